What follows belongs to an exercise in optimizing a design on an open flow for small area; a production flow would make more cautious choices.
The RTL was checked by simulation tests, not by an equivalence proof against the original design.
Order is by start time. A run may have started before the one above it ended, and the first run may already hold edits.
Not every run is shown, and edits may drop behaviour that the tests do not exercise.
Power and IR drop assume default switching activity.

**flow/config.mk**
```make
export PLATFORM = sky130hd
export DESIGN_NAME = rv32i_top
export DESIGN_NICKNAME = rv32i_top
export VERILOG_FILES = /design/flow/design.v
export SDC_FILE = /design/flow/constraint.sdc
export NUM_CORES = 4
export LEC_CHECK = 0
export CAP_MARGIN = 30
export CORE_MARGIN = 2
export CORE_UTILIZATION = 40
export SLEW_MARGIN = 30
```
**flow/constraint.sdc**
```tcl
create_clock -name core_clock -period 10.0 [get_ports {clk}]
set_input_delay 2.0000 -clock core_clock [delete_from_list [all_inputs] [get_ports {clk}]]
set_output_delay 2.0000 -clock core_clock [all_outputs]
set_load 0.01 [all_outputs]
```
**flow/run.sh**
```bash
#!/bin/bash
# synth_recipe.tcl (not shown) runs the flow's synth.tcl, then flattens the netlist and writes it again
# the make line also repeats each setting of config.mk as NAME=value (left out here)
make -C /OpenROAD-flow-scripts/flow DESIGN_CONFIG=/design/flow/config.mk WORK_HOME=/design/flow/orfs CLKGATE_MAP_FILE= SYNTH_SCRIPT=/design/flow/synth_recipe.tcl finish
```
**flow/design.v**
```verilog
module instruction_decompressor(
    input  logic         decompressor_en,
    input  logic [31:0]  compressed_inst,
    output logic [31:0]  decompressed_inst
);
    logic [15:0] compressed_instr;
    assign compressed_instr = compressed_inst[15:0];
    always_comb begin
        if (!decompressor_en)
            decompressed_inst = compressed_inst;
        else begin
            case ({compressed_instr[15:13], compressed_instr[1:0]})
                5'b00000: decompressed_inst = {2'b00, compressed_instr[10:7], compressed_instr[12:11],
                                compressed_instr[5], compressed_instr[6], 2'b00,
                                5'd2, 3'b000, 2'b01, compressed_instr[4:2], 7'b0010011};
                5'b01000: decompressed_inst = {5'b00000, compressed_instr[5], compressed_instr[12:10],
                                compressed_instr[6], 2'b00, 2'b01, compressed_instr[9:7],
                                3'b010, 2'b01, compressed_instr[4:2], 7'b0000011};
                5'b11000: decompressed_inst = {5'b00000, compressed_instr[5], compressed_instr[12],
                                2'b01, compressed_instr[4:2], 2'b01, compressed_instr[9:7],
                                3'b010, compressed_instr[11:10], compressed_instr[6], 2'b00,
                                7'b0100011};
                5'b00001: begin
                    if (compressed_instr[12:2] == 11'b0)
                        decompressed_inst = {25'b0, 7'b0010011};
                    else
                        decompressed_inst = {{7{compressed_instr[12]}}, compressed_instr[6:2],
                                compressed_instr[11:7], 3'b000, compressed_instr[11:7],
                                7'b0010011};
                end
                5'b00101: decompressed_inst = {compressed_instr[12], compressed_instr[8],
                                compressed_instr[10:9], compressed_instr[6],
                                compressed_instr[7], compressed_instr[2],
                                compressed_instr[11], compressed_instr[5:3],
                                compressed_instr[12], {8{compressed_instr[12]}},
                                5'd1, 7'b1101111};
                5'b01001: decompressed_inst = {{7{compressed_instr[12]}}, compressed_instr[6:2],
                                5'd0, 3'b000, compressed_instr[11:7],
                                7'b0010011};
                5'b01101: begin
                    if (compressed_instr[11:7] == 5'd2)
                        decompressed_inst = {{3{compressed_instr[12]}}, compressed_instr[4],
                                compressed_instr[3], compressed_instr[5],
                                compressed_instr[2], compressed_instr[6], 4'b0000,
                                5'd2, 3'b000, 5'd2, 7'b0010011};
                    else
                        decompressed_inst = {{15{compressed_instr[12]}}, compressed_instr[6:2],
                                compressed_instr[11:7], 7'b0110111};
                end
                5'b10001: begin
                    if ((compressed_instr[12:10] == 3'b011) && (compressed_instr[6:5] == 2'b00))
                        decompressed_inst = {7'b0100000, 2'b01, compressed_instr[4:2],
                                2'b01, compressed_instr[9:7], 3'b000,
                                2'b01, compressed_instr[9:7], 7'b0110011};
                    else if ((compressed_instr[12:10] == 3'b011) && (compressed_instr[6:5] == 2'b01))
                        decompressed_inst = {7'b0000000, 2'b01, compressed_instr[4:2],
                                2'b01, compressed_instr[9:7], 3'b100,
                                2'b01, compressed_instr[9:7], 7'b0110011};
                    else if ((compressed_instr[12:10] == 3'b011) && (compressed_instr[6:5] == 2'b10))
                        decompressed_inst = {7'b0000000, 2'b01, compressed_instr[4:2],
                                2'b01, compressed_instr[9:7], 3'b110,
                                2'b01, compressed_instr[9:7], 7'b0110011};
                    else if ((compressed_instr[12:10] == 3'b011) && (compressed_instr[6:5] == 2'b11))
                        decompressed_inst = {7'b0000000, 2'b01, compressed_instr[4:2],
                                2'b01, compressed_instr[9:7], 3'b111,
                                2'b01, compressed_instr[9:7], 7'b0110011};
                    else if (compressed_instr[11:10] == 2'b10)
                        decompressed_inst = {{7{compressed_instr[12]}}, compressed_instr[6:2],
                                2'b01, compressed_instr[9:7], 3'b111,
                                2'b01, compressed_instr[9:7], 7'b0010011};
                    else if ((compressed_instr[12] == 1'b0) && (compressed_instr[6:2] == 5'b0))
                        decompressed_inst = 32'b0;
                    else if (compressed_instr[11:10] == 2'b00)
                        decompressed_inst = {7'b0000000, compressed_instr[6:2],
                                2'b01, compressed_instr[9:7], 3'b101,
                                2'b01, compressed_instr[9:7], 7'b0010011};
                    else
                        decompressed_inst = {7'b0100000, compressed_instr[6:2],
                                2'b01, compressed_instr[9:7], 3'b101,
                                2'b01, compressed_instr[9:7], 7'b0010011};
                end
                5'b10101: decompressed_inst = {compressed_instr[12], compressed_instr[8],
                                compressed_instr[10:9], compressed_instr[6],
                                compressed_instr[7], compressed_instr[2],
                                compressed_instr[11], compressed_instr[5:3],
                                compressed_instr[12], {8{compressed_instr[12]}},
                                5'd0, 7'b1101111};
                5'b11001: decompressed_inst = {{4{compressed_instr[12]}}, compressed_instr[6],
                                compressed_instr[5], compressed_instr[2], 5'd0,
                                2'b01, compressed_instr[9:7], 3'b000,
                                compressed_instr[11], compressed_instr[10],
                                compressed_instr[4], compressed_instr[3],
                                compressed_instr[12], 7'b1100011};
                5'b11101: decompressed_inst = {{4{compressed_instr[12]}}, compressed_instr[6],
                                compressed_instr[5], compressed_instr[2], 5'd0,
                                2'b01, compressed_instr[9:7], 3'b001,
                                compressed_instr[11], compressed_instr[10],
                                compressed_instr[4], compressed_instr[3],
                                compressed_instr[12], 7'b1100011};
                5'b00010: decompressed_inst = {7'b0000000, compressed_instr[6:2],
                                compressed_instr[11:7], 3'b001,
                                compressed_instr[11:7], 7'b0010011};
                5'b01010: decompressed_inst = {4'b0000, compressed_instr[3:2],
                                compressed_instr[12], compressed_instr[6:4],
                                2'b0, 5'd2, 3'b010,
                                compressed_instr[11:7], 7'b0000011};
                5'b11010: decompressed_inst = {4'b0000, compressed_instr[8:7],
                                compressed_instr[12], compressed_instr[6:2],
                                5'd2, 3'b010, compressed_instr[11:9],
                                2'b00, 7'b0100011};
                5'b10010: begin
                    if (compressed_instr[6:2] == 5'd0) begin
                        if (compressed_instr[12] && (compressed_instr[11:7] != 5'b0))
                            decompressed_inst = {12'b0, compressed_instr[11:7], 3'b000,
                                   5'd1, 7'b1100111};
                        else
                            decompressed_inst = {12'b0, compressed_instr[11:7], 3'b000,
                                   5'd0, 7'b1100111};
                    end else if (compressed_instr[11:7] != 5'b0) begin
                        if (compressed_instr[12] == 1'b0)
                            decompressed_inst = {7'b0000000, compressed_instr[6:2],
                                   5'd0, 3'b000, compressed_instr[11:7],
                                   7'b0110011};
                        else
                            decompressed_inst = {7'b0000000, compressed_instr[6:2],
                                   compressed_instr[11:7], 3'b000,
                                   compressed_instr[11:7], 7'b0110011};
                    end else begin
                        decompressed_inst = 32'b0;
                    end
                end
                default: decompressed_inst = compressed_inst;
            endcase
        end
    end
endmodule
module rv32i_top #(
    parameter DMEM_DEPTH = 1024,
    parameter IMEM_DEPTH = 1024
)(
    input  logic        clk,
    input  logic        reset_n,
    output logic [31:0] mem_addr_mem,
    output logic [31:0] mem_wdata_mem,
    output logic        mem_write_mem,
    output logic [2:0]  mem_op_mem,
    input  logic [31:0] mem_rdata_mem,
    output logic        mem_read_mem,
    output logic [31:0] current_pc,
    input  logic [31:0] inst,
    input  logic        stall_pipl,
    output logic        if_id_reg_en,
    input  logic        timer_int
);
    logic load_hazard, pc_sel_mem, trap_taken, mret_mem, hold_pc;
    logic flush;
    assign flush        = pc_sel_mem | trap_taken | mret_mem;
    assign if_id_reg_en = ~(stall_pipl | load_hazard);
    logic pipe_en;
    assign pipe_en      = ~stall_pipl;
    logic [31:0] pc, pc_plus_4, trap_pc, pc_jump_mem;
    logic [31:1] mepc;
    logic        ecall_mem;
    logic [31:2] mtvec_hi;
    assign pc_plus_4 = {pc[31:2] + 30'd1, pc[1:0]};
    assign trap_pc   = {mtvec_hi + (ecall_mem ? 30'd11 : 30'd7), 2'b00};
    always_ff @(posedge clk or negedge reset_n) begin
        if (!reset_n)
            pc <= 32'hfffff000;
        else if ((if_id_reg_en | trap_taken | mret_mem) & ~hold_pc) begin
            if (trap_taken)      pc <= trap_pc;
            else if (mret_mem)   pc <= {mepc, 1'b0};
            else if (pc_sel_mem) pc <= pc_jump_mem;
            else                 pc <= pc_plus_4;
        end
    end
    assign current_pc = pc;
    logic        en_ff, clr_ff;
    logic [31:0] pc4_if2, inst_ff, raw;
    always_ff @(posedge clk or negedge reset_n) begin
        if (!reset_n) begin
            en_ff   <= 1'b0;
            clr_ff  <= 1'b0;
            pc4_if2 <= 32'h0;
            inst_ff <= 32'h0;
        end else begin
            en_ff  <= if_id_reg_en;
            clr_ff <= flush;
            if (flush)             pc4_if2 <= 32'h0;
            else if (if_id_reg_en) pc4_if2 <= pc_plus_4;
            if (flush)             inst_ff <= 32'h00000013;
            else if (en_ff)        inst_ff <= inst;
        end
    end
    assign raw = en_ff ? inst : inst_ff;
    localparam logic [1:0] S_NORMAL = 2'd0, S_SECOND16 = 2'd1, S_SPLIT32 = 2'd2;
    logic [1:0]  cstate, cstate_nx;
    logic        v_inst;
    logic [15:0] saved_half, saved_upper;
    logic [31:0] saved_pc;
    logic        lower_c, upper_c;
    assign lower_c = v_inst & (raw[1:0]   != 2'b11);
    assign upper_c = v_inst & (raw[17:16] != 2'b11);
    always_ff @(posedge clk or negedge reset_n) begin
        if (!reset_n) begin
            cstate      <= S_NORMAL;
            v_inst      <= 1'b0;
            saved_half  <= 16'h0;
            saved_upper <= 16'h0;
            saved_pc    <= 32'h0;
        end else begin
            v_inst      <= 1'b1;
            cstate      <= cstate_nx;
            saved_upper <= raw[31:16];
            if (cstate == S_NORMAL && lower_c && !upper_c) begin
                saved_half <= raw[31:16];
                saved_pc   <= pc;
            end
        end
    end
    logic        is_comp;
    logic [31:0] dec_in, corrected_pc;
    always_comb begin
        cstate_nx    = S_NORMAL;
        hold_pc      = 1'b0;
        is_comp      = 1'b0;
        dec_in       = raw;
        corrected_pc = pc;
        case (cstate)
            S_NORMAL: begin
                if (lower_c) begin
                    is_comp = 1'b1;
                    dec_in  = {16'b0, raw[15:0]};
                    if (upper_c) begin
                        cstate_nx = S_SECOND16;
                        hold_pc   = 1'b1;
                    end else
                        cstate_nx = S_SPLIT32;
                end
            end
            S_SECOND16: begin
                is_comp      = 1'b1;
                dec_in       = {16'b0, saved_upper};
                corrected_pc = {pc[31:1] + 31'd1, pc[0]};
            end
            S_SPLIT32: begin
                dec_in       = {raw[15:0], saved_half};
                corrected_pc = saved_pc;
                if (upper_c) begin
                    cstate_nx = S_SECOND16;
                    hold_pc   = 1'b1;
                end
            end
            default: ;
        endcase
    end
    logic [31:0] inst_if;
    instruction_decompressor decomp (
        .decompressor_en  (is_comp),
        .compressed_inst  (dec_in),
        .decompressed_inst(inst_if)
    );
    logic [31:0] pc_id, pc4_id, inst_id;
    always_ff @(posedge clk or negedge reset_n) begin
        if (!reset_n) begin
            pc_id   <= 32'h0;
            pc4_id  <= 32'h0;
            inst_id <= 32'h0;
        end else if (flush | clr_ff) begin
            pc_id   <= 32'h0;
            pc4_id  <= 32'h0;
            inst_id <= 32'h0;
        end else if (if_id_reg_en) begin
            pc_id   <= corrected_pc;
            pc4_id  <= pc4_if2;
            inst_id <= inst_if;
        end
    end
    logic [6:0] opcode_id;
    logic [2:0] f3_id;
    logic [4:0] rs1_id, rs2_id;
    assign opcode_id = inst_id[6:0];
    assign f3_id     = inst_id[14:12];
    assign rs1_id    = inst_id[19:15];
    assign rs2_id    = inst_id[24:20];
    logic is_sys_id, mret_id, ecall_id, csr_id;
    assign is_sys_id = (opcode_id == 7'b1110011);
    assign mret_id   = is_sys_id & (f3_id == 3'b000) & (inst_id[31:20] == 12'h302);
    assign ecall_id  = is_sys_id & (f3_id == 3'b000) & (inst_id[31:20] == 12'h000);
    assign csr_id    = is_sys_id & (f3_id != 3'b000);
    logic rw_id, mw_id, m2r_id, br_id, src_id, jump_id, lui_id, auipc_id, jal_id, rtype_id;
    logic [1:0] aop_id;
    always_comb begin
        rw_id = 0; mw_id = 0; m2r_id = 0; br_id = 0; src_id = 0; jump_id = 0;
        lui_id = 0; auipc_id = 0; jal_id = 0; rtype_id = 0; aop_id = 2'b00;
        case (opcode_id)
            7'b0110011: begin rw_id = 1; aop_id = 2'b11; rtype_id = 1; end
            7'b0010011: begin rw_id = 1; aop_id = 2'b01; src_id = 1; end
            7'b1100111: begin rw_id = 1; src_id = 1; jump_id = 1; end
            7'b0000011: begin rw_id = 1; m2r_id = 1; src_id = 1; end
            7'b0100011: begin mw_id = 1; src_id = 1; end
            7'b1100011: begin aop_id = 2'b10; br_id = 1; end
            7'b1101111: begin rw_id = 1; src_id = 1; jump_id = 1; jal_id = 1; end
            7'b0110111: begin rw_id = 1; src_id = 1; lui_id = 1; end
            7'b0010111: begin rw_id = 1; src_id = 1; auipc_id = 1; end
            7'b1110011: begin rw_id = csr_id; end
            default: ;
        endcase
    end
    logic [4:0]  rd_wb;
    logic        rw_wb;
    logic [31:0] wdata_wb;
    logic [31:1][31:0] rf;
    logic [31:1]       rf_valid;
    logic [31:1]       rf_we;
    always_comb begin
        for (int i = 1; i < 32; i++)
            rf_we[i] = rw_wb & (rd_wb == i[4:0]);
    end
    always_ff @(posedge clk or negedge reset_n) begin
        if (!reset_n)
            rf_valid <= '0;
        else
            rf_valid <= rf_valid | rf_we;
    end
    always_ff @(posedge clk) begin
        for (int i = 1; i < 32; i++)
            if (rf_we[i]) rf[i] <= wdata_wb;
    end
    logic [31:0] rf_rd1, rf_rd2;
    always_comb begin
        rf_rd1 = '0;
        rf_rd2 = '0;
        for (int i = 1; i < 32; i++) begin
            rf_rd1 = rf_rd1 | ({32{rf_valid[i] & (rs1_id == i[4:0])}} & rf[i]);
            rf_rd2 = rf_rd2 | ({32{rf_valid[i] & (rs2_id == i[4:0])}} & rf[i]);
        end
    end
    logic fwd1_id, fwd2_id;
    assign fwd1_id = rw_wb & (rs1_id == rd_wb) & (rd_wb != 5'd0);
    assign fwd2_id = rw_wb & (rs2_id == rd_wb) & (rd_wb != 5'd0);
    logic [31:0] rdata1_id, rdata2_id;
    assign rdata1_id = fwd1_id ? wdata_wb : rf_rd1;
    assign rdata2_id = fwd2_id ? wdata_wb : rf_rd2;
    logic        m2r_exe;
    logic [4:0]  rd_exe;
    assign load_hazard = m2r_exe & (rd_exe != 5'd0) &
                         (((rd_exe == rs1_id) & ~(auipc_id | lui_id)) |
                          ((rd_exe == rs2_id) & (rtype_id | br_id)));
    logic [31:0] pc_exe, pc4_exe, rdata1_exe, rdata2_exe;
    logic [31:7] ir_exe;
    logic rw_exe, mw_exe, br_exe, src_exe, jump_exe, lui_exe, auipc_exe, jal_exe;
    logic csel_exe, csr_exe, mret_exe, ecall_exe;
    logic [1:0] aop_exe;
    always_ff @(posedge clk or negedge reset_n) begin
        if (!reset_n) begin
            pc_exe <= '0; pc4_exe <= '0; rdata1_exe <= '0; rdata2_exe <= '0; ir_exe <= '0;
            rw_exe <= 0; mw_exe <= 0; m2r_exe <= 0; br_exe <= 0; src_exe <= 0; jump_exe <= 0;
            lui_exe <= 0; auipc_exe <= 0; jal_exe <= 0; aop_exe <= '0;
            csel_exe <= 0; csr_exe <= 0; mret_exe <= 0; ecall_exe <= 0;
        end else if (flush | load_hazard) begin
            pc_exe <= '0; pc4_exe <= '0; rdata1_exe <= '0; rdata2_exe <= '0; ir_exe <= '0;
            rw_exe <= 0; mw_exe <= 0; m2r_exe <= 0; br_exe <= 0; src_exe <= 0; jump_exe <= 0;
            lui_exe <= 0; auipc_exe <= 0; jal_exe <= 0; aop_exe <= '0;
            csel_exe <= 0; csr_exe <= 0; mret_exe <= 0; ecall_exe <= 0;
        end else if (pipe_en) begin
            pc_exe <= pc_id; pc4_exe <= pc4_id; rdata1_exe <= rdata1_id; rdata2_exe <= rdata2_id;
            ir_exe <= inst_id[31:7];
            rw_exe <= rw_id; mw_exe <= mw_id; m2r_exe <= m2r_id; br_exe <= br_id; src_exe <= src_id;
            jump_exe <= jump_id; lui_exe <= lui_id; auipc_exe <= auipc_id; jal_exe <= jal_id;
            aop_exe <= aop_id;
            csel_exe <= csr_id & f3_id[2]; csr_exe <= csr_id; mret_exe <= mret_id; ecall_exe <= ecall_id;
        end
    end
    logic [4:0] rs1_exe, rs2_exe;
    logic [2:0] f3_exe;
    assign rs1_exe = ir_exe[19:15];
    assign rs2_exe = ir_exe[24:20];
    assign rd_exe  = ir_exe[11:7];
    assign f3_exe  = ir_exe[14:12];
    logic [31:0] imm_exe;
    logic u_t, i_t;
    assign u_t = lui_exe | auipc_exe;
    assign i_t = ~(jal_exe | br_exe | mw_exe | u_t);
    assign imm_exe[0]     = (ir_exe[20] & i_t) | (ir_exe[7] & mw_exe);
    assign imm_exe[4:1]   = ((ir_exe[24:21] & {4{jal_exe | i_t}}) | (ir_exe[11:8] & {4{br_exe | mw_exe}})) & ~{4{u_t}};
    assign imm_exe[10:5]  = ir_exe[30:25] & ~{6{u_t}};
    assign imm_exe[11]    = (ir_exe[20] & jal_exe) | (ir_exe[7] & br_exe) | (ir_exe[31] & (i_t | mw_exe));
    assign imm_exe[19:12] = (u_t | jal_exe) ? ir_exe[19:12] : {8{ir_exe[31]}};
    assign imm_exe[30:20] = u_t ? ir_exe[30:20] : {11{ir_exe[31]}};
    assign imm_exe[31]    = ir_exe[31];
    logic [4:0]  rd_mem;
    logic        rw_mem;
    logic [31:0] result_mem;
    logic [31:0] a_raw, a_fwd, b_fwd;
    assign a_raw = csel_exe ? {27'b0, rs1_exe} : rdata1_exe;
    always_comb begin
        if (rw_mem & (rs1_exe == rd_mem) & (rd_mem != 5'd0))     a_fwd = result_mem;
        else if (rw_wb & (rs1_exe == rd_wb) & (rd_wb != 5'd0))   a_fwd = wdata_wb;
        else                                                    a_fwd = a_raw;
        if (rw_mem & (rs2_exe == rd_mem) & (rd_mem != 5'd0))     b_fwd = result_mem;
        else if (rw_wb & (rs2_exe == rd_wb) & (rd_wb != 5'd0))   b_fwd = wdata_wb;
        else                                                    b_fwd = rdata2_exe;
    end
    logic [31:0] op1, op2;
    assign op1 = auipc_exe ? pc_exe : a_fwd;
    assign op2 = src_exe ? imm_exe : b_fwd;
    logic [3:0] actl;
    always_comb begin
        case (aop_exe)
            2'b11: actl = {ir_exe[30], f3_exe};
            2'b01: actl = {(f3_exe == 3'b101) & ir_exe[30], f3_exe};
            2'b10: actl = f3_exe[2] ? 4'd2 : 4'd8;
            default: actl = 4'd0;
        endcase
    end
    logic [31:0] alu_out;
    logic [31:0] sum;
    assign sum = op1 + (op2 ^ {32{actl[3]}}) + {31'b0, actl[3]};
    always_comb begin
        case (actl)
            4'd0, 4'd8: alu_out = sum;
            4'd2, 4'd3: alu_out = {31'b0, op1 < op2};
            4'd1:       alu_out = op1 << op2[4:0];
            4'd5:       alu_out = op1 >> op2[4:0];
            4'd13:      alu_out = $signed(op1) >>> op2[4:0];
            4'd4:       alu_out = op1 ^ op2;
            4'd6:       alu_out = op1 | op2;
            4'd7:       alu_out = op1 & op2;
            default:    alu_out = 32'd0;
        endcase
    end
    logic [31:0] pc_jump_exe, result_exe;
    assign pc_jump_exe = ((~jal_exe & jump_exe) ? a_fwd : pc_exe) + imm_exe;
    assign result_exe  = lui_exe ? imm_exe : (jump_exe ? pc4_exe : alu_out);
    logic [2:0] csel_code_exe;
    always_comb begin
        case (ir_exe[31:20])
            12'h300: csel_code_exe = 3'd1;
            12'h304: csel_code_exe = 3'd2;
            12'h305: csel_code_exe = 3'd3;
            12'h340: csel_code_exe = 3'd4;
            12'h341: csel_code_exe = 3'd5;
            12'h342: csel_code_exe = 3'd6;
            12'h344: csel_code_exe = 3'd7;
            default: csel_code_exe = 3'd0;
        endcase
    end
    logic [31:0] b_mem, cwd_mem, pc_mem;
    logic [4:0]  rs1_mem, rs2_mem;
    logic [2:0]  f3_mem, ccode_mem;
    logic mw_mem, m2r_mem, br_mem, jump_mem, zero_mem, csr_mem;
    always_ff @(posedge clk or negedge reset_n) begin
        if (!reset_n) begin
            result_mem <= '0; pc_jump_mem <= '0; b_mem <= '0; cwd_mem <= '0; pc_mem <= '0;
            rs1_mem <= '0; rs2_mem <= '0; rd_mem <= '0; f3_mem <= '0; ccode_mem <= '0;
            rw_mem <= 0; mw_mem <= 0; m2r_mem <= 0; br_mem <= 0; jump_mem <= 0; zero_mem <= 0;
            csr_mem <= 0; mret_mem <= 0; ecall_mem <= 0;
        end else if (flush) begin
            result_mem <= '0; pc_jump_mem <= '0; b_mem <= '0; cwd_mem <= '0; pc_mem <= '0;
            rs1_mem <= '0; rs2_mem <= '0; rd_mem <= '0; f3_mem <= '0; ccode_mem <= '0;
            rw_mem <= 0; mw_mem <= 0; m2r_mem <= 0; br_mem <= 0; jump_mem <= 0; zero_mem <= 0;
            csr_mem <= 0; mret_mem <= 0; ecall_mem <= 0;
        end else if (pipe_en) begin
            result_mem <= result_exe; pc_jump_mem <= pc_jump_exe; b_mem <= b_fwd;
            cwd_mem <= rdata1_exe; pc_mem <= pc_exe;
            rs1_mem <= rs1_exe; rs2_mem <= rs2_exe; rd_mem <= rd_exe; f3_mem <= f3_exe;
            ccode_mem <= csel_code_exe;
            rw_mem <= rw_exe; mw_mem <= mw_exe; m2r_mem <= m2r_exe; br_mem <= br_exe;
            jump_mem <= jump_exe; zero_mem <= (alu_out == 32'd0);
            csr_mem <= csr_exe; mret_mem <= mret_exe; ecall_mem <= ecall_exe;
        end
    end
    assign mem_addr_mem  = result_mem;
    assign mem_op_mem    = f3_mem;
    assign mem_write_mem = mw_mem;
    assign mem_read_mem  = m2r_mem;
    assign mem_wdata_mem = (rw_wb & (rs2_mem == rd_wb) & (rd_wb != 5'd0)) ? wdata_wb : b_mem;
    logic cmp;
    always_comb begin
        case (f3_mem)
            3'd0, 3'd3, 3'd5, 3'd7: cmp = zero_mem;
            default:                cmp = ~zero_mem;
        endcase
    end
    assign pc_sel_mem = (br_mem & cmp) | jump_mem;
    logic [31:0] mstatus, mie, mscratch, mcause, pc_anti_flush;
    logic [1:0]  mtvec_lo;
    logic        mip7;
    logic [31:0] result_wb;
    logic [31:0] csr_wdata, csr_rdata;
    assign csr_wdata = (rs1_mem == rd_wb) ? result_wb : cwd_mem;
    always_comb begin
        case (ccode_mem)
            3'd1: csr_rdata = mstatus;
            3'd2: csr_rdata = mie;
            3'd3: csr_rdata = {mtvec_hi, mtvec_lo};
            3'd4: csr_rdata = mscratch;
            3'd5: csr_rdata = {mepc, 1'b0};
            3'd6: csr_rdata = mcause;
            3'd7: csr_rdata = {24'b0, mip7, 7'b0};
            default: csr_rdata = 32'h0;
        endcase
    end
    assign trap_taken = (mstatus[3] & mip7 & mie[7] & ~mret_mem) | ecall_mem;
    function automatic [31:0] csr_upd(input [31:0] old, input [2:0] op, input [31:0] wd);
        case (op)
            3'b001:  csr_upd = wd;
            3'b010:  csr_upd = old | wd;
            3'b011:  csr_upd = old & ~wd;
            default: csr_upd = old;
        endcase
    endfunction
    always_ff @(posedge clk or negedge reset_n) begin
        if (!reset_n) begin
            mstatus <= '0; mie <= '0; mtvec_hi <= '0; mtvec_lo <= '0; mscratch <= '0;
            mepc <= '0; mcause <= '0; mip7 <= 1'b0; pc_anti_flush <= '0;
        end else begin
            mip7 <= timer_int;
            if (mret_mem) begin
                mstatus[3] <= mstatus[7];
                mstatus[7] <= 1'b1;
            end
            if (pc_mem != 32'd0)
                pc_anti_flush <= pc_mem;
            else if (trap_taken) begin
                mepc       <= pc_anti_flush[31:1];
                mcause     <= ecall_mem ? 32'd11 : 32'h80000007;
                mstatus[7] <= mstatus[3];
                mstatus[3] <= 1'b0;
                mip7       <= 1'b0;
            end
            if (csr_mem) begin
                case (ccode_mem)
                    3'd1: mstatus  <= csr_upd(mstatus, f3_mem, csr_wdata);
                    3'd2: mie      <= csr_upd(mie, f3_mem, csr_wdata);
                    3'd3: {mtvec_hi, mtvec_lo} <= csr_upd({mtvec_hi, mtvec_lo}, f3_mem, csr_wdata);
                    3'd4: mscratch <= csr_upd(mscratch, f3_mem, csr_wdata);
                    3'd5: mepc     <= csr_upd({mepc, 1'b0}, f3_mem, csr_wdata) >> 1;
                    3'd6: mcause   <= csr_upd(mcause, f3_mem, csr_wdata);
                    default: ;
                endcase
            end
        end
    end
    logic [31:0] cdata_wb;
    logic        m2r_wb, c2r_wb;
    always_ff @(posedge clk or negedge reset_n) begin
        if (!reset_n) begin
            rd_wb <= '0; result_wb <= '0; cdata_wb <= '0; rw_wb <= 0; m2r_wb <= 0; c2r_wb <= 0;
        end else if (pipe_en) begin
            rd_wb <= rd_mem; result_wb <= result_mem; cdata_wb <= csr_rdata;
            rw_wb <= rw_mem; m2r_wb <= m2r_mem; c2r_wb <= csr_mem;
        end
    end
    assign wdata_wb = m2r_wb ? mem_rdata_mem : (c2r_wb ? cdata_wb : result_wb);
endmodule
```
==> results of run 1 <==
## worst max-delay path, cell delays in order
cell and delay (ns):
clkdlybuf4s50_1 0.48, nand2_1 0.14, o21ai_2 0.14, and4_1 0.34, o311ai_4 0.61, nand2_2 0.21
a21o_1 0.24, fa_1 0.48, a211oi_1 0.34, o21ai_0 0.23, a2111oi_0 0.43, buf_4 0.20
or3_1 0.15, a21oi_1 0.14, o21ai_0 0.37, o21ai_0 0.21, a21oi_1 0.22, xnor2_1 0.17
nor2_1 0.07, or4_1 0.66, nand4bb_1 0.23, or4_1 0.55, nor2_1 0.12, a21o_1 0.10
## placed cells by master, fill, tap and decap left out, drive strengths merged, types with 76 or more instances in the layout
cell	n
nand2	599
a21o	88
inv	220
nor3	121
nor4	84
nand4	184
xnor2	124
mux2	110
ha	167
buf	331
a221oi	376
o21ai	717
a22o	592
nand3	194
edfxtp	992
clkbuf	271
mux2i	344
and3	92
clkdlybuf4s50	167
clkinv	84
nor2	545
a22oi	402
a21oi	410
and2	76
dfrtp	925
## layout make-up
type | instances | area, µm² | area share [%]
Clock inverter | 116 | 1510 | 1.34
Inverter | 222 | 841 | 0.745
Timing Repair Buffer | 498 | 4420 | 3.92
Antenna cell | 25 | 62.6 | 0.0554
Clock buffer | 271 | 5720 | 5.07
Tap cell | 3312 | 4140 | 3.67
Sequential cell | 1937 | 53500 | 47.4
Multi-Input combinational cell | 6143 | 42700 | 37.9
## cells by family (layout without fill, tap and decap cells)
kind of cell	after synthesis	after routing
xor gates and xnor gates	181	181
and+or+nand+nor	2090	2090
other	1	26
muxes	466	466
AOI/OAI and AO/OA	3236	3236
adders and majority gates	169	169
DFF	1937	1937
buffers and inverters	1008	1107
## metrics by stage
stage	std cells	worst slack, ns
floorplan	9088	2.12
CTS	12500	2.09
global placement	12100	1.11
global route	12500	1.54
detailed placement	12100	1.20
finish	12500	1.91
## worst min path at each step
| stage | endpoint | cells after the start |
|---|---|---|
| 6_report | pc_anti_flush[5] | 1 |
| 5_1_grt | pc_exe[6] | 1 |
| 4_1_cts | pc_anti_flush[18] | 1 |
| 3_5_place_dp | pc_anti_flush[14] | 1 |
| 3_3_place_gp | pc_anti_flush[6] | 1 |
| 2_1_floorplan | mret_exe | 2 |
## per-layer routing
layer / share of wire (%) / wire length, µm
met3: 13 / 69000
met4: 9.5 / 48500
met5: 0.060 / 306
met1: 36 / 182000
met2: 41 / 212000
## power breakdown
part	internal [mW]	switching (mW)	total (mW)
registers	9.90	1.54	11.4
clock network	4.64	3.53	8.17
logic	3.28	7.37	10.7
total	17.8	12.4	30.3
==> summary.txt, run 1 <==
Run status
  – Status: complete, no violations

Global route
  – GR Util met1: 48.8%
  – Vias in the first global route: 85000
  – Global-route wire length before repair: 697000 µm
  – Total grt overflow: 0
  – Met3 usage in global routing: 13.4%
  – Antenna violations before repair: 41
  – Largest net degree at the start of global routing: 158
  – Grt met2 use: 56.5%
  – GRT Util Overall: 39.4%
  – GRT busiest layer: met2

Clocking
  – Clock Sinks: 1937
  – Clock latency on the worst-skew pair: 0.95 ns
  – Hold buffer count at cts: 0
  – CTS HTree Levels: 4
  – Root Buffer: clkbuf_16
  – CTS tree: done
  – Post_cts resized: 0
  – Post-CTS setup buffers: 0
  – Clock-pin slew on the worst setup and hold paths: 0.07 ns
  – Max clock buf depth: 3
  – Num CTS Buffers: 207

Layout
  – Fin util: 45.8%
  – Largest Register: rf
  – Finished Cell Area: 0.113 mm²
  – Largest register FFs: 992
  – Filler cells: 22700
  – Nets: 9246
  – Area grow syn2layout: 13.8%
  – Share of layout cells above drive strength 1: 11.7%

Floorplanning
  – Die W: 502 µm
  – Initial Util: 40.3%
  – Die area: 0.252 mm²
  – Core box area: 0.246 mm²
  – Core Rows: 182
  – Die span in y: 502 µm
  – # IOs: 170

Timing
  – Final setup viols: 0
  – Final Hold Vio Count: 0
  – Slew Limit Headroom: 21.9%
  – RSZ-0062 raised after global routing: no
  – Fmax: 0.124 GHz
  – Minimum clock period: 8.09 ns
  – Worst Tran Pin Value: 1.17 ns
  – Worst hold slack: 0.462 ns
  – Setup Skew: 0.128 ns
  – Final period util: 80.9%
  – Fin Setup TNS: 0 ns
  – Fin. max-slew vios: 0

Logic synthesis
  – FFs w/ async S/R, synth: 48.8%
  – Post-Syn Area: 0.0992 mm²
  – Synthesized area per cell: 10.9 µm²
  – Most common cell in the synthesized netlist: edfxtp_1
  – Netlist cell types: 99
  – Ranking of synthesized cells by area: edfxtp_1 (30%), dfrtp_1 (23%), a22o_1 (5.2%), o21ai_0 (3.6%), mux2i_1 (3.5%)
  – Mux contribution to synthesized area: 4.99%
  – Number of synthesized flops with an enable pin: 992
  – Synth Area in Simple Gates: 10.0%
  – Area share of fa/ha/maj cells after synthesis: 2.15%
  – Post-Syn Instances: 9088
  – Xor/xnor share of the synthesized area: 1.60%
  – Top cell type's share of synthesized area: 30.0%
  – Top_reg_cell synth: edfxtp_1
  – Largest family of logic cells by synthesized area: compound AO/OA/AOI/OAI gates
  – Synthesis Warnings: 2
  – FF+latch count, synth: 1937
  – Cell taking the most area after synthesis: edfxtp_1
  – Sequential share of the synthesized area: 53.9%
  – Synth Area in Compound Gates: 23.4%
  – Post-synth top cells: edfxtp_1 (992), dfrtp_1 (925), o21ai_0 (705), clkbuf_1 (657), nand2_1 (598)

Drt
  – Mean number of vias per cell: 7.24
  – Number of routed nets with antenna violations: 0
  – DR iter-0 viols: 17000
  – Total number of vias: 90700
  – Routed len/inst: 40.9 µm
  – # DRC: 0
  – Final wirelength: 512000 µm
  – 1st-pass router iterations: 10

Power
  – Total Power: 30.3 mW
  – Maximum VDD drop: 0.000204 V
  – PD cells: 268 mW/mm²
  – Leak: 44.0 nW

Setup path
  – Worst r2r path cells: 23
  – Critical Path Start: mem_rdata_mem[0]
  – CP Capture Type: register
  – CP max FO: 13
  – Critical path class: in2reg
  – Setup crit end: zero_mem
  – Worst setup SP type: primary input
  – Required time worst endpoint: 10.81 ns
  – R2R Setup Slk: 2.02 ns
  – RR Endpoint: zero_mem
  – Crit path arrival time: 8.90 ns
  – R2r startpoint: lui_exe

Run
  – # Max-Cap Violations: 0

Hold path
  – Tightest Hold Check Type: reg2reg
  – Hold Path Origin: pc_mem[5]

Place
  – Port bufs: 169
  – Placed cell area: 0.105 mm²
  – Post-DP HPWL: 326000 µm
  – Gpl congestion: 1.05
==> run 2: changes to the inputs <==
--- a/flow/design.v
+++ b/flow/design.v
@@ -178,3 +178,4 @@
     logic        en_ff, clr_ff;
-    logic [31:0] pc4_if2, inst_ff, raw;
+    logic [31:0] inst_ff, raw;
+    logic        z_if, h_if;
     always_ff @(posedge clk or negedge reset_n) begin
@@ -183,3 +184,4 @@
             clr_ff  <= 1'b0;
-            pc4_if2 <= 32'h0;
+            z_if    <= 1'b1;
+            h_if    <= 1'b0;
             inst_ff <= 32'h0;
@@ -188,4 +190,7 @@
             clr_ff <= flush;
-            if (flush)             pc4_if2 <= 32'h0;
-            else if (if_id_reg_en) pc4_if2 <= pc_plus_4;
+            if (flush)             z_if <= 1'b1;
+            else if (if_id_reg_en) begin
+                z_if <= 1'b0;
+                h_if <= hold_pc;
+            end
             if (flush)             inst_ff <= 32'h00000013;
@@ -198,4 +203,3 @@
     logic        v_inst;
-    logic [15:0] saved_half, saved_upper;
-    logic [31:0] saved_pc;
+    logic [15:0] saved_upper;
     logic        lower_c, upper_c;
@@ -207,5 +211,2 @@
             v_inst      <= 1'b0;
-            saved_half  <= 16'h0;
-            saved_upper <= 16'h0;
-            saved_pc    <= 32'h0;
         end else begin
@@ -213,11 +214,10 @@
             cstate      <= cstate_nx;
-            saved_upper <= raw[31:16];
-            if (cstate == S_NORMAL && lower_c && !upper_c) begin
-                saved_half <= raw[31:16];
-                saved_pc   <= pc;
-            end
         end
     end
+    always_ff @(posedge clk) begin
+        saved_upper <= raw[31:16];
+    end
     logic        is_comp;
     logic [31:0] dec_in, corrected_pc;
+    logic [1:0]  pc_off;    
     always_comb begin
@@ -227,3 +227,3 @@
         dec_in       = raw;
-        corrected_pc = pc;
+        pc_off       = 2'd0;
         case (cstate)
@@ -243,7 +243,7 @@
                 dec_in       = {16'b0, saved_upper};
-                corrected_pc = {pc[31:1] + 31'd1, pc[0]};
+                pc_off       = 2'd1;
             end
             S_SPLIT32: begin
-                dec_in       = {raw[15:0], saved_half};
-                corrected_pc = saved_pc;
+                dec_in       = {raw[15:0], saved_upper};
+                pc_off       = {en_ff, 1'b0};
                 if (upper_c) begin
@@ -256,2 +256,3 @@
     end
+    assign corrected_pc = pc + (pc_off[1] ? 32'hFFFF_FFFC : {30'b0, pc_off[0], 1'b0});
     logic [31:0] inst_if;
@@ -262,3 +263,6 @@
     );
-    logic [31:0] pc_id, pc4_id, inst_id;
+    logic [31:0] pc_id, inst_id;
+    logic [3:0]  lk_if, lk_id;
+    assign lk_if = {z_if, cstate == S_SECOND16,
+                    2'(((cstate == S_SPLIT32) & en_ff)) + 2'(h_if)};
     always_ff @(posedge clk or negedge reset_n) begin
@@ -266,3 +270,2 @@
             pc_id   <= 32'h0;
-            pc4_id  <= 32'h0;
             inst_id <= 32'h0;
@@ -270,3 +273,2 @@
             pc_id   <= 32'h0;
-            pc4_id  <= 32'h0;
             inst_id <= 32'h0;
@@ -274,3 +276,2 @@
             pc_id   <= corrected_pc;
-            pc4_id  <= pc4_if2;
             inst_id <= inst_if;
@@ -278,2 +279,4 @@
     end
+    always_ff @(posedge clk)
+        if (if_id_reg_en & ~(flush | clr_ff)) lk_id <= lk_if;
     logic [6:0] opcode_id;
@@ -329,2 +332,3 @@
     end
+    logic [4:0]  rs2_exe;
     logic [31:0] rf_rd1, rf_rd2;
@@ -335,11 +339,9 @@
             rf_rd1 = rf_rd1 | ({32{rf_valid[i] & (rs1_id == i[4:0])}} & rf[i]);
-            rf_rd2 = rf_rd2 | ({32{rf_valid[i] & (rs2_id == i[4:0])}} & rf[i]);
+            rf_rd2 = rf_rd2 | ({32{rf_valid[i] & (rs2_exe == i[4:0])}} & rf[i]);
         end
     end
-    logic fwd1_id, fwd2_id;
+    logic fwd1_id;
     assign fwd1_id = rw_wb & (rs1_id == rd_wb) & (rd_wb != 5'd0);
-    assign fwd2_id = rw_wb & (rs2_id == rd_wb) & (rd_wb != 5'd0);
-    logic [31:0] rdata1_id, rdata2_id;
+    logic [31:0] rdata1_id;
     assign rdata1_id = fwd1_id ? wdata_wb : rf_rd1;
-    assign rdata2_id = fwd2_id ? wdata_wb : rf_rd2;
     logic        m2r_exe;
@@ -349,3 +351,4 @@
                           ((rd_exe == rs2_id) & (rtype_id | br_id)));
-    logic [31:0] pc_exe, pc4_exe, rdata1_exe, rdata2_exe;
+    logic [31:0] pc_exe, rdata1_exe;
+    logic [3:0]  lk_exe;
     logic [31:7] ir_exe;
@@ -354,5 +357,13 @@
     logic [1:0] aop_exe;
+    always_ff @(posedge clk) begin
+        if (flush | load_hazard) begin
+            rdata1_exe <= '0; ir_exe <= '0;
+        end else if (pipe_en) begin
+            rdata1_exe <= rdata1_id; ir_exe <= inst_id[31:7];
+        end
+        if (pipe_en & ~(flush | load_hazard)) lk_exe <= lk_id;
+    end
     always_ff @(posedge clk or negedge reset_n) begin
         if (!reset_n) begin
-            pc_exe <= '0; pc4_exe <= '0; rdata1_exe <= '0; rdata2_exe <= '0; ir_exe <= '0;
+            pc_exe <= '0;
             rw_exe <= 0; mw_exe <= 0; m2r_exe <= 0; br_exe <= 0; src_exe <= 0; jump_exe <= 0;
@@ -361,3 +372,3 @@
         end else if (flush | load_hazard) begin
-            pc_exe <= '0; pc4_exe <= '0; rdata1_exe <= '0; rdata2_exe <= '0; ir_exe <= '0;
+            pc_exe <= '0;
             rw_exe <= 0; mw_exe <= 0; m2r_exe <= 0; br_exe <= 0; src_exe <= 0; jump_exe <= 0;
@@ -366,4 +377,3 @@
         end else if (pipe_en) begin
-            pc_exe <= pc_id; pc4_exe <= pc4_id; rdata1_exe <= rdata1_id; rdata2_exe <= rdata2_id;
-            ir_exe <= inst_id[31:7];
+            pc_exe <= pc_id;
             rw_exe <= rw_id; mw_exe <= mw_id; m2r_exe <= m2r_id; br_exe <= br_id; src_exe <= src_id;
@@ -374,3 +384,3 @@
     end
-    logic [4:0] rs1_exe, rs2_exe;
+    logic [4:0] rs1_exe;
     logic [2:0] f3_exe;
@@ -402,3 +412,3 @@
         else if (rw_wb & (rs2_exe == rd_wb) & (rd_wb != 5'd0))   b_fwd = wdata_wb;
-        else                                                    b_fwd = rdata2_exe;
+        else                                                    b_fwd = rf_rd2;
     end
@@ -418,3 +428,13 @@
     logic [31:0] sum;
-    assign sum = op1 + (op2 ^ {32{actl[3]}}) + {31'b0, actl[3]};
+    logic        sub, cout;
+    assign sub = actl[3] | (actl[3:1] == 3'b001);
+    assign {cout, sum} = {1'b0, op1} + {1'b0, op2 ^ {32{sub}}} + {32'b0, sub};
+    logic        shl;
+    logic [31:0] sh_in, sh_out, sh_rev;
+    assign shl = (actl == 4'd1);
+    always_comb
+        for (int i = 0; i < 32; i++) sh_in[i] = shl ? op1[31 - i] : op1[i];
+    assign sh_out = 32'($signed({(actl == 4'd13) & op1[31], sh_in}) >>> op2[4:0]);
+    always_comb
+        for (int i = 0; i < 32; i++) sh_rev[i] = sh_out[31 - i];
     always_comb begin
@@ -422,6 +442,5 @@
             4'd0, 4'd8: alu_out = sum;
-            4'd2, 4'd3: alu_out = {31'b0, op1 < op2};
-            4'd1:       alu_out = op1 << op2[4:0];
-            4'd5:       alu_out = op1 >> op2[4:0];
-            4'd13:      alu_out = $signed(op1) >>> op2[4:0];
+            4'd2, 4'd3: alu_out = {31'b0, ~cout};
+            4'd1:       alu_out = sh_rev;
+            4'd5, 4'd13: alu_out = sh_out;
             4'd4:       alu_out = op1 ^ op2;
@@ -434,2 +453,5 @@
     assign pc_jump_exe = ((~jal_exe & jump_exe) ? a_fwd : pc_exe) + imm_exe;
+    logic [31:0] lk_off, pc4_exe;
+    assign lk_off  = lk_exe[2] ? (lk_exe[0] ? 32'd2 : 32'hFFFF_FFFE) : {28'b0, lk_exe[1:0], 2'b00};
+    assign pc4_exe = lk_exe[3] ? 32'd0 : pc_exe + lk_off;
     assign result_exe  = lui_exe ? imm_exe : (jump_exe ? pc4_exe : alu_out);
@@ -448,25 +470,29 @@
     end
-    logic [31:0] b_mem, cwd_mem, pc_mem;
-    logic [4:0]  rs1_mem, rs2_mem;
+    logic [31:0] x_exe, x_mem;
+    logic [4:0]  rs2_mem;
     logic [2:0]  f3_mem, ccode_mem;
-    logic mw_mem, m2r_mem, br_mem, jump_mem, zero_mem, csr_mem;
+    logic mw_mem, m2r_mem, br_mem, jump_mem, zero_mem, csr_mem, nz_mem;
+    logic [31:0] last_pc;    
+    assign x_exe = csr_exe ? ((rs1_exe == rd_mem) ? result_mem : rdata1_exe)
+                 : (mw_exe ? b_fwd : pc_jump_exe);
+    always_ff @(posedge clk) begin
+        if (pipe_en & ~flush) begin
+            result_mem <= result_exe; x_mem <= x_exe;
+            rs2_mem <= rs2_exe; rd_mem <= rd_exe; f3_mem <= f3_exe;
+            ccode_mem <= csel_code_exe; zero_mem <= (alu_out == 32'd0);
+        end
+    end
     always_ff @(posedge clk or negedge reset_n) begin
         if (!reset_n) begin
-            result_mem <= '0; pc_jump_mem <= '0; b_mem <= '0; cwd_mem <= '0; pc_mem <= '0;
-            rs1_mem <= '0; rs2_mem <= '0; rd_mem <= '0; f3_mem <= '0; ccode_mem <= '0;
-            rw_mem <= 0; mw_mem <= 0; m2r_mem <= 0; br_mem <= 0; jump_mem <= 0; zero_mem <= 0;
-            csr_mem <= 0; mret_mem <= 0; ecall_mem <= 0;
+            rw_mem <= 0; mw_mem <= 0; m2r_mem <= 0; br_mem <= 0; jump_mem <= 0;
+            csr_mem <= 0; mret_mem <= 0; ecall_mem <= 0; nz_mem <= 0;
+            last_pc <= '0;
         end else if (flush) begin
-            result_mem <= '0; pc_jump_mem <= '0; b_mem <= '0; cwd_mem <= '0; pc_mem <= '0;
-            rs1_mem <= '0; rs2_mem <= '0; rd_mem <= '0; f3_mem <= '0; ccode_mem <= '0;
-            rw_mem <= 0; mw_mem <= 0; m2r_mem <= 0; br_mem <= 0; jump_mem <= 0; zero_mem <= 0;
-            csr_mem <= 0; mret_mem <= 0; ecall_mem <= 0;
+            rw_mem <= 0; mw_mem <= 0; m2r_mem <= 0; br_mem <= 0; jump_mem <= 0;
+            csr_mem <= 0; mret_mem <= 0; ecall_mem <= 0; nz_mem <= 0;
         end else if (pipe_en) begin
-            result_mem <= result_exe; pc_jump_mem <= pc_jump_exe; b_mem <= b_fwd;
-            cwd_mem <= rdata1_exe; pc_mem <= pc_exe;
-            rs1_mem <= rs1_exe; rs2_mem <= rs2_exe; rd_mem <= rd_exe; f3_mem <= f3_exe;
-            ccode_mem <= csel_code_exe;
             rw_mem <= rw_exe; mw_mem <= mw_exe; m2r_mem <= m2r_exe; br_mem <= br_exe;
-            jump_mem <= jump_exe; zero_mem <= (alu_out == 32'd0);
-            csr_mem <= csr_exe; mret_mem <= mret_exe; ecall_mem <= ecall_exe;
+            jump_mem <= jump_exe; csr_mem <= csr_exe; mret_mem <= mret_exe; ecall_mem <= ecall_exe;
+            nz_mem <= (pc_exe != 32'd0);
+            if (pc_exe != 32'd0) last_pc <= pc_exe;
         end
@@ -477,3 +503,4 @@
     assign mem_read_mem  = m2r_mem;
-    assign mem_wdata_mem = (rw_wb & (rs2_mem == rd_wb) & (rd_wb != 5'd0)) ? wdata_wb : b_mem;
+    assign mem_wdata_mem = (rw_wb & (rs2_mem == rd_wb) & (rd_wb != 5'd0)) ? wdata_wb : x_mem;
+    assign pc_jump_mem   = x_mem;
     logic cmp;
@@ -486,8 +513,7 @@
     assign pc_sel_mem = (br_mem & cmp) | jump_mem;
-    logic [31:0] mstatus, mie, mscratch, mcause, pc_anti_flush;
+    logic [31:0] mstatus, mie, mscratch, mcause;
     logic [1:0]  mtvec_lo;
     logic        mip7;
-    logic [31:0] result_wb;
     logic [31:0] csr_wdata, csr_rdata;
-    assign csr_wdata = (rs1_mem == rd_wb) ? result_wb : cwd_mem;
+    assign csr_wdata = x_mem;
     always_comb begin
@@ -504,3 +530,2 @@
     end
-    assign trap_taken = (mstatus[3] & mip7 & mie[7] & ~mret_mem) | ecall_mem;
     function automatic [31:0] csr_upd(input [31:0] old, input [2:0] op, input [31:0] wd);
@@ -513,2 +538,5 @@
     endfunction
+    logic [31:0] csr_new;
+    assign csr_new = csr_upd(csr_rdata, f3_mem, csr_wdata);
+    assign trap_taken = (mstatus[3] & mip7 & mie[7] & ~mret_mem) | ecall_mem;
     always_ff @(posedge clk or negedge reset_n) begin
@@ -516,3 +544,3 @@
             mstatus <= '0; mie <= '0; mtvec_hi <= '0; mtvec_lo <= '0; mscratch <= '0;
-            mepc <= '0; mcause <= '0; mip7 <= 1'b0; pc_anti_flush <= '0;
+            mepc <= '0; mcause <= '0; mip7 <= 1'b0;
         end else begin
@@ -523,6 +551,4 @@
             end
-            if (pc_mem != 32'd0)
-                pc_anti_flush <= pc_mem;
-            else if (trap_taken) begin
-                mepc       <= pc_anti_flush[31:1];
+            if (!nz_mem && trap_taken) begin
+                mepc       <= last_pc[31:1];
                 mcause     <= ecall_mem ? 32'd11 : 32'h80000007;
@@ -532,10 +558,10 @@
             end
-            if (csr_mem) begin
+            if (csr_mem && (f3_mem == 3'b001 || f3_mem == 3'b010 || f3_mem == 3'b011)) begin
                 case (ccode_mem)
-                    3'd1: mstatus  <= csr_upd(mstatus, f3_mem, csr_wdata);
-                    3'd2: mie      <= csr_upd(mie, f3_mem, csr_wdata);
-                    3'd3: {mtvec_hi, mtvec_lo} <= csr_upd({mtvec_hi, mtvec_lo}, f3_mem, csr_wdata);
-                    3'd4: mscratch <= csr_upd(mscratch, f3_mem, csr_wdata);
-                    3'd5: mepc     <= csr_upd({mepc, 1'b0}, f3_mem, csr_wdata) >> 1;
-                    3'd6: mcause   <= csr_upd(mcause, f3_mem, csr_wdata);
+                    3'd1: mstatus  <= csr_new;
+                    3'd2: mie      <= csr_new;
+                    3'd3: {mtvec_hi, mtvec_lo} <= csr_new;
+                    3'd4: mscratch <= csr_new;
+                    3'd5: mepc     <= csr_new[31:1];
+                    3'd6: mcause   <= csr_new;
                     default: ;
@@ -545,13 +571,17 @@
     end
-    logic [31:0] cdata_wb;
-    logic        m2r_wb, c2r_wb;
+    logic [31:0] val_wb;
+    logic        m2r_wb;
     always_ff @(posedge clk or negedge reset_n) begin
         if (!reset_n) begin
-            rd_wb <= '0; result_wb <= '0; cdata_wb <= '0; rw_wb <= 0; m2r_wb <= 0; c2r_wb <= 0;
+            rw_wb <= 0; m2r_wb <= 0;
         end else if (pipe_en) begin
-            rd_wb <= rd_mem; result_wb <= result_mem; cdata_wb <= csr_rdata;
-            rw_wb <= rw_mem; m2r_wb <= m2r_mem; c2r_wb <= csr_mem;
+            rw_wb <= rw_mem; m2r_wb <= m2r_mem;
         end
     end
-    assign wdata_wb = m2r_wb ? mem_rdata_mem : (c2r_wb ? cdata_wb : result_wb);
+    always_ff @(posedge clk)
+        if (pipe_en) begin
+            rd_wb  <= rd_mem;
+            val_wb <= csr_mem ? csr_rdata : result_mem;
+        end
+    assign wdata_wb = m2r_wb ? mem_rdata_mem : val_wb;
 endmodule
--- a/flow/config.mk
+++ b/flow/config.mk
@@ -7,5 +7,8 @@
 export LEC_CHECK = 0
-export CAP_MARGIN = 30
+export CAP_MARGIN = 20
 export CORE_MARGIN = 2
-export CORE_UTILIZATION = 40
-export SLEW_MARGIN = 30
+export CORE_UTILIZATION = 45
+export CTS_BUF_LIST = sky130_fd_sc_hd__clkbuf_16
+export CTS_CLUSTER_DIAMETER = 100
+export CTS_CLUSTER_SIZE = 20
+export SLEW_MARGIN = 20
==> run 2 against run 1 <==
Against the previous run: critical endpoint is now result_mem[0]; clock-buffer cell count is 171 lower; largest cell class unchanged; routed wire length is 9.1% lower; still clean; area after synthesis is 13% lower; critical path type is now reg2reg; die area is 22% lower; total power is 25% lower; sequential share of layout area is 1.1 points higher; non-clock buffer count is 14 higher; maximum frequency is 9.2% lower; first-iteration DRC count is 6.6% higher; combinational power is 22% lower.
==> summary.txt, run 2 <==
Global route
  – GRT busiest layer: met1
  – Grt met2 use: 60.8%
  – Met3 usage in global routing: 20.0%
  – GRT Util Overall: 45.7%
  – GR Util met1: 62.7%
  – Total grt overflow: 0
  – Largest net degree at the start of global routing: 113
  – Global-route wire length before repair: 621000 µm
  – Vias in the first global route: 73200
  – Antenna violations before repair: 30

Logic synthesis
  – Cell taking the most area after synthesis: edfxtp_1
  – Ranking of synthesized cells by area: edfxtp_1 (39%), dfrtp_1 (12%), a22o_1 (4.2%), a221oi_1 (4.1%), ha_1 (2.8%)
  – Synthesized area per cell: 10.9 µm²
  – Post-synth top cells: edfxtp_1 (1118), nor2_1 (628), nand2_1 (627), clkbuf_1 (476), a21oi_1 (475)
  – FFs w/ async S/R, synth: 27.3%
  – Post-Syn Instances: 7953
  – FF+latch count, synth: 1638
  – Top cell type's share of synthesized area: 38.7%
  – Most common cell in the synthesized netlist: edfxtp_1
  – Sequential share of the synthesized area: 53.4%
  – Number of synthesized flops with an enable pin: 1118
  – Synthesis Warnings: 2
  – Post-Syn Area: 0.0867 mm²
  – Top_reg_cell synth: edfxtp_1
  – Netlist cell types: 105

Run
  – # Max-Cap Violations: 0

Timing
  – Minimum clock period: 8.91 ns
  – Fin. max-slew vios: 0
  – Worst Tran Pin Value: 1.21 ns
  – Worst hold slack: 0.428 ns
  – Fmax: 0.112 GHz
  – Final Hold Vio Count: 0
  – Setup Skew: 0.105 ns
  – Final period util: 89.1%
  – Fin Setup TNS: 0 ns
  – RSZ-0062 raised after global routing: no
  – Final setup viols: 0
  – Slew Limit Headroom: 18.3%

Run status
  – Status: complete, no violations

Layout
  – Most common cell after layout, fill and taps aside: edfxtp_1
  – Nets: 8234
  – Largest register FFs: 992
  – Most frequent cells in the layout: edfxtp_1 (1118), nand2_1 (625), nor2_1 (588)
  – Share of layout cells above drive strength 1: 10.3%
  – Largest Register: rf
  – Finished Cell Area: 0.0955 mm²
  – Area grow syn2layout: 10.1%
  – Fin util: 49.7%

Floorplanning
  – # IOs: 170
  – Initial Util: 45.1%
  – Core box area: 0.192 mm²
  – Die span in y: 443 µm
  – Die W: 443 µm
  – Core Rows: 161
  – Die area: 0.196 mm²

Power
  – Combinational share of power: 37.0%
  – Leak: 35.8 nW
  – Sw Ratio: 42.9%
  – Sequential share of power: 43.3%
  – Total Power: 22.7 mW
  – Switching power: 9.72 mW
  – Internal Power: 12.9 mW
  – PD cells: 237 mW/mm²
  – Clock share of power: 19.7%
  – Maximum VDD drop: 0.000169 V

Setup path
  – Required time worst endpoint: 10.53 ns
  – Worst setup SP type: register
  – Critical path class: reg2reg
  – Worst r2r path cells: 28
  – Crit path largest cell delay: 1.13 ns
  – Most used cell, CP: a21oi_1
  – Crit path arrival time: 9.43 ns
  – CP max FO: 19
  – Slowest stage cell, crit path: and3_2
  – CP Capture Type: register

Clocking
  – CTS HTree Levels: 3
  – Clock latency on the worst-skew pair: 0.86 ns
  – Hold buffer count at cts: 0
  – CTS tree: done
  – Max clock buf depth: 3
  – Num CTS Buffers: 99
  – Post-CTS setup buffers: 0
  – Root Buffer: clkbuf_16
  – Clock Sinks: 1638
  – Clock-pin slew on the worst setup and hold paths: 0.09 ns
  – Post_cts resized: 0

Drt
  – Routed len/inst: 44.0 µm
  – DR iter-0 viols: 18100
  – Number of routed nets with antenna violations: 0
  – 1st-pass router iterations: 22
  – Total number of vias: 81000
  – Mean number of vias per cell: 7.66
  – Final wirelength: 465000 µm
  – # DRC: 0

Hold path
  – WHS Path Cells: 0
  – Tightest Hold Check Type: reg2reg

Place
  – Placed cell area: 0.0923 mm²
  – Gpl congestion: 1.04
  – Post-DP HPWL: 306000 µm
  – Port bufs: 169
[run 2: changes by cell type in the layout (fill, tap and decap cells not counted), moves of 44 or more]
cell | previous run | this run
edfxtp_1 | 992 | 1118
dfrtp_1 | 921 | 419
dfxtp_1 | 0 | 72
a21o_1 | 88 | 39
and3_1 | 33 | 90
clkbuf_16 | 207 | 100
o21ai_0 | 697 | 382
mux2i_1 | 338 | 185
nor2_1 | 505 | 588
a22o_1 | 592 | 417
xor2_1 | 57 | 101
a21oi_1 | 407 | 474
nor3_1 | 97 | 141
a22oi_1 | 402 | 297
[run 2: worst max-delay path, delay by kind of cell, from the launching register on]
| family | cells | cell delay [ns] |
|---|---|---|
| DFF | 1 | 0.56 |
| and+or+nand+nor | 9 | 3.10 |
| buffers and inverters | 1 | 0.45 |
| muxes | 1 | 0.29 |
| adders and majority gates | 1 | 0.44 |
| AOI/OAI and AO/OA | 15 | 3.58 |
| xor gates and xnor gates | 1 | 0.14 |
[run 2: worst paths after layout]
check / start / to / slack, ns
worst max-delay path: ir_exe[23] / result_mem[0] / 1.09
worst min-delay path: lk_id[2] / lk_exe[2] / 0.43
worst max register to register: ir_exe[23] / result_mem[0] / 1.09
worst min register to register: lk_id[2] / lk_exe[2] / 0.43
max in group asynchronous: reset_n / csr_exe / 6.74
min in group asynchronous: reset_n / mscratch[22] / 1.19
[run 2: routing by layer]
layer / part of all wire (%) / wire length, µm / vias to the layer above
met1: 38 / 176000 / 39900
met4: 6.5 / 30000 / 24
met3: 17 / 79200 / 1771
li1: - / - / 31100
met5: 0.053 / 248 / -
met2: 39 / 180000 / 8206
[run 2: cells by family (layout without fill, tap and decap cells)]
| family | count (synthesis) | count (layout) | share of synthesized area, % |
|---|---|---|---|
| AOI/OAI and AO/OA | 2636 | 2636 | 22.1 |
| xor gates and xnor gates | 215 | 215 | 2.17 |
| adders and majority gates | 202 | 202 | 2.95 |
| buffers and inverters | 806 | 877 | 3.66 |
| DFF | 1638 | 1638 | 53.4 |
| muxes | 289 | 289 | 3.89 |
| other | 1 | 29 | 0.00433 |
| and+or+nand+nor | 2166 | 2166 | 11.9 |
[run 2: cell type report]
class,count,area (µm²)
clock inverter,60,522
sequential,1638,46300
inverter,205,774
timing repair buffer,512,4380
antenna,28,70.1
tap,2526,3160
multi-input combinational,5509,37800
clock buffer,100,2500
fill,17300,96500
[run 2: power by group through the flow]
| stage | Clock (mW) | Sequential [mW] | Combinational, mW |
|---|---|---|---|
| 6_report | 4.47 | 9.80 | 8.39 |
| 5_1_grt | 4.66 | 9.75 | 8.68 |
| 4_1_cts | 4.44 | 9.69 | 7.98 |
| 3_5_place_dp | 0 | 9.83 | 7.94 |
| 3_3_place_gp | 0 | 9.82 | 7.93 |
| 2_1_floorplan | 0 | 8.97 | 4.46 |
[run 2: per-stage QoR]
stage	cells	setup slack [ns]
after floorplan	7953	3.08
after global placement	10400	0.718
after detailed placement	10400	1.26
after CTS	10500	1.68
after global routing	10600	1.00
final	10600	1.09
==> run 3: changes to the inputs <==
--- a/flow/design.v
+++ b/flow/design.v
@@ -164,4 +164,8 @@
     logic [31:2] mtvec_hi;
+    logic        v_mie, v_mtvec, v_mscratch, v_mepc, v_mcause;
+    logic        mie7_g;
+    logic [31:2] mtvec_g;
+    logic [31:1] mepc_g;
     assign pc_plus_4 = {pc[31:2] + 30'd1, pc[1:0]};
-    assign trap_pc   = {mtvec_hi + (ecall_mem ? 30'd11 : 30'd7), 2'b00};
+    assign trap_pc   = {mtvec_g + (ecall_mem ? 30'd11 : 30'd7), 2'b00};
     always_ff @(posedge clk or negedge reset_n) begin
@@ -171,3 +175,3 @@
             if (trap_taken)      pc <= trap_pc;
-            else if (mret_mem)   pc <= {mepc, 1'b0};
+            else if (mret_mem)   pc <= {mepc_g, 1'b0};
             else if (pc_sel_mem) pc <= pc_jump_mem;
@@ -267,11 +271,12 @@
                     2'(((cstate == S_SPLIT32) & en_ff)) + 2'(h_if)};
+    logic nz_id;
     always_ff @(posedge clk or negedge reset_n) begin
         if (!reset_n) begin
-            pc_id   <= 32'h0;
+            nz_id   <= 1'b0;
             inst_id <= 32'h0;
         end else if (flush | clr_ff) begin
-            pc_id   <= 32'h0;
+            nz_id   <= 1'b0;
             inst_id <= 32'h0;
         end else if (if_id_reg_en) begin
-            pc_id   <= corrected_pc;
+            nz_id   <= (corrected_pc != 32'd0);
             inst_id <= inst_if;
@@ -280,3 +285,6 @@
     always_ff @(posedge clk)
-        if (if_id_reg_en & ~(flush | clr_ff)) lk_id <= lk_if;
+        if (if_id_reg_en & ~(flush | clr_ff)) begin
+            lk_id <= lk_if;
+            pc_id <= corrected_pc;
+        end
     logic [6:0] opcode_id;
@@ -355,3 +363,3 @@
     logic rw_exe, mw_exe, br_exe, src_exe, jump_exe, lui_exe, auipc_exe, jal_exe;
-    logic csel_exe, csr_exe, mret_exe, ecall_exe;
+    logic csel_exe, csr_exe, mret_exe, ecall_exe, nz_exe;
     logic [1:0] aop_exe;
@@ -363,3 +371,6 @@
         end
-        if (pipe_en & ~(flush | load_hazard)) lk_exe <= lk_id;
+        if (pipe_en & ~(flush | load_hazard)) begin
+            lk_exe <= lk_id;
+            pc_exe <= pc_id;
+        end
     end
@@ -367,3 +378,3 @@
         if (!reset_n) begin
-            pc_exe <= '0;
+            nz_exe <= 1'b0;
             rw_exe <= 0; mw_exe <= 0; m2r_exe <= 0; br_exe <= 0; src_exe <= 0; jump_exe <= 0;
@@ -372,3 +383,3 @@
         end else if (flush | load_hazard) begin
-            pc_exe <= '0;
+            nz_exe <= 1'b0;
             rw_exe <= 0; mw_exe <= 0; m2r_exe <= 0; br_exe <= 0; src_exe <= 0; jump_exe <= 0;
@@ -377,3 +388,3 @@
         end else if (pipe_en) begin
-            pc_exe <= pc_id;
+            nz_exe <= nz_id;
             rw_exe <= rw_id; mw_exe <= mw_id; m2r_exe <= m2r_id; br_exe <= br_id; src_exe <= src_id;
@@ -495,4 +506,4 @@
             jump_mem <= jump_exe; csr_mem <= csr_exe; mret_mem <= mret_exe; ecall_mem <= ecall_exe;
-            nz_mem <= (pc_exe != 32'd0);
-            if (pc_exe != 32'd0) last_pc <= pc_exe;
+            nz_mem <= nz_exe;
+            if (nz_exe) last_pc <= pc_exe;
         end
@@ -514,2 +525,5 @@
     logic [31:0] mstatus, mie, mscratch, mcause;
+    assign mie7_g  = v_mie & mie[7];
+    assign mtvec_g = v_mtvec ? mtvec_hi : 30'd0;
+    assign mepc_g  = v_mepc ? mepc : 31'd0;
     logic [1:0]  mtvec_lo;
@@ -521,7 +535,7 @@
             3'd1: csr_rdata = mstatus;
-            3'd2: csr_rdata = mie;
-            3'd3: csr_rdata = {mtvec_hi, mtvec_lo};
-            3'd4: csr_rdata = mscratch;
-            3'd5: csr_rdata = {mepc, 1'b0};
-            3'd6: csr_rdata = mcause;
+            3'd2: csr_rdata = v_mie ? mie : 32'd0;
+            3'd3: csr_rdata = v_mtvec ? {mtvec_hi, mtvec_lo} : 32'd0;
+            3'd4: csr_rdata = v_mscratch ? mscratch : 32'd0;
+            3'd5: csr_rdata = {mepc_g, 1'b0};
+            3'd6: csr_rdata = v_mcause ? mcause : 32'd0;
             3'd7: csr_rdata = {24'b0, mip7, 7'b0};
@@ -540,7 +554,10 @@
     assign csr_new = csr_upd(csr_rdata, f3_mem, csr_wdata);
-    assign trap_taken = (mstatus[3] & mip7 & mie[7] & ~mret_mem) | ecall_mem;
+    assign trap_taken = (mstatus[3] & mip7 & mie7_g & ~mret_mem) | ecall_mem;
+    logic trap_upd, csr_wr;
+    assign trap_upd = !nz_mem && trap_taken;
+    assign csr_wr   = csr_mem && (f3_mem == 3'b001 || f3_mem == 3'b010 || f3_mem == 3'b011);
     always_ff @(posedge clk or negedge reset_n) begin
         if (!reset_n) begin
-            mstatus <= '0; mie <= '0; mtvec_hi <= '0; mtvec_lo <= '0; mscratch <= '0;
-            mepc <= '0; mcause <= '0; mip7 <= 1'b0;
+            mstatus <= '0; mip7 <= 1'b0;
+            v_mie <= 1'b0; v_mtvec <= 1'b0; v_mscratch <= 1'b0; v_mepc <= 1'b0; v_mcause <= 1'b0;
         end else begin
@@ -551,5 +568,5 @@
             end
-            if (!nz_mem && trap_taken) begin
-                mepc       <= last_pc[31:1];
-                mcause     <= ecall_mem ? 32'd11 : 32'h80000007;
+            if (trap_upd) begin
+                v_mepc     <= 1'b1;
+                v_mcause   <= 1'b1;
                 mstatus[7] <= mstatus[3];
@@ -558,10 +575,10 @@
             end
-            if (csr_mem && (f3_mem == 3'b001 || f3_mem == 3'b010 || f3_mem == 3'b011)) begin
+            if (csr_wr) begin
                 case (ccode_mem)
-                    3'd1: mstatus  <= csr_new;
-                    3'd2: mie      <= csr_new;
-                    3'd3: {mtvec_hi, mtvec_lo} <= csr_new;
-                    3'd4: mscratch <= csr_new;
-                    3'd5: mepc     <= csr_new[31:1];
-                    3'd6: mcause   <= csr_new;
+                    3'd1: mstatus    <= csr_new;
+                    3'd2: v_mie      <= 1'b1;
+                    3'd3: v_mtvec    <= 1'b1;
+                    3'd4: v_mscratch <= 1'b1;
+                    3'd5: v_mepc     <= 1'b1;
+                    3'd6: v_mcause   <= 1'b1;
                     default: ;
@@ -570,2 +587,18 @@
         end
+    end
+    always_ff @(posedge clk) begin
+        if (trap_upd) begin
+            mepc   <= last_pc[31:1];
+            mcause <= ecall_mem ? 32'd11 : 32'h80000007;
+        end
+        if (csr_wr) begin
+            case (ccode_mem)
+                3'd2: mie      <= csr_new;
+                3'd3: {mtvec_hi, mtvec_lo} <= csr_new;
+                3'd4: mscratch <= csr_new;
+                3'd5: mepc     <= csr_new[31:1];
+                3'd6: mcause   <= csr_new;
+                default: ;
+            endcase
+        end
     end
==> flow/flow/run.sh (new file) <==
#!/bin/bash
# The standard layout (standard.sh), except that the synthesis step
# reads a copy of the ORFS scripts whose ABC script maps with a large delay
# relaxation (&nf -R 1000), i.e. area-oriented mapping. Registers, the
# synthesis passes around ABC and every later step are unchanged.
set -euo pipefail
HERE=$(pwd)
rm -rf "$HERE/orfs_scripts"
cp -r "$FLOW_HOME/scripts" "$HERE/orfs_scripts"
sed -i 's/^&nf$/\&nf -R 1000/' "$HERE/orfs_scripts/abc_speed.script"
cp "$HERE/orfs_scripts/abc_speed.script" "$HERE/abc_script_used.log"
bash standard.sh SCRIPTS_DIR="$HERE/orfs_scripts" synth > "$HERE/synth_make.log" 2>&1
bash standard.sh > "$HERE/layout_make.log" 2>&1
==> flow/standard.sh (new file) <==
#!/bin/bash
# synth_recipe.tcl (not shown) runs the flow's synth.tcl, then flattens the netlist and writes it again
# the make line also repeats each setting of config.mk as NAME=value (left out here)
make -C /OpenROAD-flow-scripts/flow DESIGN_CONFIG=/design/flow/config.mk WORK_HOME=/design/flow/orfs CLKGATE_MAP_FILE= SYNTH_SCRIPT=/design/flow/synth_recipe.tcl "${@:-finish}"
--- a/flow/config.mk
+++ b/flow/config.mk
@@ -9,3 +9,3 @@
 export CORE_MARGIN = 2
-export CORE_UTILIZATION = 45
+export CORE_UTILIZATION = 50
 export CTS_BUF_LIST = sky130_fd_sc_hd__clkbuf_16
removed: flow/run.sh
==> run 3 against run 2 <==
Against the previous run: clock-buffer cell count shrank 5; routed wire length shrank 8.9%; largest power group is now combinational cells; synthesized cell count decreased by 3.2%; still clean on timing, DRC and antenna.
==> summary.txt, run 3 <==
Layout
  – Most common cell after layout, fill and taps aside: edfxtp_1
  – Most frequent cells in the layout: edfxtp_1 (1278), nor2_1 (635), nand2_1 (483)
  – Largest Register: rf
  – Filler cells: 14600
  – Largest register FFs: 992
  – Area grow syn2layout: 9.33%
  – Nets: 7928
  – Share of layout cells above drive strength 1: 10.3%
  – Finished Cell Area: 0.0931 mm²

Logic synthesis
  – Number of synthesized flops with an enable pin: 1278
  – Cell taking the most area after synthesis: edfxtp_1
  – Ranking of synthesized cells by area: edfxtp_1 (45%), dfrtp_1 (6.2%), a221oi_1 (3.5%), a22oi_1 (3.3%), dfxtp_1 (3.2%)
  – Synthesized area per cell: 11.1 µm²
  – Sequential share of the synthesized area: 55.1%
  – Synthesis Warnings: 2
  – FF+latch count, synth: 1645
  – Post-synth top cells: edfxtp_1 (1278), nor2_1 (674), clkbuf_1 (506), nand2_1 (485), a21oi_1 (440)
  – Top_reg_cell synth: edfxtp_1
  – FFs w/ async S/R, synth: 14.0%
  – Top cell type's share of synthesized area: 45.1%
  – Post-Syn Area: 0.0852 mm²
  – Netlist cell types: 109
  – Most common cell in the synthesized netlist: edfxtp_1
  – Post-Syn Instances: 7699

Floorplanning
  – Die span in y: 417 µm
  – Initial Util: 50.3%
  – # IOs: 170
  – Core box area: 0.169 mm²
  – Die W: 417 µm
  – Core Rows: 151
  – Die area: 0.174 mm²

Clocking
  – CTS HTree Levels: 3
  – CTS tree: done
  – Num CTS Buffers: 94
  – Clock-pin slew on the worst setup and hold paths: 0.09 ns
  – Root Buffer: clkbuf_16
  – Max clock buf depth: 3
  – Post-CTS setup buffers: 0
  – Clock Sinks: 1645
  – Clock latency on the worst-skew pair: 0.82 ns

Drt
  – Mean number of vias per cell: 7.65
  – DR iter-0 viols: 17800
  – # DRC: 0
  – Final wirelength: 424000 µm
  – Routed len/inst: 42.5 µm
  – Number of routed nets with antenna violations: 0
  – 1st-pass router iterations: 22
  – Total number of vias: 76200

Hold path
  – Tightest Hold Check Type: reg2reg

Timing
  – Minimum clock period: 9.48 ns
  – Final setup viols: 0
  – Final Hold Vio Count: 0
  – Fin. max-slew vios: 0
  – RSZ-0062 raised after global routing: no
  – Final setup margin: 0.519 ns
  – Slew Limit Headroom: 10.7%
  – Fin Setup TNS: 0 ns
  – Final period util: 94.8%
  – Worst hold slack: 0.424 ns
  – Fmax: 0.105 GHz
  – Worst Tran Pin Value: 1.33 ns
  – Setup Skew: 0.0731 ns

Place
  – Port bufs: 169
  – Place WS: 0.285 ns
  – Placed cell area: 0.0902 mm²
  – Gpl congestion: 1.05
  – Post-DP HPWL: 275000 µm

Power
  – PD cells: 269 mW/mm²
  – Combinational share of power: 43.0%
  – Leak: 33.7 nW
  – Sequential share of power: 40.3%
  – Maximum VDD drop: 0.000267 V
  – Switching power: 11.1 mW
  – Internal Power: 13.9 mW
  – Sw Ratio: 44.4%
  – Clock share of power: 16.7%

Setup path
  – Worst setup SP type: register
  – Slowest stage cell, crit path: and3_2
  – CP max FO: 23
  – CP Capture Type: register
  – Most used cell, CP: a21oi_1
  – Crit path arrival time: 10.02 ns
  – Required time worst endpoint: 10.54 ns
  – Critical path class: reg2reg
  – Crit path largest cell delay: 0.74 ns

Run
  – # Max-Cap Violations: 0

Global route
  – Antenna violations before repair: 35
  – Global-route wire length before repair: 572000 µm
  – Largest net degree at the start of global routing: 127
  – GRT Util Overall: 47.3%
  – Vias in the first global route: 69700
  – Total grt overflow: 0

Run status
  – Status: complete, no violations
run 3: cell types whose count changed after synthesis, moves of 69 or more:
cell and delta:
a22o_1 -128, a22oi_1 +79, edfxtp_1 +160, dfrtp_1 -216, nand2_1 -142, a221oi_1 -69
run 3: logic make-up after synthesis:
logic type / share of synthesized area (%)
compound gates: 20.8
xor+xnor: 2.22
fa+ha+maj: 3.00
buf+inv: 3.71
flops: 55.1
mux: 3.78
other cells: 0.00440
simple gates: 11.4
run 3: layout make-up:
cell class	instances	area [µm²]	area share (%)
inverters	207	777	0.835
well taps	2218	2780	2.98
diodes	16	40.0	0.0430
flip-flops and latches	1645	46900	50.4
clock buffers	95	2380	2.55
multi-input cells	5244	35700	38.4
repair buffers	467	4070	4.37
clock inverters	69	407	0.437
run 3: final timing paths:
path                             from        endpoint  slack (ns)  depth (start not counted)
min in group asynchronous     reset_n      mstatus[4]        1.24                          1
setup / recovery           ir_exe[20]  result_mem[30]        0.52                         40
hold / removal               pc_id[3]       pc_exe[3]        0.42                          0
max in group asynchronous     reset_n       auipc_exe        7.16                          2
hold reg to reg              pc_id[3]       pc_exe[3]        0.42                          0
setup reg to reg           ir_exe[20]  result_mem[30]        0.52                         40
run 3: power by group through the flow:
stage / Combinational, mW / Sequential [mW] / Clock, mW
detailed placement: 10.2 / 10.1 / 0
finish: 10.8 / 10.1 / 4.17
floorplan: 5.94 / 9.25 / 0
global route: 11.1 / 10.0 / 4.39
global placement: 10.1 / 10.1 / 0
CTS: 10.2 / 9.94 / 4.16
run 3: routing by layer:
metal	vias up	GRT usage, %	part of all wire [%]	wire length, µm
met2	7370	64.9	39	166000
met5	-	0.889	0.087	368
met4	36	28.2	8.4	35500
met1	37000	61.9	35	150000
li1	29800	-	-	-
met3	1972	20.1	17	71200
run 3: worst max-delay path, delay by kind of cell, from the launching register on:
kind                     cells  cell delay, ns
multiplexers                 1            0.28
AND/OR/NAND/NOR             12            2.48
adder cells (fa/ha/maj)      1            0.28
XOR/XNOR                     1            0.20
AO/OA/AOI/OAI               22            4.59
flip-flops                   1            0.64
buffers and inverters        3            0.72
run 3: through the flow:
stage          instances  power (mW)  util (%)
2_1_floorplan       7699        15.2         -
3_3_place_gp        9781        20.2      53.3
3_5_place_dp        9781        20.3      53.3
4_1_cts             9945        24.3      54.9
5_1_grt             9951        25.6      55.0
6_report            9961        25.0      55.0
run 3: repair_timing:
action,CTS,global route
gates resized for setup,0,2
endpoints found under the hold margin,0,0
hold buffers,0,0
endpoints found under the setup margin,0,2
==> run 4: changes to the inputs <==
--- a/flow/design.v
+++ b/flow/design.v
@@ -1 +1,23 @@
+module rf_aoi222 (
+    input  logic a0, b0, a1, b1, a2, b2,
+    output logic y
+);
+    assign y = ~((a0 & b0) | (a1 & b1) | (a2 & b2));
+endmodule
+module rf_read_bit (
+    input  logic [32:0] sel,
+    input  logic [32:0] d,
+    output logic        q
+);
+    logic [10:0] y;
+    for (genvar k = 0; k < 11; k++) begin : g
+        rf_aoi222 u (
+            .a0(sel[3*k]),   .b0(d[3*k]),
+            .a1(sel[3*k+1]), .b1(d[3*k+1]),
+            .a2(sel[3*k+2]), .b2(d[3*k+2]),
+            .y(y[k])
+        );
+    end
+    assign q = ~&y;
+endmodule
 module instruction_decompressor(
@@ -341,15 +363,29 @@
     logic [4:0]  rs2_exe;
-    logic [31:0] rf_rd1, rf_rd2;
+    logic [31:0] rdata1_id, rf_rd2;
+    logic        fwd1_id;
+    assign fwd1_id  = rw_wb & (rs1_id == rd_wb) & (rd_wb != 5'd0);
+    logic [32:0] rf_sel1, rf_sel2;    
     always_comb begin
-        rf_rd1 = '0;
-        rf_rd2 = '0;
+        rf_sel1 = '0;
+        rf_sel2 = '0;
+        rf_sel1[0]  = fwd1_id;
         for (int i = 1; i < 32; i++) begin
-            rf_rd1 = rf_rd1 | ({32{rf_valid[i] & (rs1_id == i[4:0])}} & rf[i]);
-            rf_rd2 = rf_rd2 | ({32{rf_valid[i] & (rs2_exe == i[4:0])}} & rf[i]);
+            rf_sel1[i] = rf_valid[i] & (rs1_id == i[4:0]) & ~fwd1_id;
+            rf_sel2[i] = rf_valid[i] & (rs2_exe == i[4:0]);
         end
     end
-    logic fwd1_id;
-    assign fwd1_id = rw_wb & (rs1_id == rd_wb) & (rd_wb != 5'd0);
-    logic [31:0] rdata1_id;
-    assign rdata1_id = fwd1_id ? wdata_wb : rf_rd1;
+    for (genvar b = 0; b < 32; b++) begin : rf_rd
+        logic [32:0] col1, col2;
+        always_comb begin
+            col1 = '0;
+            col2 = '0;
+            for (int i = 1; i < 32; i++) begin
+                col1[i] = rf[i][b];
+                col2[i] = rf[i][b];
+            end
+            col1[0]  = wdata_wb[b];
+        end
+        rf_read_bit port1 (.sel(rf_sel1), .d(col1), .q(rdata1_id[b]));
+        rf_read_bit port2 (.sel(rf_sel2), .d(col2), .q(rf_rd2[b]));
+    end
     logic        m2r_exe;
@@ -485,3 +521,5 @@
     logic mw_mem, m2r_mem, br_mem, jump_mem, zero_mem, csr_mem, nz_mem;
-    logic [31:0] last_pc;    
+    logic [31:0] last_pc;
+    always_ff @(posedge clk)
+        if (pipe_en & ~flush & nz_exe) last_pc <= pc_exe;
     assign x_exe = csr_exe ? ((rs1_exe == rd_mem) ? result_mem : rdata1_exe)
@@ -499,3 +537,2 @@
             csr_mem <= 0; mret_mem <= 0; ecall_mem <= 0; nz_mem <= 0;
-            last_pc <= '0;
         end else if (flush) begin
@@ -507,3 +544,2 @@
             nz_mem <= nz_exe;
-            if (nz_exe) last_pc <= pc_exe;
         end
==> flow/run.sh (new file) <==
#!/bin/bash
# synth_recipe.tcl (not shown) runs the flow's synth.tcl, then flattens the netlist and writes it again
# the make line also repeats each setting of config.mk as NAME=value (left out here)
make -C /OpenROAD-flow-scripts/flow DESIGN_CONFIG=/design/flow/config.mk WORK_HOME=/design/flow/orfs CLKGATE_MAP_FILE= SYNTH_SCRIPT=/design/flow/synth_recipe.tcl finish
--- a/flow/config.mk
+++ b/flow/config.mk
@@ -14 +14,3 @@
 export SLEW_MARGIN = 20
+export SYNTH_HIERARCHICAL = 1
+export SYNTH_MINIMUM_KEEP_SIZE = 0
removed: flow/flow/run.sh
removed: flow/standard.sh
==> run 4 against run 3 <==
Against the previous run: combinational power decreased by 17%; non-clock buffer count increased by 32; critical path type unchanged; still clean on timing, DRC and antenna; cell area rose by 2.2%; register-to-register slack gained 0.28 ns; worst setup slack improved by 0.28 ns; hold slack about the same; largest power group is now registers; largest cell class unchanged.
==> summary.txt, run 4 <==
Logic synthesis
  – Cell taking the most area after synthesis: edfxtp_1
  – Top cell type's share of synthesized area: 46.0%
  – FF+latch count, synth: 1645
  – Post-Syn Area: 0.0855 mm²
  – Most common cell in the synthesized netlist: edfxtp_1
  – Number of synthesized flops with an enable pin: 1309
  – Sequential share of the synthesized area: 55.0%
  – Synthesized area per cell: 11.2 µm²
  – Top_reg_cell synth: edfxtp_1
  – Post-Syn Instances: 7651
  – FFs w/ async S/R, synth: 12.2%
  – Ranking of synthesized cells by area: edfxtp_1 (46%), a222oi_1 (8.4%), dfrtp_1 (5.2%), dfxtp_1 (3.2%), nand2_1 (3.2%)
  – Synthesis Warnings: 8
  – Netlist cell types: 112
  – Post-synth top cells: edfxtp_1 (1309), nand2_1 (719), a222oi_1 (717), nor2_1 (660), o21ai_0 (401)

Setup path
  – Slowest stage cell, crit path: and3_1
  – Required time worst endpoint: 10.65 ns
  – Worst setup SP type: register
  – CP Capture Type: register
  – R2r startpoint: ir_exe[23]
  – Crit path largest cell delay: 0.95 ns
  – CP max FO: 15
  – Most used cell, CP: nor2_1
  – Critical path class: reg2reg
  – Critical Path Start: ir_exe[23]
  – Crit path arrival time: 9.86 ns

Drt
  – Mean number of vias per cell: 7.41
  – Number of routed nets with antenna violations: 0
  – 1st-pass router iterations: 14
  – Routed len/inst: 38.2 µm
  – Total number of vias: 77000
  – DR iter-0 viols: 17000
  – # DRC: 0
  – Final wirelength: 397000 µm

Clocking
  – Hold buffer count at cts: 0
  – Num CTS Buffers: 95
  – Post_cts resized: 0
  – CTS HTree Levels: 3
  – Clock latency on the worst-skew pair: 0.80 ns
  – CTS tree: done
  – Clock-pin slew on the worst setup and hold paths: 0.09 ns
  – Root Buffer: clkbuf_16
  – Post-CTS setup buffers: 0
  – Max clock buf depth: 3
  – Clock Sinks: 1645

Place
  – Post-Place Cells: 10200
  – Port bufs: 169
  – Post-DP HPWL: 273000 µm
  – Gpl congestion: 1.08

Timing
  – Worst Tran Pin Value: 1.36 ns
  – Setup Skew: 0.0461 ns
  – Final setup viols: 0
  – Final period util: 92.0%
  – Final Hold Vio Count: 0
  – Slew Limit Headroom: 9.46%
  – Fin Setup TNS: 0 ns
  – Fmax: 0.109 GHz
  – Fin. max-slew vios: 0
  – RSZ-0062 raised after global routing: no
  – Minimum clock period: 9.20 ns

Layout
  – Largest register FFs: 992
  – Largest Register: rf
  – Most frequent cells in the layout: edfxtp_1 (1309), nand2_1 (717), a222oi_1 (717)
  – Reg area: 0.0471 mm²
  – Nets: 8307
  – Most common cell after layout, fill and taps aside: edfxtp_1
  – Share of layout cells above drive strength 1: 8.84%
  – Filler cells: 14600
  – Final std cells w/o fill: 10400
  – Area grow syn2layout: 11.3%
  – Area of the multi-input gates: 0.0373 mm²

Run status
  – Status: complete, no violations

Floorplanning
  – Die area: 0.174 mm²
  – # IOs: 170
  – Initial Util: 50.4%
  – Die span in y: 418 µm
  – Core box area: 0.170 mm²
  – Core Rows: 151
  – Die W: 418 µm

Hold path
  – Hold Path Origin: pc_id[7]
  – Tightest Hold Check Type: reg2reg

Global route
  – Global-route wire length before repair: 548000 µm
  – Largest net degree at the start of global routing: 129
  – Antenna violations before repair: 57
  – Total grt overflow: 0
  – Vias in the first global route: 70700
  – GRT Util Overall: 44.3%

Power
  – Leak: 34.9 nW
  – PD cells: 239 mW/mm²
  – Maximum VDD drop: 0.000169 V

Run
  – # Max-Cap Violations: 0
==> run 4: cell types whose count changed after synthesis, moves of 68 or more <==
cell,change
a222oi_1,+612
mux2_2,-68
a211oi_1,-73
clkbuf_1,-171
a21oi_1,-106
nand2_1,+234
a22oi_1,-281
or3_1,+70
a22o_1,-254
a221oi_1,-249
==> run 4: worst paths after layout <==
kind	depth (start not counted)	to	slack [ns]
setup / recovery	26	zero_mem	0.80
hold / removal	0	pc_exe[7]	0.42
setup reg to reg	26	zero_mem	0.80
hold reg to reg	0	pc_exe[7]	0.42
max in group asynchronous	2	en_ff	7.33
min in group asynchronous	1	mstatus[14]	1.17
==> run 4: final cells by class <==
| class | instances | share of cell area, % |
|---|---|---|
| antenna | 54 | 0.142 |
| inverter | 234 | 0.923 |
| timing repair buffer | 499 | 4.41 |
| tap | 2218 | 2.92 |
| multi-input combinational | 5568 | 39.1 |
| sequential | 1645 | 49.5 |
| clock buffer | 97 | 2.55 |
| clock inverter | 81 | 0.467 |
==> run 4: critical path: cells and delay by family (launching register included) <==
kind	cells	cell delay, ns
XOR/XNOR	2	0.48
buffers and inverters	1	0.24
AND/OR/NAND/NOR	14	4.64
AO/OA/AOI/OAI	7	2.38
multiplexers	1	0.34
adder cells (fa/ha/maj)	1	0.23
flip-flops	1	0.70
==> run 4: metal layers <==
layer  global-route usage, %  share of wire, %  vias to the layer above  wire, µm
met3                    11.0                13                     1291     53200
met2                    65.3                43                     6437    169000
met1                    56.6                35                    37700    138000
met4                    32.7               9.2                       30     36600
li1                        -                 -                    31600         -
met5                       0             0.049                        -       194
==> run 4: through the flow <==
stage / utilization [%] / cell area (µm²) / setup WS, ns / total power [mW] / hold slack, ns
detailed placement: 54.3 / 92200 / 1.36 / 18.2 / 0.405
floorplan: - / 86200 / 2.79 / 13.8 / 0.400
CTS: 56.0 / 95000 / 1.33 / 22.3 / 0.422
global route: 56.1 / 95100 / 0.622 / 23.3 / 0.432
global placement: 54.3 / 92100 / 1.29 / 18.2 / 0.400
finish: 56.1 / 95200 / 0.796 / 22.8 / 0.424
==> run 4: logic make-up after synthesis <==
logic type	share of synthesized area, %
buf+inv	2.84
other cells	0.00878
compound gates	21.0
xor+xnor	2.27
mux	3.04
simple gates	12.9
fa+ha+maj	2.90
flops	55.0
==> run 4: power breakdown <==
part           internal [mW]  switching [mW]  total (mW)
Clock                   1.79            2.40        4.19
Combinational           2.80            6.14        8.94
Sequential              8.52            1.13        9.65
Total                   13.1            9.67        22.8
==> run 4: Yosys stat by module, one instance, submodules excluded <==
| module | cells | area (µm²) | copies in the design | flip-flops and latches |
|---|---|---|---|---|
| rf_aoi222 | 1 | 10.0 | 704 | 0 |
| instruction_decompressor | 252 | 1470 | 1 | 0 |
| rf_read_bit | 4 | 23.8 | 64 | 0 |
| rv32i_top | 6439 | 75500 | 1 | 1645 |
==> run 5: changes to the inputs <==
==> flow/flow/run.sh (new file) <==
#!/bin/bash
# The standard layout (standard.sh) with two changes:
#  - the synthesis step reads a copy of the ORFS scripts whose ABC script
#    maps with a large delay relaxation (&nf -R 1000), i.e. area-oriented;
#    registers and the synthesis passes around ABC are unchanged;
#  - the port buffers that placement inserts on every input and output are
#    the smallest buffer (buf_1) instead of the default cell; the resizer
#    may still size them up.
set -euo pipefail
HERE=$(pwd)
rm -rf "$HERE/orfs_scripts"
cp -r "$FLOW_HOME/scripts" "$HERE/orfs_scripts"
sed -i 's/^&nf$/\&nf -R 1000/' "$HERE/orfs_scripts/abc_speed.script"
cp "$HERE/orfs_scripts/abc_speed.script" "$HERE/abc_script_used.log"
bash standard.sh SCRIPTS_DIR="$HERE/orfs_scripts" synth > "$HERE/synth_make.log" 2>&1
export BUFFER_PORTS_ARGS="-buffer_cell sky130_fd_sc_hd__buf_1"
bash standard.sh > "$HERE/layout_make.log" 2>&1
==> flow/standard.sh (new file) <==
#!/bin/bash
# synth_recipe.tcl (not shown) runs the flow's synth.tcl, then flattens the netlist and writes it again
# the make line also repeats each setting of config.mk as NAME=value (left out here)
make -C /OpenROAD-flow-scripts/flow DESIGN_CONFIG=/design/flow/config.mk WORK_HOME=/design/flow/orfs CLKGATE_MAP_FILE= SYNTH_SCRIPT=/design/flow/synth_recipe.tcl "${@:-finish}"
removed: flow/run.sh
==> run 5 against run 4 <==
Against the previous run: combinational power down 12%; core utilization down 0.81 points; via count fell by 5.9%; clock skew up 0.016 ns.
==> summary.txt, run 5 <==
Run status
  – Status: complete, no violations

Floorplanning
  – Die span in y: 413 µm
  – Core box area: 0.167 mm²
  – Die W: 413 µm
  – # IOs: 170
  – Initial Util: 50.2%
  – Die area: 0.171 mm²
  – Core Rows: 150

Logic synthesis
  – Top_reg_cell synth: edfxtp_1
  – Most common cell in the synthesized netlist: edfxtp_1
  – Cell taking the most area after synthesis: edfxtp_1
  – FFs w/ async S/R, synth: 12.2%
  – Ranking of synthesized cells by area: edfxtp_1 (47%), a222oi_1 (8.6%), dfrtp_1 (5.4%), dfxtp_1 (3.3%), nor2_1 (3.3%)
  – Number of synthesized flops with an enable pin: 1309
  – Sequential share of the synthesized area: 56.3%
  – Synthesis Warnings: 8
  – FF+latch count, synth: 1645
  – Post-Syn Instances: 7371
  – Synthesized area per cell: 11.3 µm²
  – Netlist cell types: 103
  – Top cell type's share of synthesized area: 47.0%
  – Post-synth top cells: edfxtp_1 (1309), nor2_1 (725), a222oi_1 (719), nand2_1 (630), a21oi_1 (383)
  – Post-Syn Area: 0.0836 mm²

Layout
  – Finished Cell Area: 0.0921 mm²
  – Reg area: 0.0471 mm²
  – Share of layout cells above drive strength 1: 8.89%
  – Area grow syn2layout: 10.2%
  – Largest Register: rf
  – Area of the multi-input gates: 0.0356 mm²
  – Filler cells: 14400
  – Largest register FFs: 992
  – Final std cells w/o fill: 10100
  – Fin util: 55.3%
  – Most common cell after layout, fill and taps aside: edfxtp_1
  – Most frequent cells in the layout: edfxtp_1 (1309), a222oi_1 (719), nor2_1 (684)
  – Nets: 8028

Power
  – Maximum VDD drop: 0.000164 V
  – Switching power: 9.01 mW
  – Sw Ratio: 41.5%
  – Sequential share of power: 44.3%
  – Internal Power: 12.7 mW
  – Clock share of power: 19.6%
  – Leak: 33.4 nW
  – Combinational share of power: 36.1%
  – PD cells: 236 mW/mm²

Setup path
  – Critical path class: reg2reg
  – CP max FO: 21
  – Crit path largest cell delay: 0.83 ns
  – CP bufs+invs: 2
  – Required time worst endpoint: 10.50 ns
  – Worst setup SP type: register
  – RR Endpoint: result_mem[30]
  – Crit path arrival time: 9.96 ns
  – R2r startpoint: ir_exe[24]
  – CP Capture Type: register
  – Slowest stage cell, crit path: o21ai_0
  – R2R Setup Slk: 0.55 ns
  – Most used cell, CP: a21oi_1
  – Critical path's top delay family: compound AO/OA/AOI/OAI gates
  – Worst r2r path cells: 35

Place
  – Port bufs: 169
  – Post-DP HPWL: 254000 µm
  – Gpl congestion: 1.04
  – Placed cell area: 0.0891 mm²
  – Post-Place Cells: 9869

Hold path
  – Hold Path Origin: pc_id[31]
  – WHS Path Cells: 0
  – Tightest Hold Check Type: reg2reg
  – Worst hold path endpoint: pc_exe[31]

Drt
  – Number of routed nets with antenna violations: 0
  – Mean number of vias per cell: 7.20
  – DR iter-0 viols: 16000
  – # DRC: 0
  – Routed len/inst: 36.8 µm
  – Final wirelength: 370000 µm
  – Total number of vias: 72500
  – 1st-pass router iterations: 13

Global route
  – Largest net degree at the start of global routing: 127
  – Global-route wire length before repair: 506000 µm
  – Total grt overflow: 0
  – GRT Util Overall: 42.1%
  – Vias in the first global route: 65500
  – Antenna violations before repair: 23

Clocking
  – Num CTS Buffers: 96
  – Clock-pin slew on the worst setup and hold paths: 0.10 ns
  – Post_cts resized: 0
  – Post-CTS setup buffers: 0
  – Hold buffer count at cts: 0
  – Clock Sinks: 1645
  – Clock latency on the worst-skew pair: 0.82 ns
  – CTS tree: done
  – Max clock buf depth: 3
  – Root Buffer: clkbuf_16
  – CTS HTree Levels: 3

Timing
  – Minimum clock period: 9.45 ns
  – Setup Skew: 0.0623 ns
  – Final period util: 94.5%
  – Fmax: 0.106 GHz
  – Final Hold Vio Count: 0
  – Fin. max-slew vios: 0
  – RSZ-0062 raised after global routing: no
  – Worst hold slack: 0.420 ns
  – Fin Setup TNS: 0 ns
  – Final setup viols: 0
  – Worst Tran Pin Value: 1.31 ns
  – Slew Limit Headroom: 11.7%

Run
  – # Max-Cap Violations: 0
==> run 5: changes by cell type after synthesis, sizes merged, moves of 49 or more <==
| cell | change |
|---|---|
| nand2 | -90 |
| nor2 | +65 |
| nand3 | -84 |
| nand4 | +49 |
| a21oi | +57 |
| or3 | -71 |
| o21ai | +52 |
==> run 5: worst max-delay path by stage <==
stage	depth (start not counted)	endpoint	slack, ns	startpoint
floorplan	37	x_mem[28]	1.86	mem_rdata_mem[0]
global placement	38	x_mem[28]	0.97	mem_rdata_mem[0]
detailed placement	41	result_mem[30]	0.88	ir_exe[24]
CTS	41	result_mem[30]	0.86	ir_exe[24]
global route	37	result_mem[28]	0.15	ir_exe[24]
finish	35	result_mem[30]	0.55	ir_exe[24]
==> run 5: cell families (layout without fill, tap and decap cells) <==
| group | count (synthesis) | in the layout | synth area share, % |
|---|---|---|---|
| multiplexers | 296 | 296 | 3.65 |
| XOR/XNOR | 224 | 224 | 2.35 |
| adder cells (fa/ha/maj) | 196 | 196 | 2.97 |
| other | 2 | 201 | 0.00898 |
| AND/OR/NAND/NOR | 2175 | 2175 | 12.0 |
| buffers and inverters | 589 | 875 | 2.68 |
| AO/OA/AOI/OAI | 2244 | 2244 | 20.0 |
| flip-flops | 1645 | 1645 | 56.3 |
==> run 5: Yosys stat by module (local to each module, per instance) <==
module,flops+latches,cells,times used,area [µm²]
instruction_decompressor,0,250,1,1400
rv32i_top,1645,6161,1,73700
rf_aoi222,0,1,704,10.0
rf_read_bit,0,4,64,22.5
==> run 5: stage by stage <==
stage,power [mW],setup slack [ns]
6_report,21.7,0.545
5_1_grt,22.3,0.147
2_1_floorplan,13.4,1.86
3_3_place_gp,17.1,0.975
3_5_place_dp,17.2,0.882
4_1_cts,21.3,0.857
==> run 5: power by group through the flow <==
stage	Sequential, mW	Clock (mW)	Combinational (mW)
floorplan	9.12	0	4.30
global placement	9.68	0	7.43
detailed placement	9.69	0	7.46
CTS	9.54	4.28	7.49
global route	9.61	4.50	8.19
finish	9.62	4.26	7.84
==> run 5: final cells by class <==
cell class | instances | area share [%]
sequential | 1645 | 51.1
multi-input combinational | 5328 | 38.6
timing repair buffer | 476 | 3.21
tap | 2204 | 2.99
clock buffer | 98 | 2.66
inverter | 217 | 0.884
clock inverter | 84 | 0.558
antenna | 8 | 0.0217
==> run 5: layer usage <==
| layer | part of all wire [%] | up-vias | routed length [µm] | GRT usage (%) |
|---|---|---|---|---|
| li1 | - | 30200 | - | - |
| met1 | 38 | 35600 | 140000 | 57.8 |
| met2 | 41 | 5752 | 153000 | 59.7 |
| met3 | 15 | 855 | 56500 | 14.1 |
| met4 | 5.7 | 4 | 21000 | 20.2 |
| met5 | 0.0065 | - | 24 | 0 |
==> run 6: changes to the inputs <==
--- a/flow/design.v
+++ b/flow/design.v
@@ -1 +1,26 @@
+module aoi22_cell (
+    input  logic a0, b0, a1, b1,
+    output logic y
+);
+    assign y = ~((a0 & b0) | (a1 & b1));
+endmodule
+module onehot3_bit (
+    input  logic [2:0] s,
+    input  logic [2:0] d,
+    output logic       q
+);
+    logic y;
+    rf_aoi222 u (.a0(s[0]), .b0(d[0]), .a1(s[1]), .b1(d[1]), .a2(s[2]), .b2(d[2]), .y(y));
+    assign q = ~y;
+endmodule
+module onehot4_bit (
+    input  logic [3:0] s,
+    input  logic [3:0] d,
+    output logic       q
+);
+    logic y0, y1;
+    aoi22_cell u0 (.a0(s[0]), .b0(d[0]), .a1(s[1]), .b1(d[1]), .y(y0));
+    aoi22_cell u1 (.a0(s[2]), .b0(d[2]), .a1(s[3]), .b1(d[3]), .y(y1));
+    assign q = ~(y0 & y1);
+endmodule
 module rf_aoi222 (
@@ -453,9 +478,12 @@
     assign a_raw = csel_exe ? {27'b0, rs1_exe} : rdata1_exe;
-    always_comb begin
-        if (rw_mem & (rs1_exe == rd_mem) & (rd_mem != 5'd0))     a_fwd = result_mem;
-        else if (rw_wb & (rs1_exe == rd_wb) & (rd_wb != 5'd0))   a_fwd = wdata_wb;
-        else                                                    a_fwd = a_raw;
-        if (rw_mem & (rs2_exe == rd_mem) & (rd_mem != 5'd0))     b_fwd = result_mem;
-        else if (rw_wb & (rs2_exe == rd_wb) & (rd_wb != 5'd0))   b_fwd = wdata_wb;
-        else                                                    b_fwd = rf_rd2;
+    logic [2:0] a_sel, b_sel;
+    assign a_sel[0] = rw_mem & (rs1_exe == rd_mem) & (rd_mem != 5'd0);
+    assign a_sel[1] = ~a_sel[0] & rw_wb & (rs1_exe == rd_wb) & (rd_wb != 5'd0);
+    assign a_sel[2] = ~a_sel[0] & ~a_sel[1];
+    assign b_sel[0] = rw_mem & (rs2_exe == rd_mem) & (rd_mem != 5'd0);
+    assign b_sel[1] = ~b_sel[0] & rw_wb & (rs2_exe == rd_wb) & (rd_wb != 5'd0);
+    assign b_sel[2] = ~b_sel[0] & ~b_sel[1];
+    for (genvar b = 0; b < 32; b++) begin : fwd_mux
+        onehot3_bit ma (.s(a_sel), .d({a_raw[b],  wdata_wb[b], result_mem[b]}), .q(a_fwd[b]));
+        onehot3_bit mb (.s(b_sel), .d({rf_rd2[b], wdata_wb[b], result_mem[b]}), .q(b_fwd[b]));
     end
@@ -503,3 +531,7 @@
     assign pc4_exe = lk_exe[3] ? 32'd0 : pc_exe + lk_off;
-    assign result_exe  = lui_exe ? imm_exe : (jump_exe ? pc4_exe : alu_out);
+    logic [2:0] r_sel;
+    assign r_sel = {~lui_exe & ~jump_exe, ~lui_exe & jump_exe, lui_exe};
+    for (genvar b = 0; b < 32; b++) begin : res_mux
+        onehot3_bit mr (.s(r_sel), .d({alu_out[b], pc4_exe[b], imm_exe[b]}), .q(result_exe[b]));
+    end
     logic [2:0] csel_code_exe;
@@ -524,4 +556,9 @@
         if (pipe_en & ~flush & nz_exe) last_pc <= pc_exe;
-    assign x_exe = csr_exe ? ((rs1_exe == rd_mem) ? result_mem : rdata1_exe)
-                 : (mw_exe ? b_fwd : pc_jump_exe);
+    logic [3:0] x_sel;
+    logic       x_fwd;
+    assign x_fwd = (rs1_exe == rd_mem);
+    assign x_sel = {~csr_exe & ~mw_exe, ~csr_exe & mw_exe, csr_exe & ~x_fwd, csr_exe & x_fwd};
+    for (genvar b = 0; b < 32; b++) begin : x_mux
+        onehot4_bit mx (.s(x_sel), .d({pc_jump_exe[b], b_fwd[b], rdata1_exe[b], result_mem[b]}), .q(x_exe[b]));
+    end
     always_ff @(posedge clk) begin
==> run 6 against run 5 <==
Against the previous run: maximum frequency fell by 0.87%; worst setup slack got worse by 0.083 ns; sequential power fell by 1%; combinational power fell by about 20%; die area fell by 2.6%; clock skew rose by 0.040 ns; register-to-register slack got worse by 0.08 ns; cell area fell by 2.6%; clock-buffer cell count fell by 1; largest cell class unchanged; largest power group unchanged.
==> summary.txt, run 6 <==
Power
  – Maximum VDD drop: 0.000165 V
  – Leak: 32.5 nW
  – PD cells: 222 mW/mm²

Timing
  – Final Hold Vio Count: 0
  – Final period util: 95.4%
  – Worst hold slack: 0.424 ns
  – Slew Limit Headroom: 21.2%
  – Setup Skew: 0.103 ns
  – Minimum clock period: 9.54 ns
  – Final setup viols: 0
  – Fmax: 0.105 GHz
  – Fin. max-slew vios: 0
  – RSZ-0062 raised after global routing: no
  – Fin Setup TNS: 0 ns
  – Worst Tran Pin Value: 1.17 ns

Logic synthesis
  – Cell taking the most area after synthesis: edfxtp_1
  – Post-synth top cells: edfxtp_1 (1309), a222oi_1 (833), nand2_1 (517), nor2_1 (511), o21ai_0 (345)
  – Post-Syn Instances: 6725
  – Synthesis Warnings: 8
  – Ranking of synthesized cells by area: edfxtp_1 (48%), a222oi_1 (10%), dfrtp_1 (5.5%), dfxtp_1 (3.3%), ha_1 (3.0%)
  – Netlist cell types: 95
  – Synth Area in Compound Gates: 20.5%
  – Sequential share of the synthesized area: 57.8%
  – Number of synthesized flops with an enable pin: 1309
  – Top cell type's share of synthesized area: 48.3%
  – Mux contribution to synthesized area: 2.93%
  – FF+latch count, synth: 1645
  – Most common cell in the synthesized netlist: edfxtp_1
  – FFs w/ async S/R, synth: 12.2%
  – Synth Area in Simple Gates: 10.8%
  – Xor/xnor share of the synthesized area: 2.39%
  – Post-Syn Area: 0.0814 mm²
  – Largest family of logic cells by synthesized area: compound AO/OA/AOI/OAI gates
  – Top_reg_cell synth: edfxtp_1
  – Synthesized area per cell: 12.1 µm²
  – Area share of fa/ha/maj cells after synthesis: 3.06%

Drt
  – Mean number of vias per cell: 7.30
  – Total number of vias: 68800
  – Number of routed nets with antenna violations: 0
  – 1st-pass router iterations: 13
  – Final wirelength: 345000 µm
  – Routed len/inst: 36.6 µm
  – DR iter-0 viols: 15500
  – # DRC: 0

Setup path
  – CP Capture Type: register
  – Slowest stage cell, crit path: or4_1
  – Crit path arrival time: 10.08 ns
  – R2r startpoint: ir_exe[23]
  – Critical path class: reg2reg
  – Crit path largest cell delay: 0.57 ns
  – R2R Setup Slk: 0.46 ns
  – Critical Path Start: ir_exe[23]
  – Required time worst endpoint: 10.55 ns
  – CP max FO: 19
  – Worst r2r path cells: 36
  – RR Endpoint: zero_mem
  – Setup crit end: zero_mem
  – Worst setup SP type: register
  – Most used cell, CP: a21oi_1

Layout
  – Most frequent cells in the layout: edfxtp_1 (1309), a222oi_1 (833), nand2_1 (516)
  – Area grow syn2layout: 10.3%
  – Nets: 7428
  – Largest Register: rf
  – Share of layout cells above drive strength 1: 10.5%
  – Largest register FFs: 992
  – Most common cell after layout, fill and taps aside: edfxtp_1

Floorplanning
  – Die span in y: 408 µm
  – Core box area: 0.162 mm²
  – Initial Util: 50.2%
  – # IOs: 170
  – Core Rows: 148
  – Die area: 0.166 mm²
  – Die W: 408 µm

Place
  – Gpl congestion: 1.01
  – Post-DP HPWL: 231000 µm
  – Port bufs: 169

Global route
  – GRT Util Overall: 40.0%
  – Antenna violations before repair: 24
  – Vias in the first global route: 64500
  – Total grt overflow: 0
  – Global-route wire length before repair: 480000 µm
  – Largest net degree at the start of global routing: 71

Clocking
  – Max clock buf depth: 3
  – Clock Sinks: 1645
  – CTS tree: done
  – Post_cts resized: 0
  – Hold buffer count at cts: 0
  – CTS HTree Levels: 3
  – Post-CTS setup buffers: 0
  – Clock latency on the worst-skew pair: 0.79 ns
  – Root Buffer: clkbuf_16
  – Num CTS Buffers: 95
  – Clock-pin slew on the worst setup and hold paths: 0.09 ns

Run
  – # Max-Cap Violations: 0

Hold path
  – Tightest Hold Check Type: reg2reg

Run status
  – Status: complete, no violations
-- run 6: cell types whose count changed after synthesis, sizes merged, moves of 63 or more --
cell    previous run  this run
a22o              38       101
a222oi           719       833
nand2            630       520
mux2              69       139
nor2             727       513
mux2i            227        81
clkbuf           317       239
o21ai            458       353
a21oi            393       261
-- run 6: per-stage QoR --
stage / instance area [µm²] / setup WS (ns) / util [%] / power, mW / instances
floorplan: 82200 / 0.569 / - / 12.7 / 6916
global placement: 86900 / 0.807 / 53.6 / 15.6 / 9241
detailed placement: 86900 / 0.782 / 53.6 / 15.6 / 9242
CTS: 89700 / 0.662 / 55.3 / 19.7 / 9412
global route: 89800 / 0.0293 / 55.3 / 20.5 / 9412
finish: 89800 / 0.462 / 55.3 / 19.9 / 9421
-- run 6: logic make-up (layout without fill, tap and decap cells) --
kind of cell	count (synthesis)	after routing
simple gates	1829	1829
xor+xnor	222	222
compound gates	2067	2067
other cells	2	202
mux	220	220
flops	1645	1645
buf+inv	543	864
fa+ha+maj	197	197
-- run 6: how the worst min path moves through the flow --
stage / from / to / cells past startpoint / slack [ns]
floorplan: lk_id[0] / lk_exe[0] / 0 / 0.40
detailed placement: pc_id[10] / pc_exe[10] / 0 / 0.40
global placement: pc_id[14] / pc_exe[14] / 0 / 0.40
CTS: pc_id[28] / pc_exe[28] / 0 / 0.42
global route: pc_id[28] / pc_exe[28] / 0 / 0.43
finish: pc_id[20] / pc_exe[20] / 0 / 0.42
-- run 6: layout make-up --
cell class,instances,area (µm²)
fillers,13900,72400
flip-flops and latches,1645,47100
multi-input cells,4728,33500
well taps,2175,2720
repair buffers,436,2640
clock buffers,97,2430
inverters,258,970
clock inverters,73,429
diodes,9,22.5
-- run 6: critical path, delay by kind of cell, from the launching register on --
family	cells	cell delay, ns
XOR/XNOR	2	0.25
adder cells (fa/ha/maj)	1	0.35
AND/OR/NAND/NOR	17	4.15
AO/OA/AOI/OAI	11	3.14
flip-flops	1	0.35
buffers and inverters	4	0.81
multiplexers	1	0.21
-- run 6: metal layers --
| layer | wire length, µm | vias to the layer above | track usage, % |
|---|---|---|---|
| li1 | - | 28300 | - |
| met1 | 129000 | 34100 | 54.1 |
| met2 | 149000 | 5397 | 59.6 |
| met3 | 47300 | 910 | 10.8 |
| met4 | 19600 | 14 | 19.6 |
| met5 | 93 | - | 0.0575 |
-- run 6: power breakdown --
| group | switching (mW) | total, mW | internal, mW |
|---|---|---|---|
| sequential | 1.03 | 9.48 | 8.45 |
| combinational | 4.27 | 6.29 | 2.02 |
| clock | 2.38 | 4.17 | 1.79 |
-- run 6: per-module statistics from Yosys, one instance, submodules excluded --
module                    times used  flops+latches  cells inside  cell area (µm²)
aoi22_cell                        64              0             1             12.5
instruction_decompressor           1              0           250             1400
onehot3_bit                       96              0             1             3.75
onehot4_bit                       32              0             1             3.75
rf_aoi222                        800              0             1             10.0
rf_read_bit                       64              0             4             22.5
rv32i_top                          1           1645          5227            69300
==> run 7: changes to the inputs <==
--- a/flow/config.mk
+++ b/flow/config.mk
@@ -9,3 +9,3 @@
 export CORE_MARGIN = 2
-export CORE_UTILIZATION = 50
+export CORE_UTILIZATION = 58
 export CTS_BUF_LIST = sky130_fd_sc_hd__clkbuf_16
==> run 7 against run 6 <==
Against the previous run: area after synthesis stayed put; clock skew is 0.025 ns lower; critical endpoint unchanged; cell area is 0.62% lower; core utilization is 8.7 points higher; die area is 14% lower; first-iteration DRC count is 14% higher; sequential share of layout area is 0.32 points higher; still clean on timing, DRC and antenna.
==> summary.txt, run 7 <==
Layout
  – Nets: 7416
  – Share of layout cells above drive strength 1: 10.3%
  – Final std cells w/o fill: 9100
  – Most common cell after layout, fill and taps aside: edfxtp_1
  – Area grow syn2layout: 9.60%
  – Filler cells: 10800
  – Largest register FFs: 992
  – Finished Cell Area: 0.0892 mm²
  – Most frequent cells in the layout: edfxtp_1 (1309), a222oi_1 (833), nand2_1 (516)
  – Largest Register: rf

Logic synthesis
  – Number of synthesized flops with an enable pin: 1309
  – FF+latch count, synth: 1645
  – Synthesized area per cell: 12.1 µm²
  – Top cell type's share of synthesized area: 48.3%
  – Sequential share of the synthesized area: 57.8%
  – Post-Syn Area: 0.0814 mm²
  – Netlist cell types: 95
  – Most common cell in the synthesized netlist: edfxtp_1
  – FFs w/ async S/R, synth: 12.2%
  – Cell taking the most area after synthesis: edfxtp_1
  – Post-Syn Instances: 6725
  – Synthesis Warnings: 8
  – Top_reg_cell synth: edfxtp_1
  – Post-synth top cells: edfxtp_1 (1309), a222oi_1 (833), nand2_1 (517), nor2_1 (511), o21ai_0 (345)
  – Ranking of synthesized cells by area: edfxtp_1 (48%), a222oi_1 (10%), dfrtp_1 (5.5%), dfxtp_1 (3.3%), ha_1 (3.0%)

Clocking
  – Post-CTS setup buffers: 0
  – Num CTS Buffers: 94
  – CTS tree: done
  – Clock-pin slew on the worst setup and hold paths: 0.09 ns
  – Clock latency on the worst-skew pair: 0.79 ns
  – CTS HTree Levels: 3
  – Hold buffer count at cts: 0
  – Max clock buf depth: 3
  – Root Buffer: clkbuf_16
  – Post_cts resized: 0
  – Clock Sinks: 1645

Setup path
  – Crit path arrival time: 9.73 ns
  – Crit path largest cell delay: 0.55 ns
  – Required time worst endpoint: 10.62 ns
  – Most used cell, CP: a21oi_1
  – Worst r2r path cells: 34
  – Slowest stage cell, crit path: or4_1
  – Critical path class: reg2reg
  – R2r startpoint: ir_exe[21]
  – Worst setup SP type: register
  – CP Capture Type: register
  – CP max FO: 24
  – Critical Path Start: ir_exe[21]

Place
  – Place WS: 1.03 ns
  – Post-Place Cells: 8929
  – Port bufs: 169
  – Gpl congestion: 1.01
  – Post-DP HPWL: 224000 µm
  – Placed cell area: 0.0864 mm²

Timing
  – Fmax: 0.110 GHz
  – Setup Skew: 0.0777 ns
  – Worst Tran Pin Value: 1.16 ns
  – RSZ-0062 raised after global routing: no
  – Slew Limit Headroom: 22.4%
  – Final period util: 91.1%
  – Minimum clock period: 9.11 ns
  – Final setup margin: 0.891 ns
  – Final Hold Vio Count: 0
  – Fin. max-slew vios: 0
  – Final setup viols: 0
  – Fin Setup TNS: 0 ns

Global route
  – Global-route wire length before repair: 465000 µm
  – Total grt overflow: 0
  – GRT Util Overall: 45.3%
  – Largest net degree at the start of global routing: 74
  – Antenna violations before repair: 27
  – Vias in the first global route: 65200

Run
  – # Max-Cap Violations: 0

Drt
  – 1st-pass router iterations: 14
  – Total number of vias: 69700
  – Mean number of vias per cell: 7.66
  – Number of routed nets with antenna violations: 0
  – DR iter-0 viols: 17600
  – # DRC: 0
  – Routed len/inst: 36.6 µm
  – Final wirelength: 333000 µm

Hold path
  – Hold Path Origin: pc_id[5]
  – Tightest Hold Check Type: reg2reg
  – WHS Path Cells: 0

Run status
  – Status: complete, no violations

Power
  – Total Power: 19.8 mW
  – PD cells: 222 mW/mm²
  – Leak: 32.4 nW
  – Maximum VDD drop: 0.000209 V

Floorplanning
  – Die area: 0.143 mm²
  – Core box area: 0.139 mm²
  – # IOs: 170
  – Die W: 379 µm
  – Die span in y: 379 µm
  – Core Rows: 137
  – Initial Util: 58.4%
run 7: cell types whose count changed in the layout (fill, tap and decap cells not counted), sizes merged:
cell / change
clkinv: +2
clkinvlp: +1
inv: -7
clkbuf: -2
buf: -11
diode: -5
run 7: path summary, 6_finish.rpt:
kind	endpoint	slack [ns]
min reg2reg	pc_exe[5]	0.41
min in group asynchronous	mstatus[29]	1.25
min	pc_exe[5]	0.41
max reg2reg	zero_mem	0.89
max in group asynchronous	m2r_wb	6.64
max	zero_mem	0.89
run 7: report_power, final:
group / total, mW / switching, mW / internal (mW)
Sequential: 9.42 / 0.968 / 8.45
Combinational: 6.28 / 4.27 / 2.02
Clock: 4.07 / 2.32 / 1.75
run 7: kinds of logic after synthesis:
family / after synthesis / synth area share [%]
compound gates: 2067 / 20.5
xor+xnor: 222 / 2.39
fa+ha+maj: 197 / 3.06
buf+inv: 543 / 2.55
flops: 1645 / 57.8
mux: 220 / 2.93
other cells: 2 / 0.00923
simple gates: 1829 / 10.8
run 7: layout make-up:
type | instances | area (µm²) | share of cell area (%)
flip-flops and latches | 1645 | 47100 | 52.8
multi-input cells | 4728 | 33500 | 37.5
repair buffers | 425 | 2550 | 2.86
clock buffers | 95 | 2380 | 2.66
well taps | 1876 | 2350 | 2.63
inverters | 258 | 970 | 1.09
clock inverters | 69 | 404 | 0.453
diodes | 4 | 10.0 | 0.0112
run 7: modules after synthesis, one instance, submodules excluded:
module / flip-flops and latches / area [µm²] / cells inside / copies in the design
aoi22_cell: 0 / 12.5 / 1 / 64
instruction_decompressor: 0 / 1400 / 250 / 1
onehot3_bit: 0 / 3.75 / 1 / 96
onehot4_bit: 0 / 3.75 / 1 / 32
rf_aoi222: 0 / 10.0 / 1 / 800
rf_read_bit: 0 / 22.5 / 4 / 64
rv32i_top: 1645 / 69300 / 5227 / 1
run 7: critical path, delay by kind of cell, from the launching register on:
| kind | cells | cell delay, ns |
|---|---|---|
| AO/OA/AOI/OAI | 11 | 2.90 |
| XOR/XNOR | 2 | 0.25 |
| adder cells (fa/ha/maj) | 1 | 0.35 |
| buffers and inverters | 3 | 0.66 |
| flip-flops | 1 | 0.51 |
| multiplexers | 1 | 0.21 |
| AND/OR/NAND/NOR | 16 | 4.13 |
run 7: per-stage QoR:
step	hold WS (ns)	utilization (%)
6_report	0.407	64.0
5_1_grt	0.420	64.0
4_1_cts	0.408	64.0
3_5_place_dp	0.405	62.0
3_3_place_gp	0.402	62.0
2_1_floorplan	0.400	-
run 7: per-layer routing:
metal,up-vias,track usage [%],routed length [µm]
met5,-,0.137,293
met4,34,25.3,22800
met3,1303,15.8,56000
met2,6404,66.3,141000
met1,33600,58.9,113000
li1,28300,-,-
==> run 8: changes to the inputs <==
--- a/flow/config.mk
+++ b/flow/config.mk
@@ -12,3 +12,3 @@
 export CTS_CLUSTER_DIAMETER = 100
-export CTS_CLUSTER_SIZE = 20
+export CTS_CLUSTER_SIZE = 25
 export SLEW_MARGIN = 20
==> run 8 against run 7 <==
Against the previous run: routed wire length hardly changed; sequential power hardly changed; die area stayed put; maximum frequency hardly changed; clock-buffer cell count is 17 lower; sequential share of layout area is 0.27 points higher; largest power group unchanged.
==> summary.txt, run 8 <==
Timing
  – RSZ-0062 raised after global routing: no
  – Final setup viols: 0
  – Final period util: 91.0%
  – Minimum clock period: 9.10 ns
  – Fmax: 0.110 GHz
  – Final Hold Vio Count: 0
  – Fin. max-slew vios: 0
  – Fin Setup TNS: 0 ns
  – Setup Skew: 0.0501 ns
  – Slew Limit Headroom: 15.1%
  – Worst Tran Pin Value: 1.27 ns

Place
  – Gpl congestion: 1.01
  – Post-Place Cells: 8929
  – Post-DP HPWL: 224000 µm
  – Port bufs: 169

Clocking
  – Max clock buf depth: 3
  – Clock-pin slew on the worst setup and hold paths: 0.10 ns
  – Post-CTS setup buffers: 0
  – CTS HTree Levels: 3
  – Post_cts resized: 0
  – CTS tree: done
  – Clock Sinks: 1645
  – Hold buffer count at cts: 0
  – Root Buffer: clkbuf_16
  – Clock latency on the worst-skew pair: 0.77 ns
  – Num CTS Buffers: 78

Logic synthesis
  – Post-Syn Area: 0.0814 mm²
  – Post-Syn Instances: 6725
  – FF+latch count, synth: 1645
  – Post-synth top cells: edfxtp_1 (1309), a222oi_1 (833), nand2_1 (517), nor2_1 (511), o21ai_0 (345)
  – Area share of fa/ha/maj cells after synthesis: 3.06%
  – Synth Area in Compound Gates: 20.5%
  – Number of synthesized flops with an enable pin: 1309
  – Sequential share of the synthesized area: 57.8%
  – Ranking of synthesized cells by area: edfxtp_1 (48%), a222oi_1 (10%), dfrtp_1 (5.5%), dfxtp_1 (3.3%), ha_1 (3.0%)
  – Most common cell in the synthesized netlist: edfxtp_1
  – Synth Area in Simple Gates: 10.8%
  – FFs w/ async S/R, synth: 12.2%
  – Mux contribution to synthesized area: 2.93%
  – Synthesis Warnings: 8
  – Top cell type's share of synthesized area: 48.3%
  – Top_reg_cell synth: edfxtp_1
  – Synthesized area per cell: 12.1 µm²
  – Xor/xnor share of the synthesized area: 2.39%
  – Netlist cell types: 95
  – Cell taking the most area after synthesis: edfxtp_1
  – Largest family of logic cells by synthesized area: compound AO/OA/AOI/OAI gates

Setup path
  – Worst r2r path cells: 32
  – R2r startpoint: rd_wb[3]
  – Critical Path Start: rd_wb[3]
  – Crit path largest cell delay: 0.63 ns
  – CP Capture Type: register
  – Slowest stage cell, crit path: or4_1
  – CP bufs+invs: 2
  – CP max FO: 31
  – RR Endpoint: zero_mem
  – R2R Setup Slk: 0.90 ns
  – Most used cell, CP: a21oi_1
  – Critical path class: reg2reg
  – Worst setup SP type: register
  – Critical path's top delay family: simple AND/OR/NAND/NOR gates
  – Crit path arrival time: 9.68 ns
  – Required time worst endpoint: 10.58 ns

Layout
  – Most common cell after layout, fill and taps aside: edfxtp_1
  – Largest Register: rf
  – Largest register FFs: 992
  – Area grow syn2layout: 9.04%
  – Nets: 7398
  – Filler cells: 10900
  – Most frequent cells in the layout: edfxtp_1 (1309), a222oi_1 (833), nand2_1 (516)
  – Share of layout cells above drive strength 1: 10.1%
  – Final std cells w/o fill: 9072

Run status
  – Status: complete, no violations

Drt
  – # DRC: 0
  – Mean number of vias per cell: 7.69
  – 1st-pass router iterations: 15
  – Number of routed nets with antenna violations: 0
  – DR iter-0 viols: 17400
  – Total number of vias: 69700
  – Routed len/inst: 36.7 µm
  – Final wirelength: 333000 µm

Power
  – Clock share of power: 19.2%
  – PD cells: 219 mW/mm²
  – Combinational share of power: 32.3%
  – Sequential share of power: 48.4%
  – Sw Ratio: 38.6%
  – Total Power: 19.4 mW
  – Internal Power: 11.9 mW
  – Maximum VDD drop: 0.000196 V
  – Switching power: 7.50 mW
  – Leak: 32.1 nW

Global route
  – GRT Util Overall: 45.3%
  – Largest net degree at the start of global routing: 74
  – Global-route wire length before repair: 465000 µm
  – Vias in the first global route: 65100
  – Total grt overflow: 0
  – Antenna violations before repair: 26

Floorplanning
  – Core box area: 0.139 mm²
  – Die span in y: 379 µm
  – Initial Util: 58.4%
  – Die area: 0.143 mm²
  – Die W: 379 µm
  – # IOs: 170
  – Core Rows: 137

Hold path
  – WHS Path Cells: 0
  – Worst hold path endpoint: pc_exe[24]
  – Tightest Hold Check Type: reg2reg
  – Hold Path Origin: pc_id[24]

Run
  – # Max-Cap Violations: 0
[run 8: layer usage]
layer	routed length [µm]	GRT usage, %	up-vias
met2	142000	66.6	6565
li1	-	-	28300
met3	55600	15.6	1187
met4	21400	24.6	22
met5	228	0.137	-
met1	114000	59.0	33700
[run 8: worst max path at each step]
stage	to	slack (ns)	depth (start not counted)
2_1_floorplan	zero_mem	0.57	34
3_3_place_gp	zero_mem	1.04	30
3_5_place_dp	zero_mem	1.03	32
4_1_cts	zero_mem	0.96	32
5_1_grt	x_mem[31]	0.34	42
6_report	zero_mem	0.90	32
[run 8: final cells by class]
type	instances	area, µm²	share of cell area (%)
inverters	258	970	1.09
clock inverters	56	387	0.436
repair buffers	423	2530	2.85
well taps	1876	2350	2.64
clock buffers	78	1950	2.20
multi-input cells	4728	33500	37.7
flip-flops and latches	1645	47100	53.0
diodes	8	20.0	0.0226
[run 8: through the flow]
stage | setup slack (ns) | area (µm²) | utilization (%) | hold slack [ns]
2_1_floorplan | 0.569 | 82200 | - | 0.400
3_3_place_gp | 1.04 | 86400 | 62.0 | 0.402
3_5_place_dp | 1.03 | 86400 | 62.0 | 0.405
4_1_cts | 0.961 | 88700 | 63.7 | 0.399
5_1_grt | 0.344 | 88700 | 63.7 | 0.416
6_report | 0.899 | 88800 | 63.7 | 0.417
[run 8: logic make-up (layout without fill, tap and decap cells)]
logic type,after synthesis,after routing
compound gates,2067,2067
simple gates,1829,1829
flops,1645,1645
buf+inv,543,815
xor+xnor,222,222
mux,220,220
fa+ha+maj,197,197
other cells,2,201
[run 8: power by group through the flow]
stage / registers, mW / clock network [mW] / logic (mW)
after detailed placement: 9.49 / 0 / 5.99
after global placement: 9.47 / 0 / 5.94
final: 9.42 / 3.74 / 6.28
after CTS: 9.33 / 3.72 / 6.02
after global routing: 9.42 / 3.95 / 6.60
after floorplan: 9.00 / 0 / 3.73
[run 8: modules after synthesis (local to each module, per instance)]
module                    flip-flops and latches  cells
aoi22_cell                                     0      1
instruction_decompressor                       0    250
onehot3_bit                                    0      1
onehot4_bit                                    0      1
rf_aoi222                                      0      1
rf_read_bit                                    0      4
rv32i_top                                   1645   5227

[separate check: timing with driven ports]
The flow's constraints put no driver on any port. The routed layouts listed below were extracted and timed again, unchanged, in two steps.
Step 1 (the two cells are an assumption about what drives the block):
set clk [get_ports {clk}]
set_driving_cell -lib_cell sky130_fd_sc_hd__clkbuf_16 $clk
set_driving_cell -lib_cell sky130_fd_sc_hd__buf_2 [delete_from_list [all_inputs] $clk]
Step 2 also shifts input and output timing later by t, the mid clock arrival at the registers, as if the neighbouring blocks saw the same clock.
Three values: no drivers, after step 1, after step 2; two values: the first two.
run | t (ns) | setup WS [ns] | worst setup path after step 2 | worst data-port slew with drivers (ns) | pins driven straight from the clock port
run 1 | 0.978 | 1.912 / 1.990 / 1.011 | input to register | 0.10 | 1
run 2 | 0.890 | 1.095 / 1.095 / 0.914 | input to register | 0.14 | 1
run 3 | 0.878 | 0.519 / 0.519 / 0.105 | input to register | 0.09 | 1
run 4 | 0.873 | 0.796 / 0.796 / 0.796 | register to register | 0.06 | 1
run 5 | 0.875 | 0.545 / 0.545 / 0.545 | register to register | 0.08 | 1
run 6 | 0.834 | 0.462 / 0.462 / 0.462 | register to register | 0.09 | 1
run 7 | 0.836 | 0.891 / 0.891 / 0.891 | register to register | 0.08 | 1
run 8 | 0.835 | 0.899 / 0.899 / 0.899 | register to register | 0.08 | 1
After both steps every run listed still meets setup and hold. The setup slack of run 1, which loses most, moves by +0.078 ns with the drivers and by -0.901 ns with both steps.
